Source: an optimization exercise on an open RTL-to-GDS flow (aim: a short achievable clock period and few clock cycles). Production flows keep margins and buffers that such runs may drop. The RTL was checked by simulation tests, not by an equivalence proof against the original design. The runs stand in the order in which they began. Some may have run side by side, so a run need not build on the results above it, and the first need not be the original design. Not every run is shown, and edits may drop behaviour that the tests do not exercise. Power figures rest on the tool's default switching activity, not on a simulated workload.

==> flow/run.sh <==
#!/bin/bash
# synth_recipe.tcl (not shown) runs the flow's synth.tcl, then flattens the netlist and writes it again
# the make line also repeats each setting of config.mk as NAME=value (left out here)
make -C /OpenROAD-flow-scripts/flow DESIGN_CONFIG=/design/flow/config.mk WORK_HOME=/design/flow/orfs CLKGATE_MAP_FILE= SYNTH_SCRIPT=/design/flow/synth_recipe.tcl finish
==> flow/constraint.sdc <==
create_clock -name core_clock -period 10.0 [get_ports {clk}]
set_input_delay 2.0000 -clock core_clock [delete_from_list [all_inputs] [get_ports {clk}]]
set_output_delay 2.0000 -clock core_clock [all_outputs]
set_load 0.01 [all_outputs]
==> flow/config.mk <==
export PLATFORM = sky130hd
export DESIGN_NAME = CompleteComputer
export DESIGN_NICKNAME = CompleteComputer
export VERILOG_FILES = /design/flow/design.v
export SDC_FILE = /design/flow/constraint.sdc
export NUM_CORES = 4
export LEC_CHECK = 0
export CAP_MARGIN = 20
export CORE_MARGIN = 2
export CORE_UTILIZATION = 40
export SLEW_MARGIN = 20
==> flow/design.v <==
`timescale 1ns / 1ps
module RAM32X8S #(
    parameter [31:0] INIT_00 = 32'h0, parameter [31:0] INIT_01 = 32'h0,
    parameter [31:0] INIT_02 = 32'h0, parameter [31:0] INIT_03 = 32'h0,
    parameter [31:0] INIT_04 = 32'h0, parameter [31:0] INIT_05 = 32'h0,
    parameter [31:0] INIT_06 = 32'h0, parameter [31:0] INIT_07 = 32'h0
    )(
    input A0, input A1, input A2, input A3, input A4,
    input [7:0] D,
    input WCLK,
    input WE,
    output [7:0] O
    );
    reg [7:0] mem [0:31];
    wire [4:0] a = {A4, A3, A2, A1, A0};
    always @(posedge WCLK) begin
        if (WE) mem[a] <= D;
    end
    assign O = mem[a];
endmodule
`timescale 1ns / 1ps
module Decoder3x8(
	input [2:0] I, 		 
	input Enable,	 
	output reg [7:0] O);	 
	integer i;
	always @(*) begin
		if(Enable) begin
			for (i = 0; i<8 ; i=i+1) begin
				if (I == i) O[i] = 1'b1;
				else O[i] = 1'b0;
			end
		end
		else O = 8'b00000000;
	end
endmodule
`timescale 1ns / 1ps
module Mul2x1(
    input addr,
    input I0,
    input I1,
    output O);
	assign O = (addr) ? I1 : I0;
endmodule
`timescale 1ns / 1ps
module Mul3b2x1(
	input addr,
	input [2:0] D0,
	input [2:0] D1,
	output [2:0] F);
    genvar i;
    generate
        for (i = 0; i < 3; i = i + 1) begin: mux
            Mul2x1 M1(
                .addr(addr),
                .I0(D0[i]),
                .I1(D1[i]),
                .O(F[i])
            );
        end
    endgenerate
endmodule
`timescale 1ns / 1ps
module Mul8b2x1(
	input addr,
	input [7:0] D0,
	input [7:0] D1,
	output [7:0] F);
    genvar i;
    generate
        for (i = 0; i < 8; i = i + 1) begin: mux
            Mul2x1 M1(
                .addr(addr),
                .I0(D0[i]),
                .I1(D1[i]),
                .O(F[i])
            );
        end
    endgenerate
endmodule
`timescale 1ns / 1ps
module Mul16b2x1(
	input addr,
	input [15:0] D0,
	input [15:0] D1,
	output [15:0] F);
    genvar i;
    generate
        for (i = 0; i < 16; i = i + 1) begin: mux
            Mul2x1 M1(
                .addr(addr),
                .I0(D0[i]),
                .I1(D1[i]),
                .O(F[i])
            );
        end
    endgenerate
endmodule
`timescale 1ns / 1ps
module Mul16b4x1(
	input [1:0] addr,
	input [15:0] D0,
	input [15:0] D1,
    input [15:0] D2,
    input [15:0] D3,
	output reg [15:0] F);
    always @(*) begin
        case (addr)
            2'b00: F = D0;
            2'b01: F = D1;
            2'b10: F = D2;
            2'b11: F = D3;
            default: F = 16'b0;  
        endcase
    end
endmodule
`timescale 1ns / 1ps
module Mul16b8x1(
	input [2:0] addr,
	input [15:0] D0,
	input [15:0] D1,
	input [15:0] D2,
	input [15:0] D3,
	input [15:0] D4,
	input [15:0] D5,
	input [15:0] D6,
	input [15:0] D7,
	output reg [15:0] OutData);
    always @(*) begin
    	case (addr)
            3'b000: OutData = D0;
            3'b001: OutData = D1;
            3'b010: OutData = D2;
            3'b011: OutData = D3;
            3'b100: OutData = D4;
            3'b101: OutData = D5;
            3'b110: OutData = D6;
            3'b111: OutData = D7;
            default: OutData = 16'b0;
        endcase
    end
endmodule
`timescale 1ns / 1ps
module FA1b(
	input A,
    input B,
    input Cin,
    output Sum,
    output Cout);
    assign {Cout, Sum} = A + B + Cin;
endmodule
`timescale 1ns / 1ps
module FA16b(
	input [15:0] A,
    input [15:0] B,
    input Cin,
    output [15:0] Sum,
    output Cout);
    wire [15:0] C;
    genvar i;
    generate
        for (i=0; i<16; i=i+1) begin: FA
            if (i==0) begin
                FA1b FA1b_inst(
                    .A(A[i]),
                    .B(B[i]),
                    .Cin(Cin),
                    .Sum(Sum[i]),
                    .Cout(C[i])
                );
            end else begin
                FA1b FA1b_inst(
                    .A(A[i]),
                    .B(B[i]),
                    .Cin(C[i-1]),
                    .Sum(Sum[i]),
                    .Cout(C[i])
                );
            end
        end
    endgenerate
    assign Cout = C[15];
endmodule
`timescale 1ns / 1ps
module FA16b2c(
	input [15:0] A,
    input [15:0] B,
    input Flag,
    input PSW_C,
    input ALUop,
    output [15:0] Sum,
    output Cout,
    output Z,
    output N);
    wire [15:0] oprandB;
    wire Cin;
    Mul2x1 M1(
        .addr(Flag),
        .I0(ALUop),
        .I1(PSW_C),
        .O(Cin)
    );
    assign oprandB = {16{ALUop}} ^ B;
    FA16b FA16b_inst(
        .A(A),
        .B(oprandB),
        .Cin(Cin),
        .Sum(Sum),
        .Cout(Cout)
    );
    assign Z = ~(|Sum);
    assign N = Sum[15];
endmodule
`timescale 1ns / 1ps
module PCFA2c(
	input [15:0] A,
    input [15:0] B,
    input Cin,
    output [15:0] Sum
    );
	wire [15:0] C;	 
    genvar i;
    generate
        for (i=0; i<16; i=i+1) begin: FAchain
            if (i==0) begin
                FA1b FA1b_0(
                    .A(A[i]),
                    .B(B[i]),
                    .Cin(Cin),
                    .Sum(Sum[i]),
                    .Cout(C[i])
                );
            end else begin
                FA1b FA1b_others(
                    .A(A[i]),
                    .B(B[i]),
                    .Cin(C[i-1]),
                    .Sum(Sum[i]),
                    .Cout(C[i])
                );
            end
        end
    endgenerate
endmodule
`timescale 1ns / 1ps
module Reg16bClkEn(
	input clk, 				 
	input clk_en,			 
	input [15:0] D,			 
	output reg [15:0] Q);	 
	always @(posedge clk) begin
		if (clk_en) Q <= D;
	end
endmodule
`timescale 1ns / 1ps
module Reg16bClkEnR(
	input clk, 				 
	input clk_en,			 
	input rst,				 
	input [15:0] D,			 
	output reg [15:0] Q);	 
	always @(posedge clk, posedge rst) begin
		if(rst) Q <= 16'b0;
		else if (clk_en) Q <= D;
	end
endmodule
`timescale 1ns / 1ps
module Reg16bClkEnRp(
	input clk, 				 
	input clk_en,			 
	input rst,				 
	input [15:0] D,			 
	output reg [15:0] Q);	 
	always @(posedge clk, posedge rst) begin
		if(rst) Q <= 16'b0;
		else if (clk_en) Q <= D;
	end
endmodule
`timescale 1ns / 1ps
module Reg16bClkEnp(
	input clk, 				 
	input clk_en,			 
	input [15:0] D,			 
	output reg [15:0] Q);	 
	always @(posedge clk) begin
		if (clk_en) Q <= D;
	end
endmodule
`timescale 1ns / 1ps
module RegisterFile(
	input clk,					 
	input WE,					 
	input [2:0] Waddr,			 
	input [15:0] Wdata,			 
	input [2:0] Aaddr,			 
	input [2:0] Baddr,			 
	output [15:0] Adata,	 
	output [15:0] Bdata);	 
	wire [7:0] WEtarget;		 
	wire [15:0] regs [0:7];	 
	Decoder3x8 decoder(		 
		.I(Waddr),			 
		.Enable(WE),		 
		.O(WEtarget));		 
	genvar i;
	generate
		for (i = 0; i < 8; i = i + 1) begin: genReg
			Reg16bClkEn reg16b(
				.clk(clk),			 
				.clk_en(WEtarget[i]),	 
				.D(Wdata),				 
				.Q(regs[i]));			 
		end
	endgenerate
	Mul16b8x1 muxA(			 
		.addr(Aaddr),			 
		.D0(regs[0]),			 
		.D1(regs[1]),			 
		.D2(regs[2]),			 
		.D3(regs[3]),			 
		.D4(regs[4]),			 
		.D5(regs[5]),			 
		.D6(regs[6]),			 
		.D7(regs[7]),			 
		.OutData(Adata));		 
	Mul16b8x1 muxB(			 
		.addr(Baddr),			 
		.D0(regs[0]),			 
		.D1(regs[1]),			 
		.D2(regs[2]),			 
		.D3(regs[3]),			 
		.D4(regs[4]),			 
		.D5(regs[5]),			 
		.D6(regs[6]),			 
		.D7(regs[7]),			 
		.OutData(Bdata));		 
endmodule
`timescale 1ns / 1ps
module Memory256x16(
	input clk,					 
	input Tbornot,			 
	input [7:0] Addr_tb,	 
	input [15:0] Data_tb,	 
	input WE_tb,			 
	input [7:0] Addr_pc,	 
	input [15:0] Data_pc,	 
	input WE_pc,			 
	output [15:0] MemOut	 
	);
	wire [7:0] addr;		 
	wire [15:0] Data;		 
	wire WE;				 
	wire [7:0] WEtarget;	 
	wire [15:0] Q [0:7];	 
	Mul8b2x1 Addr_choose(	 
		.addr(Tbornot),			 
		.D0(Addr_pc),			 
		.D1(Addr_tb),			 
		.F(addr));				 
	Mul16b2x1 Data_choose(	 
		.addr(Tbornot),			 
		.D0(Data_pc),			 
		.D1(Data_tb),			 
		.F(Data));				 
	Mul2x1 WE_choose(		 
		.addr(Tbornot),			 
		.I0(WE_pc),				 
		.I1(WE_tb),				 
		.O(WE));			 
	Decoder3x8 WE_decoder(	 
		.I(addr[7:5]),		 
		.Enable(WE),			 
		.O(WEtarget));			 
	genvar i;
	generate
		for (i = 0; i < 8; i = i + 1) begin: genMem
			RAM32X8S #( .INIT_00(32'h00000000), .INIT_01(32'h00000000),
			.INIT_02(32'h00000000), .INIT_03(32'h00000000),
			.INIT_04(32'h00000000), .INIT_05(32'h00000000),
			.INIT_06(32'h00000000), .INIT_07(32'h00000000)
			)MEM_Group_low(
				.A0(addr[0]), .A1(addr[1]), .A2(addr[2]), .A3(addr[3]), .A4(addr[4]), 
				.D(Data[7:0]), .WCLK(clk), .WE(WEtarget[i]), .O(Q[i][7:0]));
			RAM32X8S #( .INIT_00(32'h00000000), .INIT_01(32'h00000000),
			.INIT_02(32'h00000000), .INIT_03(32'h00000000), 
			.INIT_04(32'h00000000), .INIT_05(32'h00000000),
			.INIT_06(32'h00000000), .INIT_07(32'h00000000)
			) MEM_Group_high(
				.A0(addr[0]), .A1(addr[1]), .A2(addr[2]), .A3(addr[3]), .A4(addr[4]), 
				.D(Data[15:8]), .WCLK(clk), .WE(WEtarget[i]), .O(Q[i][15:8]));
		end
	endgenerate
	Mul16b8x1 MemOut_choose(	 
		.addr(addr[7:5]),			 
		.D0(Q[0]),					 
		.D1(Q[1]),					 
		.D2(Q[2]),					 
		.D3(Q[3]),					 
		.D4(Q[4]),					 
		.D5(Q[5]),					 
		.D6(Q[6]),					 
		.D7(Q[7]),					 
		.OutData(MemOut));				 
endmodule
`timescale 1ns / 1ps
module PCcircuitry(
	input [15:0] PC,
    input [10:0] Ins,
    input Branch,
    input [1:0] Jump,
    input [15:0] Rm,
    input [15:0] Rd,
    output [15:0] PCplus1_mul,
    output [15:0] nextPC
    );
	wire [15:0] PCBranch;	 
    wire [15:0] PCFA;        
    PCFA2c PCFA2c_0(
        .A(16'h0001),
        .B(PC),
        .Cin(1'b0),
        .Sum(PCplus1_mul)
    );
    PCFA2c PCFA2c_1(
        .A(PC),
        .B({{8{Ins[7]}}, Ins[7:0]}),  
        .Cin(1'b0),
        .Sum(PCBranch)
    );
    Mul16b2x1 BranchOrNot(
        .addr(Branch),	         
        .D0(PCplus1_mul),		 
        .D1(PCBranch),			 
        .F(PCFA));			     
    Mul16b4x1 NextPCchoose(
        .addr(Jump),			 
        .D0(PCFA),				 
        .D1({PC[15:11], Ins}),	 
        .D2(Rm),				 
        .D3(Rd),				 
        .F(nextPC));			 
endmodule
`timescale 1ns / 1ps
module RFplusALU(
    input clk,
    input Reset,
    input WBRF,
    input WBresource,
    input RBresource,
    input OprandB,
    input LI,
    input Buff_OutR,
    input ALUop,
    input Flag,
    input PSW_C,
    input [10:0] Ins,
    input [15:0] WBData,
    input [15:0] MEMData,
    output [15:0] Rm,
    output [15:0] Rd,
    output [15:0] Sum,
    output [15:0] OutR_EXE,
    output C,
    output Z,
    output N,
    output [15:0] LI_EXE,
    output [15:0] OutR);
    wire [2:0] RB_addr;
    Mul3b2x1 M1(
        .addr(RBresource),
        .D0(Ins[4:2]),
        .D1(Ins[10:8]),
        .F(RB_addr)
    );
    wire [15:0] Data_Write;
    Mul16b2x1 M2(
        .addr(WBresource),
        .D0(WBData),
        .D1(MEMData),
        .F(Data_Write)
    );
    wire [15:0] AData;
    wire [15:0] BData;
    RegisterFile RF(
        .clk(clk),
        .WE(WBRF),
        .Waddr(Ins[10:8]),
        .Wdata(Data_Write),
        .Aaddr(Ins[7:5]),
        .Baddr(RB_addr),
        .Adata(AData),
        .Bdata(BData)
    );
	assign Rm = AData;
    assign Rd = BData;
    wire [15:0] ALUinB;
    Mul16b2x1 M3(
        .addr(OprandB),
        .D0(BData),
        .D1({10'b0, Ins[4:0]}),
        .F(ALUinB)
    );
    wire [15:0] LI_EXEbuffer;
    Mul16b2x1 M4(
        .addr(LI),
        .D0({8'b0, Ins[7:0]}),
        .D1({Ins[7:0], BData[7:0]}),
        .F(LI_EXEbuffer)
    );
    wire [15:0] oprandA_EXE;
    Reg16bClkEnR R1(
        .clk(clk),
        .clk_en(Buff_OutR),
        .rst(Reset),
        .D(AData),
        .Q(OutR)
    );
    Reg16bClkEn R1_2(
        .clk(clk),
        .clk_en(1'b1),
        .D(AData),
        .Q(oprandA_EXE)
    );
    assign OutR_EXE = oprandA_EXE;
    wire [15:0] oprandB_EXE;
    Reg16bClkEn R2(
        .clk(clk),
        .clk_en(1'b1),
        .D(ALUinB),
        .Q(oprandB_EXE)
    );
    Reg16bClkEn R3(
        .clk(clk),
        .clk_en(1'b1),
        .D(LI_EXEbuffer),
        .Q(LI_EXE)
    );
    FA16b2c FA(
        .A(oprandA_EXE),
        .B(oprandB_EXE),
        .Flag(Flag),
        .PSW_C(PSW_C),
        .ALUop(ALUop),
        .Sum(Sum),
        .Cout(C),
        .Z(Z),
        .N(N)
    );
endmodule
`timescale 1ns / 1ps
module TimingGenerator(
    input clk,
    input En,
    input Rst,
    input LastStage,
    output reg [2:0] Cnt
    );
    wire OR_LastStageRst;
    assign OR_LastStageRst = LastStage | Rst;
    always @(posedge clk) begin
        if(OR_LastStageRst) Cnt <= 3'b000;
        else if(En) begin
            Cnt <= Cnt + 1;
        end
    end
endmodule
`timescale 1ns / 1ps
module InsDecoder(
    input Rst,
    input [15:8] InsM,
    input [1:0] InsL,
    input [2:0] Cnt,
    input [1:0] PSW_NZC,
    output reg Branch,
    output reg [1:0] Jump,
    output reg Buff_PC,
    output reg MEMresource,
    output reg ALUorNot,
    output reg LIorMOV,
    output reg WE_MEM,
    output reg Buff_MEMIns,
    output reg OprandB,
    output reg RBresource,
    output reg WBresource,
    output reg LI,
    output reg Buff_OutR,
    output reg PCplus1orWB,
    output reg WE_RF,
    output reg Flag,
    output reg ALUop,
    output reg Buff_PSW,
    output reg Done
    );
    reg branch_condition;
    reg sub_condition;
    reg PCplus1orWB_condition;
    reg OprandB_condition;
    reg RBresource_condition1, RBresource_condition2;
    reg WE_RF_condition1, WE_RF_condition2;
    reg Buff_PC_condition1, Buff_PC_condition2, Buff_PC_condition3, Buff_PC_condition4;
    always @(*) begin
        if( (Rst == 0) && (InsM[15:12]==4'b1001) ) Jump[1] = 1'b1;
        else Jump[1] = 1'b0;
    end
    always @(*) begin
        if( (Rst == 0) && ((InsM[15:11]==5'b10011)||(InsM[15:11]==5'b10000)) ) Jump[0] = 1'b1;
        else Jump[0] = 1'b0;
    end
    always @(*) begin
        branch_condition = (InsM[11:8] == 4'b1110) 
            || (InsM[8] ^ ( (PSW_NZC[1] && (~InsM[9]))
            || (PSW_NZC[0] && InsM[9]) ));
        if(Rst) Branch = 1'b0;
        else if ( ( {InsM[15:12], branch_condition} == 5'b11001 )
            || (InsM[15:11] == 5'b10001) ) Branch = 1'b1;
        else Branch = 1'b0;
    end
    always @(*) begin
        sub_condition = ({InsM[15:14], InsM[11]} == 3'b010)
            || ({InsM[15:11], InsL[1:0]} == 7'b0011001)
            || ({InsM[15:11], InsL[1]} == 6'b000001);
        if ({Rst, Cnt[2:0], sub_condition}==5'b00101) ALUop = 1'b1;
        else ALUop = 1'b0;
    end
    always @(*) begin
        if({Rst, Cnt[2:0], InsM[15:11], InsL[0]} == 15'b0010_00000_1) Flag = 1'b1;
        else Flag = 1'b0;
    end
    always @(*) begin
        PCplus1orWB_condition = ~(InsM[15:11] == 5'b11100);
        if({Rst, Cnt[2:0], PCplus1orWB_condition} == 5'b01001) PCplus1orWB = 1'b1;
        else PCplus1orWB = 1'b0;
    end
    always @(*) begin
        if({Rst, Cnt[2:0], InsM[15:11]} == 9'b0001_00001) LI = 1'b1;
        else LI = 1'b0;
    end
    always @(*) begin
        OprandB_condition = (InsM[15:11] == 5'b01000)
            || ({InsM[15:14], InsM[12:11]} == 4'b0011)
            || ({InsM[15:13], InsM[11]} == 4'b0011);
        if({Rst, Cnt[2:0], OprandB_condition} == 5'b0001_1) OprandB = 1'b1;
        else OprandB = 1'b0;
    end
    always @(*) begin
        RBresource_condition1 = (InsM[15:11] == 5'b00001) || (InsM[15:11] == 5'b 10011);
        RBresource_condition2 = (InsM[15:11] == 5'b00101) || ({InsM[15:11], InsL[1:0]} == 7'b00110_00);
        case (Cnt)
            3'b001: RBresource = (Rst? 1'b0 : RBresource_condition1);
            3'b010: RBresource = (Rst? 1'b0 : RBresource_condition2);
            default: RBresource = 1'b0;
        endcase
    end
    always @(*) begin
        WE_RF_condition1 = (~(InsM[15:11] == 5'b11100)) && (Cnt[2:0] == 3'b100);
        WE_RF_condition2 = ( (InsM[15:11] == 5'b10010) || (InsM[15:11] == 5'b10001) )
                            && (Cnt[2:0] == 3'b001);
        if (Rst) WE_RF = 1'b0;
        else WE_RF = WE_RF_condition1 || WE_RF_condition2;
    end
    always @(*) begin
        if( ({Rst, Cnt[2:0]} == 4'b0100) &&
            ( (InsM[15:11] == 5'b00011) || (InsM[15:11] == 5'b00100) ) )WBresource = 1'b1;
        else WBresource = 1'b0;
    end
    always @(*) begin
        Buff_PC_condition1 = ({InsM[15:11], InsL[0]} == 6'b111000) || ({InsM[15], InsM[13]} == 2'b10);
        Buff_PC_condition2 = ({InsM[15:11], InsL[1:0]} == 7'b00110_01);
        Buff_PC_condition3 = ({InsM[15:11], InsL[1:0]} == 7'b00110_00) || (InsM[15:11] == 5'b00101);
        Buff_PC_condition4 = (InsM[15:13] == 3'b000) || (InsM[15:11] == 5'b00100) || (InsM[15:13] == 3'b010) || (InsM[13:11] == 3'b111);
        if(Rst) Buff_PC = 1'b0;
        else begin
            case (Cnt)
                3'b001: Buff_PC = Buff_PC_condition1;
                3'b010: Buff_PC = Buff_PC_condition2;
                3'b011: Buff_PC = Buff_PC_condition3;
                3'b100: Buff_PC = Buff_PC_condition4;
                default: Buff_PC = 1'b0;
            endcase
        end
    end
    always @(*) begin
        if ({Rst, Cnt[2:0]} == 4'b0010) begin
            case(InsM[15:11])
                5'b00000: Buff_PSW = 1'b1;
                5'b00111: Buff_PSW = 1'b1;
                5'b01000: Buff_PSW = 1'b1;
                5'b00110: Buff_PSW = InsL[0] & (~InsL[1]);
                default: Buff_PSW = 1'b0;
            endcase
        end else begin
            Buff_PSW = 1'b0;
        end
    end
    always @(*) begin
        Buff_MEMIns = Rst || (Cnt[2:0] == 3'b000);
    end
    always @(*) begin
        if({Rst, Cnt[2:0]} == 4'b0011) begin
            case (InsM[15:11])
                5'b00101: WE_MEM = 1'b1;
                5'b00110: WE_MEM = ~|(InsL);
                default: WE_MEM = 1'b0;
            endcase
        end
        else WE_MEM = 1'b0;
    end
    always @(*) begin
        LIorMOV = (InsM[15:11] == 5'b01011) && (Cnt[2:0] == 3'b011) && (Rst == 1'b0);
    end
    always @(*) begin
        if({Rst, Cnt[2:0]} == 4'b0011) begin
            case (InsM[15:11])
                5'b00001: ALUorNot = 1'b1;
                5'b00010: ALUorNot = 1'b1;
                5'b01011: ALUorNot = 1'b1;
                default: ALUorNot = 1'b0;
            endcase
        end else ALUorNot = 1'b0;
    end
    always @(*) begin
        if({Rst, Cnt[2:0]} == 4'b0011) begin
            case (InsM[15:11])
                5'b00011: MEMresource = 1'b1;
                5'b00100: MEMresource = 1'b1;
                5'b00101: MEMresource = 1'b1;
                5'b00110: MEMresource = ~|(InsL);
                default: MEMresource = 1'b0;
            endcase
        end else MEMresource = 1'b0;
    end
    always @(*) begin
        Buff_OutR = (Rst == 1'b0) && (InsM[15:11] == 5'b11100)
                    && (InsL[1:0] == 2'b00) && (Cnt[2:0] == 3'b001);
    end
    always @(*) begin
        Done = (Rst == 1'b0) && (Cnt[2:1] == 2'b01)
                && (InsM[15:11] == 5'b11100) && (InsL[1:0] == 2'b01);
    end
endmodule
`timescale 1ns / 1ps
module Controller(
    input clk,          input Rst,
    input [15:8] InsM,  input [1:0] InsL,   input [1:0] PSW_NZC,
    output Buff_PC,     output PCplus1orWB, output [1:0] Jump,  output Branch,
    output Buff_MEMIns, output MEMresource, output WE_MEM,
    output WBresource,  output RBresource,  output WE_RF,
    output Buff_OutR,   output Buff_PSW,    output OprandB,     output Flag, output ALUop, 
    output LIorMOV,     output ALUorNot,    output LI,
    output Done
    );
    wire [2:0] Cnt;
    TimingGenerator TG(
        .clk(clk), .En(~Done), .Rst(Rst), .LastStage(Buff_PC),
        .Cnt(Cnt)
    );
    InsDecoder ID(
        .Rst(Rst),
        .InsM(InsM), .InsL(InsL),
        .Cnt(Cnt), .PSW_NZC(PSW_NZC),
        .Buff_PC(Buff_PC), .PCplus1orWB(PCplus1orWB), .Branch(Branch), .Jump(Jump), 
        .WE_MEM(WE_MEM), .MEMresource(MEMresource), .Buff_MEMIns(Buff_MEMIns),
        .WE_RF(WE_RF), .RBresource(RBresource), .WBresource(WBresource),
        .Buff_OutR(Buff_OutR), .Buff_PSW(Buff_PSW), .Flag(Flag), .ALUop(ALUop), .OprandB(OprandB),
        .ALUorNot(ALUorNot), .LI(LI), .LIorMOV(LIorMOV),
        .Done(Done)
    );
endmodule
`timescale 1ns / 1ps
module Datapath(
	input clk,
	input Rst,
	input TBorNot,
    input [7:0] Tb_MEMAddr,
    input [15:0] Tb_MEMData,
    input Tb_MEMWE,
    input [1:0] Jump,
	input Branch,
	input Buff_PC,
	input WBresource,
	input PCplus1orWB,
	input RBresource,
	input WE_RF,
	input LI,
	input oprandB,
    input Flag,
	input ALUop,
    input Buff_PSW,
	input Buff_OutR,
	input MEMresource,
	input LIorMOV,
	input ALUorNot,
    input Buff_MEMIns,
	input WE_MEM,
    output [1:0] InsL,
    output [15:8] InsM,
    output [15:0] OutM,
    output [15:0] OutNextPC,
    output [15:0] OutPC,
    output [15:0] OutR,
    output reg [2:0] PSW_NZC
	);
	wire [15:0] PCplus1_mul;
	wire [15:0] LIorMOV_Data;
	wire [15:0] ALUorNot_Out;
	wire [7:0] Addr_pc;
	wire [15:0] Ins;
	wire [15:0] MEMData;
	wire [15:0] MemRead;
	wire [15:0] WBData1;
	wire [15:0] WBDataMux;
	wire [15:0] Rm, Rd;
	wire N, Z, C;
	wire [15:0] Sum;
	wire [15:0] LI_EXE;
	wire [15:0] OutR_EXE;
	wire [15:0] LI_MEM;
	wire [15:0] OutR_MEM;
	wire [15:0] WDR;
	wire [15:0] ALU_MEM;
	PCcircuitry PCcircuit(
		.Branch(Branch),
		.Jump(Jump),
		.PC(OutPC),
		.Ins(Ins[10:0]),
		.Rm(Rm),
		.Rd(Rd),
		.PCplus1_mul(PCplus1_mul),
		.nextPC(OutNextPC)
	);
	Reg16bClkEnRp PCbuffer(
		.clk(clk),
		.rst(Rst),
		.clk_en(Buff_PC),
		.D(OutNextPC),
		.Q(OutPC)
	);
	Mul16b2x1 Mux_LIorMOV(
		.addr(LIorMOV),
		.D0(LI_MEM),
		.D1(OutR_MEM),
		.F(LIorMOV_Data)
	);
	Mul16b2x1 Mux_ALUorNot(
		.addr(ALUorNot),
		.D0(ALU_MEM),
		.D1(LIorMOV_Data),
		.F(ALUorNot_Out)
	);
	Mul8b2x1 PCorWB(
		.addr(MEMresource),
		.D0(OutPC[7:0]),
		.D1(ALU_MEM[7:0]),
		.F(Addr_pc)
	);
	Memory256x16 MEM(
		.clk(clk),
		.Tbornot(TBorNot),
		.Addr_tb(Tb_MEMAddr),
		.Data_tb(Tb_MEMData),
		.WE_tb(Tb_MEMWE),
		.Addr_pc(Addr_pc),
		.Data_pc(WDR),
		.WE_pc(WE_MEM),
		.MemOut(MemRead)
	);
	Reg16bClkEnp OutMbuffer(
		.clk(clk),
		.clk_en(1'b1),
		.D(MemRead),
		.Q(OutM)
	);
	Reg16bClkEnp Insbuffer(
		.clk(clk),
		.clk_en(Buff_MEMIns),
		.D(MemRead),
		.Q(Ins)
	);
	assign InsL = Ins[1:0];
	assign InsM = Ins[15:8];
	Reg16bClkEnp MEMDatabuffer(
		.clk(clk),
		.clk_en(1'b1),
		.D(MemRead),
		.Q(MEMData)
	);
	Reg16bClkEnp MEMWBbuffer(
		.clk(clk),
		.clk_en(1'b1),
		.D(ALUorNot_Out),
		.Q(WBData1)
	);
	Mul16b2x1 Mux_WBData(
		.addr(PCplus1orWB),
		.D0(PCplus1_mul),
		.D1(WBData1),
		.F(WBDataMux)
	);
	RFplusALU RFplusALU_module(
		.clk(clk),
		.Reset(Rst),
		.WBRF(WE_RF),
		.WBData(WBDataMux),
		.MEMData(MEMData),
		.Ins(Ins[10:0]),
		.LI(LI),
		.Buff_OutR(Buff_OutR),
		.OprandB(oprandB),
		.WBresource(WBresource),
		.RBresource(RBresource),
		.PSW_C(PSW_NZC[0]),
		.Flag(Flag),
		.ALUop(ALUop),
		.Rm(Rm),
		.Rd(Rd),
		.Sum(Sum),
		.LI_EXE(LI_EXE),
		.N(N),
		.Z(Z),
		.C(C),
		.OutR_EXE(OutR_EXE),
		.OutR(OutR)
	);
	always @(posedge clk, posedge Rst) begin
		if(Rst) PSW_NZC <= 3'b000;
		else if(Buff_PSW) begin
			PSW_NZC[2:0] <= {N, Z, C};
		end
	end
	Reg16bClkEnp ALUbuffer(
		.clk(clk),
		.clk_en(1'b1),
		.D(Sum),
		.Q(ALU_MEM)
	);
	Reg16bClkEnp LIbuffer(
		.clk(clk),
		.clk_en(1'b1),
		.D(LI_EXE),
		.Q(LI_MEM)
	);
	Reg16bClkEnp OutRBuffer(
		.clk(clk),
		.clk_en(1'b1),
		.D(OutR_EXE),
		.Q(OutR_MEM)
	);
	Reg16bClkEnp WDRBuffer(
		.clk(clk),
		.clk_en(1'b1),
		.D(Rd),
		.Q(WDR)
	);
endmodule
`timescale 1ns / 1ps
module CompleteComputer(
    input clk,          input Rst,
    input TBorNot,      input Tb_MEMWE,         input [7:0] Tb_MEMAddr, input [15:0] Tb_MEMData,
    output [15:0] OutPC,output [15:0] OutNextPC,output [15:0] OutMEM,   output [2:0] OutPSW_NZC,
    output Done,        output [15:0] OutReg
    );
    wire ALUop;
    wire ALUorNot;
    wire Branch;
    wire Buff_MEMIns;
    wire Buff_PC;
    wire Buff_PSW;
    wire Flag;
    wire [1:0] Jump;
    wire LI;
    wire Buff_OutR;
    wire LIorMOV;
    wire MEMresource;
    wire OprandB;
    wire PCplus1orWB;
    wire RBresource;
    wire WBresource;
    wire WE_MEM;
    wire WE_RF;
    wire [15:8] InsM;
    wire [1:0] InsL;
    Controller C(
        .clk(clk), .Rst(Rst),
        .PSW_NZC(OutPSW_NZC[1:0]), .InsM(InsM[15:8]), .InsL(InsL[1:0]),
        .Buff_MEMIns(Buff_MEMIns), .WE_MEM(WE_MEM), .MEMresource(MEMresource), 
        .ALUorNot(ALUorNot), .LIorMOV(LIorMOV), .LI(LI),
        .WE_RF(WE_RF), .Buff_OutR(Buff_OutR), .WBresource(WBresource), .RBresource(RBresource),
        .Buff_PSW(Buff_PSW), .OprandB(OprandB), .Flag(Flag), .ALUop(ALUop),
        .Buff_PC(Buff_PC), .PCplus1orWB(PCplus1orWB), .Branch(Branch), .Jump(Jump),
        .Done(Done)
    );
    Datapath DP(
        .clk(clk), .Rst(Rst), .TBorNot(TBorNot),
        .Tb_MEMWE(Tb_MEMWE), .Tb_MEMAddr(Tb_MEMAddr[7:0]), .Tb_MEMData(Tb_MEMData[15:0]),
        .Buff_MEMIns(Buff_MEMIns), .WE_MEM(WE_MEM), .MEMresource(MEMresource), 
        .ALUorNot(ALUorNot), .LIorMOV(LIorMOV), .LI(LI),
        .WE_RF(WE_RF), .Buff_OutR(Buff_OutR), .WBresource(WBresource), .RBresource(RBresource),  
        .Buff_PSW(Buff_PSW), .oprandB(OprandB), .Flag(Flag), .ALUop(ALUop),
        .Buff_PC(Buff_PC), .PCplus1orWB(PCplus1orWB), .Branch(Branch), .Jump(Jump),
        .PSW_NZC(OutPSW_NZC[2:0]), .InsM(InsM[15:8]), .InsL(InsL[1:0]),
        .OutM(OutMEM[15:0]), .OutNextPC(OutNextPC[15:0]), .OutPC(OutPC[15:0]),
        .OutR(OutReg[15:0])
    );
endmodule
==> impl.org, run 1 <==
** Cells and area
- The net count of the finished layout is 12320.
- Fill cells in the final layout number 37650.
- The library cells used most frequently in the layout, excluding fill and tap cells, are sky130_fd_sc_hd__edfxtp_1 (4240), sky130_fd_sc_hd__nand2_1 (2126), sky130_fd_sc_hd__and3_1 (721).
- Of the cells placed in the final design, the portion with a size suffix greater than 1 is 0.1351.
- Leaving out fill and tap cells, the most frequent cell in the layout is sky130_fd_sc_hd__edfxtp_1.
- Compared with the post-synthesis result, the final layout area differs by 14.27%.

** Drt
- Per-cell via count in the routed design :: 6.084
- Detailed Route Iter0 Violations :: 16520
- For this run, design rule violations remaining after detail routing come to 0.
- Overall routed net length :: 573900 um
- Remaining number of nets flagged by the antenna check after routing :: 0
- First-pass iteration count of the detailed router :: 6
- After detailed routing, the average wire length per cell comes to 31.17 um.
- For this block, the via count after detailed routing is 112000.

** STA
- Unrepaired setup endpoints after global routing :: false
- On the final layout, the worst clock skew is 60.28 ps.
- In the finished design, the share of the clock period the worst path needs comes to 0.9806.
- For the pin with the worst max-slew slack, the measured transition is 1361 ps.
- In the final timing run, aggregate negative setup slack is 0 ps.
- Derived from the worst setup path, the maximum achievable clock frequency is 0.1020 GHz.
- The total count of hold-check failures in the final report came to 0.
- The tightest hold path in the finished design has a slack of 323.2 ps.
- Max_slew headroom :: 0.08439
- Final number of setup-violating endpoints :: 0
- Counting I/O delays and the setup requirement, the final critical path takes 9806 ps.
- The number of pins with negative max-slew slack in the final report came to 0.

** Yosys
- Number of synthesized flops with an enable pin :: 4240
- In the post-synthesis netlist, the biggest area contributors are sky130_fd_sc_hd__edfxtp_1 (72%), sky130_fd_sc_hd__nand2_1 (4.6%), sky130_fd_sc_hd__a211oi_1 (3.1%), sky130_fd_sc_hd__and3_1 (2.6%), sky130_fd_sc_hd__a31oi_1 (2.4%).
- Number of distinct library cells after synthesis :: 92
- For this run, asynchronously set or reset flops after synthesis account for 0.007915.
- Leading area contributor after synthesis :: sky130_fd_sc_hd__edfxtp_1
- Yosys warns :: 14
- The cell area that synthesis handed to floorplanning was 0.1758 sq mm.
- Proportion of netlist area held by the largest area contributor :: 0.7241
- Synthesis produced a netlist whose cell count is 11930.
- For this run, the leading register cell type out of synthesis is sky130_fd_sc_hd__edfxtp_1.
- The share of the Yosys chip area taken by registers is 0.7458.
- In this run the mean area of a mapped cell was 14.74 sq um.
- Synthesized Nets :: 12010
- Flip-flop and latch count after synthesis :: 4422

** Setup path
- Data on the critical path is required at its endpoint by 8000 ps.
- The critical path is of the register to output pin type.
- Worst-path maximum fanout :: 2
- Category of the worst setup path capture point :: output pin
- Critical path data arrival time :: 7810 ps
- Setup crit start kind :: register

** Run
- Max-capacitance violation count :: 0

** Global routing
- The first global-routing pass estimated 801100 um of wire.
- The via count of the first global-routing pass came to 103400.
- Global-route usage over all layers :: 0.2507
- The number of antenna violations at the first check in global routing is 42.
- Overflow left after global routing :: 0
- Maximum number of pins on one net before global-route repair :: 157

** Clock tree
- Root buffer cell :: sky130_fd_sc_hd__clkbuf_16
- TritonCTS Sinks :: 4422
- Clock tree from TritonCTS :: yes
- Clock latency reported for the late side of the worst-skew pair :: 1030 ps
- Number of buffers inserted during clock tree synthesis :: 449
- After clock tree synthesis, the clock-pin slew on the worst setup and hold paths is 60 ps.
- Counting along the longest clock path gives a buffer depth of 4.
- In this run, post-CTS hold repair placed 0 buffers.
- The H-tree was split into 5 levels.

** Hold path
- Path category of the worst min-delay check :: register to register

** Status
- The run finished with no timing, DRC or antenna violations.

** Floorplanning
- Die area :: 0.4449 sq mm
- The total area inside the core boundary comes to 0.4378 sq mm.
- Die Width :: 667 um
- The floorplan has 243 rows.
- Effective utilization at floorplan :: 0.4016
- The die is 667 um tall.
- Total I/O pin count :: 96

** Pwr
- Leakage component of the power :: 66.53 nW
- In this run the power density over the cells is 258.6 mW/mm^2.
- Max VDD drop :: 0.2240 mV

** Place
- The count of buffers added on input and output ports is 95.
- Once detailed placement completed, the half-perimeter wirelength came to 341500 um.
- Routability-driven placement finished with a final weighted congestion of 0.9238.
[path summary, 6_finish.rpt]
kind | slack (ps) | depth (start not counted) | startpoint | endpoint
min | 320 | 0 | DP.RFplusALU_module.R3.Q[1] | DP.LIbuffer.Q[1]
max | 190 | 24 | DP.Insbuffer.Q[0] | OutNextPC[15]
max reg2reg | 730 | 27 | DP.Insbuffer.Q[15] | DP.PSW_NZC[1]
min in group asynchronous | 1440 | 4 | Rst | DP.PCbuffer.Q[3]
min reg2reg | 320 | 0 | DP.RFplusALU_module.R3.Q[1] | DP.LIbuffer.Q[1]
max in group asynchronous | 8170 | 4 | Rst | DP.RFplusALU_module.R1.Q[11]
[routing by layer]
metal | share of wire | global-route usage
met1 | 0.39 | 0.3515
met4 | 0.050 | 0.1107
met3 | 0.12 | 0.06030
met5 | 0.00038 | 0
met2 | 0.44 | 0.3711
[state kept, by name, summed over array words and instances, names as in the netlist]
signal and count:
DP.PCbuffer.Q 16, DP.MEM.genMem.MEM_Group_high.mem 2048, DP.RFplusALU_module.R3.Q 16, DP.OutRBuffer.Q 16
DP.MEM.genMem.MEM_Group_low.mem 2048, DP.MEMWBbuffer.Q 16, DP.Insbuffer.Q 16, DP.LIbuffer.Q 16
DP.RFplusALU_module.R1_2.Q 16, DP.ALUbuffer.Q 16, DP.WDRBuffer.Q 16, DP.OutMbuffer.Q 16
DP.RFplusALU_module.RF.genReg.reg16b.Q 128, DP.PSW_NZC 3, DP.RFplusALU_module.R1.Q 16, C.TG.Cnt 3
DP.RFplusALU_module.R2.Q 16
[area by class of cell]
type,instances,area (sq um),share of cell area
multi-input cells,6513,40770,0.2029
repair buffers,795,7261,0.03614
inverters,60,225.2,0.001121
well taps,5757,7203,0.03585
clock buffers,565,11920,0.05933
clock inverters,270,2321,0.01155
diodes,29,72.57,0.0003612
flip-flops and latches,4422,131100,0.6527
[critical path: stages (launching register included)]
cell and delay [ps]:
sky130_fd_sc_hd__edfxtp_1 390, sky130_fd_sc_hd__ha_1 210, sky130_fd_sc_hd__inv_1 70, sky130_fd_sc_hd__fa_1 160, sky130_fd_sc_hd__inv_1 50, sky130_fd_sc_hd__fa_1 370
sky130_fd_sc_hd__fa_1 400, sky130_fd_sc_hd__fa_2 350, sky130_fd_sc_hd__fa_1 390, sky130_fd_sc_hd__fa_2 360, sky130_fd_sc_hd__fa_2 370, sky130_fd_sc_hd__fa_1 400
sky130_fd_sc_hd__fa_2 360, sky130_fd_sc_hd__fa_2 350, sky130_fd_sc_hd__fa_1 390, sky130_fd_sc_hd__fa_1 390, sky130_fd_sc_hd__fa_1 390, sky130_fd_sc_hd__fa_1 390
sky130_fd_sc_hd__xnor2_1 140, sky130_fd_sc_hd__nand2_1 70, sky130_fd_sc_hd__o21ai_0 100, sky130_fd_sc_hd__xnor2_1 140, sky130_fd_sc_hd__a21oi_1 190, sky130_fd_sc_hd__nand2_1 90
sky130_fd_sc_hd__dlygate4sd2_1 290
[metrics by stage]
step                cell area, sq um  std cells  setup slack [ps]  total power (W)    util
floorplan                     175800      11930             30.53          0.02994       -
global placement              186400      17540            -880.1          0.03547  0.4257
detailed placement            186500      17540            -794.4          0.03557  0.4259
CTS                           200700      18380             39.39          0.05177  0.4585
global route                  200800      18380             15.89          0.05339  0.4587
finish                        200900      18410             194.2          0.05195  0.4589
[synthesized netlist by cell type, drive strengths merged (4+ instances only)]
library cell  count
o211ai           27
xnor2            19
dfxtp           147
and3            721
fa               30
a311oi            5
a211o             4
a21boi            4
a211oi          723
and4             17
nand3           177
dfrtp            35
inv              59
nand2b           11
buf             539
nor4            136
o21a              8
ha               20
o221ai            6
a22o              7
nor2b            20
nor3b             7
nand2          2136
mux2i           165
nor3             23
o31ai             6
or4               7
a21oi           135
mux4            135
a22oi            60
edfxtp         4240
nand4            62
mux2             73
a32oi            81
nor2            388
o22ai           326
a31oi           684
o2111ai          83
and2              6
a222oi           16
o21ai           112
clkbuf          393
a221o             7
a221oi           38
[power breakdown]
| group | switching, W | leakage [nW] | internal, W |
|---|---|---|---|
| sequential | 0.000279 | 39.9 | 0.0222 |
| clock | 0.00714 | 6.98 | 0.00931 |
| combinational | 0.00947 | 19.7 | 0.00353 |
[kinds of logic (layout without fill, tap and decap cells)]
logic type	Yosys count	after routing	share of synthesized area
xor+xnor	22	22	0.001096
other cells	0	29	0
buf+inv	992	1690	0.02773
flops	4422	4422	0.7458
compound gates	2346	2346	0.09284
fa+ha+maj	50	50	0.004839
simple gates	3722	3722	0.09615
mux	373	373	0.03150
[timing repair]
| action | CTS | global route |
|---|---|---|
| gates resized for setup | 3 | 8 |
| setup endpoints to repair | 2 | 2 |
| buffers inserted | 1 | 0 |
| pin swaps | 0 | 1 |
Testbench counts, summed over its fixed seeds: cycles 170,461.
==> run 2, diff against run 1 <==
==> flow/design.v (replaced) <==
`timescale 1ns / 1ps
module CompleteComputer(
    input clk,          input Rst,
    input TBorNot,      input Tb_MEMWE,         input [7:0] Tb_MEMAddr, input [15:0] Tb_MEMData,
    output [15:0] OutPC,output [15:0] OutNextPC,output [15:0] OutMEM,   output [2:0] OutPSW_NZC,
    output Done,        output [15:0] OutReg
    );
    reg  [15:0] IR;          
    reg         IRv;         
    reg  [15:0] PC;          
    reg  [15:0] PCp1;        
    reg  [7:0]  FA;          
    reg  [15:0] FAh, FAl;    
    reg  [2:0]  NZC;         
    reg  [15:0] OutR;        
    reg         run;         
    reg         ldp;         
    reg  [2:0]  ldrd;        
    reg  [15:0] MARh, MARl;  
    reg         sp;          
    reg  [7:0]  sA;          
    reg  [15:0] sAh, sAl;    
    reg  [15:0] sD;          
    reg  [127:0] Rf;         
    reg  [4095:0] mem;       
    function [15:0] oh4(input [3:0] x);
        oh4 = 16'd1 << x;
    endfunction
    wire [4:0] op = IR[15:11];
    wire [2:0] fd = IR[10:8];
    wire [2:0] fm = IR[7:5];
    wire [2:0] fn = IR[4:2];
    wire i_alu3 = (op == 5'b00000);
    wire i_lhi  = (op == 5'b00001);
    wire i_lli  = (op == 5'b00010);
    wire i_ldri = (op == 5'b00011);
    wire i_ldrr = (op == 5'b00100);
    wire i_stri = (op == 5'b00101);
    wire i_strr = (op == 5'b00110) & ~IR[0];
    wire i_cmp  = (op == 5'b00110) &  IR[0];
    wire i_addi = (op == 5'b00111);
    wire i_subi = (op == 5'b01000);
    wire i_mov  = (op == 5'b01011);
    wire i_j    = (op == 5'b10000);
    wire i_jali = (op == 5'b10001);
    wire i_jalr = (op == 5'b10010);
    wire i_jr   = (op == 5'b10011);
    wire i_bcc  = (op == 5'b11000);
    wire i_bal  = (op == 5'b11001);
    wire i_outr = (op == 5'b11100) & ~IR[0];
    wire i_hlt  = (op == 5'b11100) &  IR[0];
    wire i_ld   = i_ldri | i_ldrr;
    wire i_st   = i_stri | i_strr;
    wire uses_m = i_alu3 | i_ldri | i_ldrr | i_stri | i_strr | i_cmp | i_addi | i_subi
                | i_mov | i_jalr | i_outr;
    wire uses_n = i_alu3 | i_ldrr | i_strr | i_cmp;
    wire uses_d = i_stri | i_strr | i_lhi | i_jr;
    wire hazard = ldp & ( (uses_m & (fm == ldrd)) | (uses_n & (fn == ldrd))
                        | (uses_d & (fd == ldrd)) );
    wire stale  = sp & (sA == PC[7:0]);
    wire exec   = IRv & ~i_hlt & ~hazard & ~stale;
    wire cond    = IR[8] ^ (IR[9] ? NZC[0] : NZC[1]);
    wire taken_b = (i_bcc & cond) | i_bal | i_jali;
    wire redir_r = i_jr | i_jalr;
    wire [15:0] Rm = Rf[16*fm +: 16];
    wire [15:0] Rn = Rf[16*fn +: 16];
    wire [15:0] Rd = Rf[16*fd +: 16];
    wire        useimm = i_addi | i_subi;
    wire [15:0] bsel = useimm ? {11'b0, IR[4:0]} : Rn;
    wire        inv  = i_subi | i_cmp | (i_alu3 & IR[1]);
    wire        cin  = i_alu3 ? (IR[0] ? NZC[0] : IR[1]) : (i_subi | i_cmp);
    wire [16:0] sum  = {1'b0, Rm} + {1'b0, bsel ^ {16{inv}}} + {16'b0, cin};
    wire [15:0] res  = sum[15:0];
    wire        setf = i_alu3 | i_cmp | i_addi | i_subi;
    wire        we_x = exec & (i_alu3 | i_lhi | i_lli | i_addi | i_subi | i_mov | i_jali | i_jalr);
    wire [15:0] wd_x = i_lhi ? {IR[7:0], Rd[7:0]} :
                       i_lli ? {8'h00, IR[7:0]} :
                       i_mov ? Rm :
                       (i_jali | i_jalr) ? PCp1 : res;
    wire [7:0]  addr8 = Rm[7:0] + ((i_ldri | i_stri) ? {3'b0, IR[4:0]} : Rn[7:0]);
    wire        st_en = exec & i_st;
    wire [7:0]  ba = PC[7:0] + IR[7:0];      
    wire [15:0] rdS, rdB, rdJ, rdD;
    rdoh portS(.d(mem), .hi(FAh),           .lo(FAl),           .y(rdS));
    rdoh portB(.d(mem), .hi(oh4(ba[7:4])),  .lo(oh4(ba[3:0])),  .y(rdB));
    rdoh portJ(.d(mem), .hi(oh4(IR[7:4])),  .lo(oh4(IR[3:0])),  .y(rdJ));
    rdoh portD(.d(mem), .hi(MARh),          .lo(MARl),          .y(rdD));
    wire hitS = sp & (sA == FA);
    wire hitB = sp & (sA == ba);
    wire hitJ = sp & (sA == IR[7:0]);
    wire [15:0] tgt_b = PC + {{8{IR[7]}}, IR[7:0]};
    wire [15:0] tgt_j = {PC[15:11], IR[10:0]};
    wire [15:0] tgt_r = i_jr ? Rd : Rm;
    wire [15:0] tgt   = redir_r ? tgt_r : i_j ? tgt_j : tgt_b;
    wire [15:0] tgtp1 = tgt + 16'd1;
    wire [15:0] PCp2  = PCp1 + 16'd1;
    wire tb_we = TBorNot & Tb_MEMWE;
    wire [15:0] M0fwd = (tb_we && Tb_MEMAddr == 8'd0) ? Tb_MEMData : mem[15:0];
    always @(posedge clk) begin
        if (Rst)                  IR <= M0fwd;
        else if (!IRv)            IR <= rdS;
        else if (!exec)           IR <= IR;
        else if (taken_b)         IR <= rdB;
        else if (i_j)             IR <= rdJ;
        else                      IR <= rdS;
    end
    reg [7:0] FA_n;
    always @(*) begin
        FA_n = FA;
        if (!IRv) begin
            if (!hitS) FA_n = PCp1[7:0];
        end else if (stale) begin
            FA_n = PC[7:0];
        end else if (exec) begin
            if (redir_r)                      FA_n = tgt[7:0];
            else if (taken_b | i_j)           FA_n = (taken_b ? hitB : hitJ) ? tgt[7:0] : tgtp1[7:0];
            else                              FA_n = hitS ? PCp1[7:0] : PCp2[7:0];
        end
    end
    always @(posedge clk or posedge Rst) begin
        if (Rst) begin
            IRv  <= 1'b1;
            PC   <= 16'd0;
            PCp1 <= 16'd1;
            FA   <= 8'd1;
            FAh  <= 16'h0001;
            FAl  <= 16'h0002;
            NZC  <= 3'b000;
            OutR <= 16'd0;
            run  <= 1'b0;
            ldp  <= 1'b0;
            sp   <= 1'b0;
        end else begin
            run <= 1'b1;
            ldp <= exec & i_ld;
            sp  <= st_en;
            FA  <= FA_n;
            FAh <= oh4(FA_n[7:4]);
            FAl <= oh4(FA_n[3:0]);
            if (!IRv) begin
                if (!hitS) IRv <= 1'b1;
            end else if (stale) begin
                IRv <= 1'b0;
            end else if (exec) begin
                if (redir_r) begin
                    IRv  <= 1'b0;
                    PC   <= tgt;
                    PCp1 <= tgtp1;
                end else if (taken_b | i_j) begin
                    PC   <= tgt;
                    PCp1 <= tgtp1;
                    if (taken_b ? hitB : hitJ) IRv <= 1'b0;
                end else begin
                    PC   <= PCp1;
                    PCp1 <= PCp2;
                    if (hitS) IRv <= 1'b0;
                end
                if (setf) NZC <= {res[15], (res == 16'd0), sum[16]};
                if (i_outr) OutR <= Rm;
            end
        end
    end
    always @(posedge clk) begin
        if (exec & i_ld) begin
            MARh <= oh4(addr8[7:4]);
            MARl <= oh4(addr8[3:0]);
            ldrd <= fd;
        end
        if (st_en) begin
            sA  <= addr8;
            sAh <= oh4(addr8[7:4]);
            sAl <= oh4(addr8[3:0]);
            sD  <= Rd;
        end
    end
    genvar gi;
    generate
        for (gi = 0; gi < 8; gi = gi + 1) begin : genR
            always @(posedge clk) begin
                if (we_x && fd == gi)          Rf[16*gi +: 16] <= wd_x;
                else if (ldp && ldrd == gi)    Rf[16*gi +: 16] <= rdD;
            end
        end
    endgenerate
    wire [15:0] wdata = run ? sD : Tb_MEMData;
    wire        swe   = sp;
    wire [15:0] Th    = oh4(Tb_MEMAddr[7:4]);
    wire [15:0] Tl    = oh4(Tb_MEMAddr[3:0]);
    generate
        for (gi = 0; gi < 256; gi = gi + 1) begin : genM
            always @(posedge clk) begin
                if ((tb_we && Th[gi/16] && Tl[gi%16]) || (swe && sAh[gi/16] && sAl[gi%16]))
                    mem[16*gi +: 16] <= wdata;
            end
        end
    endgenerate
    reg  [255:0] Tw;
    reg  [15:0]  TlQ;
    generate
        for (gi = 0; gi < 16; gi = gi + 1) begin : genT
            wire [255:0] part;
            genvar gk;
            for (gk = 0; gk < 16; gk = gk + 1) begin : genP
                assign part[16*gk +: 16] = mem[16*(16*gk+gi) +: 16];
            end
            wire [15:0] y;
            ohmux16 portT(.d(part), .s(Th), .y(y));
            always @(posedge clk) Tw[16*gi +: 16] <= y;
        end
    endgenerate
    always @(posedge clk) TlQ <= Tl;
    wire [15:0] outm;
    ohmux16 portO(.d(Tw), .s(TlQ), .y(outm));
    assign OutMEM     = outm;
    assign OutPC      = PC;
    assign OutNextPC  = PCp1;
    assign OutPSW_NZC = NZC;
    assign OutReg     = OutR;
    assign Done       = run & IRv & i_hlt & ~sp;
endmodule
module rdoh(input [4095:0] d, input [15:0] hi, input [15:0] lo, output [15:0] y);
    wire [255:0] g;      
    genvar h, l;
    generate
        for (h = 0; h < 16; h = h + 1) begin : grp
            wire [255:0] part;
            for (l = 0; l < 16; l = l + 1) begin : w
                assign part[16*l +: 16] = d[16*(16*h+l) +: 16];
            end
            ohmux16 m(.d(part), .s(lo), .y(g[16*h +: 16]));
        end
    endgenerate
    ohmux16 top(.d(g), .s(hi), .y(y));
endmodule
module ohmux16(input [255:0] d, input [15:0] s, output [15:0] y);
    genvar b, k;
    generate
        for (b = 0; b < 16; b = b + 1) begin : bit_
            wire [15:0] col;
            for (k = 0; k < 16; k = k + 1) begin : w
                assign col[k] = d[16*k + b] & s[k];
            end
            assign y[b] = |col;
        end
    endgenerate
endmodule
==> flow/flow/run.sh (new file) <==
#!/bin/bash
# The standard layout, with the timing repair aimed below the 10 ns clock
# (a setup margin), on the worst endpoints only, so the achieved period shrinks.
# The constraints are the standard flow's; only the repair target changes.
set -uo pipefail
bash standard.sh synth > synth.log 2>&1
bash standard.sh SETUP_SLACK_MARGIN=6.5 TNS_END_PERCENT=5 finish > layout.log 2>&1
==> flow/standard.sh (new file) <==
#!/bin/bash
# synth_recipe.tcl (not shown) runs the flow's synth.tcl, then flattens the netlist and writes it again
# the make line also repeats each setting of config.mk as NAME=value (left out here)
make -C /OpenROAD-flow-scripts/flow DESIGN_CONFIG=/design/flow/config.mk WORK_HOME=/design/flow/orfs CLKGATE_MAP_FILE= SYNTH_SCRIPT=/design/flow/synth_recipe.tcl "${@:-finish}"
--- a/flow/config.mk
+++ b/flow/config.mk
@@ -5,6 +5,7 @@
 export SDC_FILE = /design/flow/constraint.sdc
 export NUM_CORES = 4
 export LEC_CHECK = 0
+export ABC_CLOCK_PERIOD_IN_PS = 3000
 export CAP_MARGIN = 20
 export CORE_MARGIN = 2
 export CORE_UTILIZATION = 40
removed: flow/run.sh
==> run 2 against run 1 <==
Against the previous run:
- the run now fails in global routing
- synthesized cell count grew 110%
- area after synthesis grew 58%
==> impl.org, run 2 <==
** Place
- The pre-CTS setup slack came to 2344 ps (+3138 ps).
- The post-placement cell count was 33310 (+90%).
- The last weighted congestion value of the routability-driven placer is 1.374 (+49%).
- HPWL reported at the end of detailed placement :: 2345000 um (+590%)
- The count of input and output buffers was 95 (unchanged).

** Yosys
- The most common cell in the synthesized netlist is sky130_fd_sc_hd__edfxtp_1.
- The share of the synthesized area in the top cell type came to 0.4678 (-0.2563).
- The Yosys warning count was 1 (-13).
- The post-synthesis instance area came to 0.2780 sq mm (+58%).
- Post-synthesis sequential area ratio :: 0.4960 (-0.2499)
- Share of synthesized registers carrying an async set or reset :: 0.02022 (+0.01231)
- Synthesized Nets :: 25070 (+110%)
- The average footprint of a synthesized cell was 11.12 sq um (-25%).
- Number of distinct library cells after synthesis :: 98 (+6.5%)
- Gate count after technology mapping :: 25000 (+110%)
- Most area-consuming cells after synthesis :: sky130_fd_sc_hd__edfxtp_1 (47%), sky130_fd_sc_hd__a22o_1 (9.3%), sky130_fd_sc_hd__a221oi_1 (8.9%), sky130_fd_sc_hd__a22oi_1 (8.4%), sky130_fd_sc_hd__clkbuf_1 (2.7%)
- Most instantiated flip-flop cell in the synthesis netlist :: sky130_fd_sc_hd__edfxtp_1
- Most used standard cells in the synthesized netlist :: sky130_fd_sc_hd__edfxtp_1 (4331), sky130_fd_sc_hd__a22oi_1 (3096), sky130_fd_sc_hd__a22o_1 (2953), sky130_fd_sc_hd__a221oi_1 (2827), sky130_fd_sc_hd__clkbuf_1 (1965)
- The biggest area contributor in the post-synthesis netlist is sky130_fd_sc_hd__edfxtp_1.
- The number of synthesized flops with an enable pin came to 4331 (+2.1%).
- Flip-flop and latch count after synthesis :: 4698 (+6.2%)

** Global routing
- Via count of the first global-routing pass :: 402000
- Summed over all layers, the global routing overflow is 35470.
- Maximum number of pins on one net before global-route repair :: 213
- The first global-routing pass estimated 4905000 um of wire.
- Global-route usage over all layers :: 1.036

** Clock tree
- The CTS buffer count is 568 (+27%).
- TritonCTS Sinks :: 4698 (+6.2%)
- Root buffer cell :: sky130_fd_sc_hd__clkbuf_16
- The maximum clock path buffer count came to 4 (unchanged).
- The H-tree level count was 6 (+1).
- Hold buffer count at CTS :: 0 (unchanged)

** Floorplanning
- # rows :: 306 (+26%)
- The number of top-level pins was 96 (unchanged).
- The initial cell density of the core is 0.4010 (-0.0006364).
- The height of the chip came to 837.7 um (+26%).
- The horizontal die dimension came to 837.7 um (+26%).

** Status
- Run status :: stopped before the end
- Tool error :: [ERROR GRT-0116] Global routing finished with congestion. Check the congestion regions in the DRC Viewer.
- Last stage the flow got to :: global routing
[run 2: cell count changes after synthesis, sizes merged, moves of 611 or more]
| cell | delta |
|---|---|
| o21ai | +934 |
| a22o | +2946 |
| a22oi | +3036 |
| a221oi | +2789 |
| nand4 | +895 |
| a211oi | -650 |
| nand2 | -809 |
| clkbuf | +1572 |
| and3 | -611 |
[run 2: metrics by stage]
step	power, W	area, sq um
CTS	0.1545	333500
detailed placement	0.1177	301200
global placement	0.1178	300200
floorplan	0.06301	279600
[run 2: worst max path at each step]
stage	startpoint	endpoint	slack, ps	depth (start not counted)
2_1_floorplan	IR[2]	Rf[110]	5280	25
3_5_place_dp	IR[3]	IR[1]	2340	13
3_3_place_gp	IR[3]	IR[1]	1770	13
4_1_cts	TlQ[2]	OutMEM[12]	3980	6
[run 2: logic make-up after synthesis]
group / Yosys count / synth area share
and+or+nand+nor: 4160 / 0.07395
DFF: 4698 / 0.4960
adders and majority gates: 43 / 0.002043
muxes: 934 / 0.04081
AOI/OAI and AO/OA: 12210 / 0.3447
other: 1 / 0.00001349
buffers and inverters: 2853 / 0.03947
xor gates and xnor gates: 97 / 0.003105
[run 2: timing repair]
item                                    in CTS
buffers inserted                           515
gates cloned                                90
resized for setup                         1273
endpoints found under the setup margin    6617
pin swaps                                  222
[run 2: power groups by stage]
| stage | Clock (W) | Combinational (W) | Sequential [W] |
|---|---|---|---|
| floorplan | 0 | 0.0390 | 0.0240 |
| global placement | 0 | 0.0925 | 0.0253 |
| detailed placement | 0 | 0.0924 | 0.0252 |
| CTS | 0.0221 | 0.108 | 0.0247 |
[run 2: routing by layer]
layer	track usage	overflow
met1	1.015	7033
met2	1.081	14670
met3	1.018	6511
met4	1.040	6615
met5	0.9717	636
Testbench counts for the RTL of run 2, summed over its fixed seeds: cycles 45,326.
==> run 3, diff against run 2 <==
--- a/flow/design.v
+++ b/flow/design.v
@@ -14,6 +14,7 @@
     reg  [2:0]  NZC;         
     reg  [15:0] OutR;        
     reg         run;         
+    reg         DoneQ;       
     reg         ldp;         
     reg  [2:0]  ldrd;        
     reg  [15:0] MARh, MARl;  
@@ -21,6 +22,9 @@
     reg  [7:0]  sA;          
     reg  [15:0] sAh, sAl;    
     reg  [15:0] sD;          
+    reg  [15:0] lnk;         
+    reg  [15:0] ctg;         
+    reg  [15:0] lnkh, lnkl, ctgh, ctgl;   
     reg  [127:0] Rf;         
     reg  [4095:0] mem;       
     function [15:0] oh4(input [3:0] x);
@@ -72,6 +76,10 @@
     wire [16:0] sum  = {1'b0, Rm} + {1'b0, bsel ^ {16{inv}}} + {16'b0, cin};
     wire [15:0] res  = sum[15:0];
     wire        setf = i_alu3 | i_cmp | i_addi | i_subi;
+    wire [15:0] bop  = bsel ^ {16{inv}};
+    wire [15:0] zp   = Rm ^ bop;
+    wire [15:0] zc   = {Rm[14:0] | bop[14:0], cin};
+    wire        zero = &(zp ~^ zc);
     wire        we_x = exec & (i_alu3 | i_lhi | i_lli | i_addi | i_subi | i_mov | i_jali | i_jalr);
     wire [15:0] wd_x = i_lhi ? {IR[7:0], Rd[7:0]} :
                        i_lli ? {8'h00, IR[7:0]} :
@@ -83,43 +91,66 @@
     wire [15:0] rdS, rdB, rdJ, rdD;
     rdoh portS(.d(mem), .hi(FAh),           .lo(FAl),           .y(rdS));
     rdoh portB(.d(mem), .hi(oh4(ba[7:4])),  .lo(oh4(ba[3:0])),  .y(rdB));
-    rdoh portJ(.d(mem), .hi(oh4(IR[7:4])),  .lo(oh4(IR[3:0])),  .y(rdJ));
+    wire [15:0] pred  = IR[11] ? lnk : ctg;
+    wire [15:0] predh = IR[11] ? lnkh : ctgh;
+    wire [15:0] predl = IR[11] ? lnkl : ctgl;
+    wire [7:0]  ja    = IR[12] ? pred[7:0] : IR[7:0];
+    rdoh portJ(.d(mem), .hi(IR[12] ? predh : oh4(IR[7:4])),
+                        .lo(IR[12] ? predl : oh4(IR[3:0])), .y(rdJ));
     rdoh portD(.d(mem), .hi(MARh),          .lo(MARl),          .y(rdD));
     wire hitS = sp & (sA == FA);
     wire hitB = sp & (sA == ba);
-    wire hitJ = sp & (sA == IR[7:0]);
+    wire hitJ = sp & (sA == ja);
     wire [15:0] tgt_b = PC + {{8{IR[7]}}, IR[7:0]};
     wire [15:0] tgt_j = {PC[15:11], IR[10:0]};
     wire [15:0] tgt_r = i_jr ? Rd : Rm;
+    wire        pred_ok = (tgt_r == pred);
     wire [15:0] tgt   = redir_r ? tgt_r : i_j ? tgt_j : tgt_b;
     wire [15:0] tgtp1 = tgt + 16'd1;
     wire [15:0] PCp2  = PCp1 + 16'd1;
     wire tb_we = TBorNot & Tb_MEMWE;
     wire [15:0] M0fwd = (tb_we && Tb_MEMAddr == 8'd0) ? Tb_MEMData : mem[15:0];
-    always @(posedge clk) begin
-        if (Rst)                  IR <= M0fwd;
-        else if (!IRv)            IR <= rdS;
-        else if (!exec)           IR <= IR;
-        else if (taken_b)         IR <= rdB;
-        else if (i_j)             IR <= rdJ;
-        else                      IR <= rdS;
-    end
+    reg [15:0] IR_n;
+    always @(*) begin
+        if (Rst)                  IR_n = M0fwd;
+        else if (!IRv)            IR_n = rdS;
+        else if (!exec)           IR_n = IR;
+        else if (taken_b)         IR_n = rdB;
+        else if (i_j | redir_r)   IR_n = rdJ;
+        else                      IR_n = rdS;
+    end
+    always @(posedge clk) IR <= IR_n;
     reg [7:0] FA_n;
+    reg       IRv_n;
     always @(*) begin
-        FA_n = FA;
+        FA_n  = FA;
+        IRv_n = IRv;
         if (!IRv) begin
-            if (!hitS) FA_n = PCp1[7:0];
+            if (!hitS) begin
+                FA_n  = PCp1[7:0];
+                IRv_n = 1'b1;
+            end
         end else if (stale) begin
-            FA_n = PC[7:0];
+            FA_n  = PC[7:0];
+            IRv_n = 1'b0;
         end else if (exec) begin
-            if (redir_r)                      FA_n = tgt[7:0];
-            else if (taken_b | i_j)           FA_n = (taken_b ? hitB : hitJ) ? tgt[7:0] : tgtp1[7:0];
-            else                              FA_n = hitS ? PCp1[7:0] : PCp2[7:0];
-        end
-    end
+            if (redir_r & ~pred_ok) begin
+                FA_n  = tgt[7:0];
+                IRv_n = 1'b0;
+            end else if (taken_b | i_j | redir_r) begin
+                FA_n  = (taken_b ? hitB : hitJ) ? tgt[7:0] : tgtp1[7:0];
+                IRv_n = ~(taken_b ? hitB : hitJ);
+            end else begin
+                FA_n  = hitS ? PCp1[7:0] : PCp2[7:0];
+                IRv_n = ~hitS;
+            end
+        end
+    end
+    wire Done_n = IRv_n & (IR_n[15:11] == 5'b11100) & IR_n[0] & ~st_en;
     always @(posedge clk or posedge Rst) begin
         if (Rst) begin
             IRv  <= 1'b1;
+            DoneQ <= 1'b0;
             PC   <= 16'd0;
             PCp1 <= 16'd1;
             FA   <= 8'd1;
@@ -130,32 +161,40 @@
             run  <= 1'b0;
             ldp  <= 1'b0;
             sp   <= 1'b0;
+            lnk  <= 16'd0;
+            lnkh <= 16'h0001;
+            lnkl <= 16'h0001;
+            ctg  <= 16'd0;
+            ctgh <= 16'h0001;
+            ctgl <= 16'h0001;
         end else begin
             run <= 1'b1;
             ldp <= exec & i_ld;
             sp  <= st_en;
             FA  <= FA_n;
+            IRv <= IRv_n;
+            DoneQ <= Done_n;
             FAh <= oh4(FA_n[7:4]);
             FAl <= oh4(FA_n[3:0]);
-            if (!IRv) begin
-                if (!hitS) IRv <= 1'b1;
-            end else if (stale) begin
-                IRv <= 1'b0;
-            end else if (exec) begin
-                if (redir_r) begin
-                    IRv  <= 1'b0;
+            if (exec) begin
+                if (taken_b | i_j | redir_r) begin
                     PC   <= tgt;
                     PCp1 <= tgtp1;
-                end else if (taken_b | i_j) begin
-                    PC   <= tgt;
-                    PCp1 <= tgtp1;
-                    if (taken_b ? hitB : hitJ) IRv <= 1'b0;
                 end else begin
                     PC   <= PCp1;
                     PCp1 <= PCp2;
-                    if (hitS) IRv <= 1'b0;
                 end
-                if (setf) NZC <= {res[15], (res == 16'd0), sum[16]};
+                if (setf) NZC <= {res[15], zero, sum[16]};
+                if (i_jali | i_jalr) begin
+                    lnk  <= PCp1;
+                    lnkh <= oh4(PCp1[7:4]);
+                    lnkl <= oh4(PCp1[3:0]);
+                end
+                if (i_jalr) begin
+                    ctg  <= Rm;
+                    ctgh <= oh4(Rm[7:4]);
+                    ctgl <= oh4(Rm[3:0]);
+                end
                 if (i_outr) OutR <= Rm;
             end
         end
@@ -194,29 +233,16 @@
             end
         end
     endgenerate
-    reg  [255:0] Tw;
-    reg  [15:0]  TlQ;
-    generate
-        for (gi = 0; gi < 16; gi = gi + 1) begin : genT
-            wire [255:0] part;
-            genvar gk;
-            for (gk = 0; gk < 16; gk = gk + 1) begin : genP
-                assign part[16*gk +: 16] = mem[16*(16*gk+gi) +: 16];
-            end
-            wire [15:0] y;
-            ohmux16 portT(.d(part), .s(Th), .y(y));
-            always @(posedge clk) Tw[16*gi +: 16] <= y;
-        end
-    endgenerate
-    always @(posedge clk) TlQ <= Tl;
-    wire [15:0] outm;
-    ohmux16 portO(.d(Tw), .s(TlQ), .y(outm));
-    assign OutMEM     = outm;
+    reg  [15:0] OutM;
+    wire [15:0] rdT;
+    rdoh portT(.d(mem), .hi(Th), .lo(Tl), .y(rdT));
+    always @(posedge clk) OutM <= rdT;
+    assign OutMEM     = OutM;
     assign OutPC      = PC;
     assign OutNextPC  = PCp1;
     assign OutPSW_NZC = NZC;
     assign OutReg     = OutR;
-    assign Done       = run & IRv & i_hlt & ~sp;
+    assign Done       = DoneQ;
 endmodule
 module rdoh(input [4095:0] d, input [15:0] hi, input [15:0] lo, output [15:0] y);
     wire [255:0] g;      
--- a/flow/config.mk
+++ b/flow/config.mk
@@ -8,5 +8,5 @@
 export ABC_CLOCK_PERIOD_IN_PS = 3000
 export CAP_MARGIN = 20
 export CORE_MARGIN = 2
-export CORE_UTILIZATION = 40
+export CORE_UTILIZATION = 50
 export SLEW_MARGIN = 20
==> run 3 against run 2 <==
Against the previous run:
- the run again fails in global routing
- area after synthesis fell by 1.2%
- synthesized cell count fell by 1.1%
==> impl.org, run 3 <==
** Status
- Run status :: stopped before the end
- Last stage the flow got to :: global routing
- The first error in the log reads "[ERROR GRT-0116] Global routing finished with congestion. Check the congestion regions in the DRC Viewer".

** Floorplanning
- The site row count was 272 (-11%).
- Total I/O pin count :: 96 (unchanged)
- The initial cell density of the core is 0.5014 (+0.1005).
- Vertical die dimension :: 745.3 um (-11%)
- Die Width :: 745.3 um (-11%)

** Place
- The post-DP HPWL was 1749000 um (-25%).
- The count of input and output buffers came to 95 (unchanged).
- The post-placement cell count came to 31470 (-5.5%).
- Last weighted congestion value of the routability-driven placer :: 1.365 (-0.66%)

** Clock tree
- The root buffer cell chosen for the clock tree is sky130_fd_sc_hd__clkbuf_16.
- TritonCTS Sinks :: 4539 (-3.4%)
- The CTS buffer count is 523 (-7.9%).
- Hold buffer count at CTS :: 0 (unchanged)
- Longest Clk Path Bufs :: 4 (unchanged)
- CTS H-Tree Depth :: 6 (unchanged)

** Yosys
- The share of the synthesized area in the top cell type is 0.4727 (+0.004904).
- The post-synthesis instance area is 0.2747 sq mm (-1.2%).
- Most used standard cells in the synthesized netlist :: sky130_fd_sc_hd__edfxtp_1 (4325), sky130_fd_sc_hd__a22oi_1 (4149), sky130_fd_sc_hd__a22o_1 (2788), sky130_fd_sc_hd__a221oi_1 (2545), sky130_fd_sc_hd__clkbuf_1 (1548)
- Most instantiated flip-flop cell in the synthesis netlist :: sky130_fd_sc_hd__edfxtp_1
- Most area-consuming cells after synthesis :: sky130_fd_sc_hd__edfxtp_1 (47%), sky130_fd_sc_hd__a22oi_1 (11%), sky130_fd_sc_hd__a22o_1 (8.9%), sky130_fd_sc_hd__a221oi_1 (8.1%), sky130_fd_sc_hd__nand4_1 (2.2%)
- Average instance area after synthesis :: 11.11 sq um (about the same)
- The register area share after synthesis came to 0.4918 (-0.004124).
- By instance count, the leading cell after synthesis is sky130_fd_sc_hd__edfxtp_1.
- Share of synthesized registers carrying an async set or reset :: 0.04230 (+0.02208)
- The synthesized instance count came to 24720 (-1.1%).
- The synthesized design spends more area on one cell type than any other, namely sky130_fd_sc_hd__edfxtp_1.
- The synthesized netlist net count was 24810 (-1.0%).
- The Yosys warning count was 1 (unchanged).
- The number of synthesized flops with an enable pin came to 4325 (-0.14%).
- Flip-flop and latch count after synthesis :: 4539 (-3.4%)
- Number of distinct library cells after synthesis :: 106 (+8.2%)

** Global routing
- Global routing finished with a remaining overflow of 19770.
- Via count of the first global-routing pass :: 378500
- First-pass GRT wire length :: 3932000 um
- Entering global routing, the biggest net connects 109 pins.
- Across every metal layer, demand over resource in global routing totals 1.014.
==> run 3: cell count changes after synthesis, sizes merged, moves of 108 or more <==
cell / delta
dfxtp: -250
a31oi: +138
a221oi: -280
clkbuf: -417
a22o: -165
mux2i: -108
a21oi: -243
nand2: -286
and3: +187
o21ai: -305
a22oi: +1053
buf: +371
==> run 3: logic make-up after synthesis <==
| group | after synthesis | share of synthesized area |
|---|---|---|
| simple gates | 4219 | 0.07862 |
| buf+inv | 2842 | 0.04156 |
| flops | 4539 | 0.4918 |
| compound gates | 12250 | 0.3514 |
| other cells | 1 | 0.00001365 |
| xor+xnor | 121 | 0.004012 |
| fa+ha+maj | 63 | 0.002978 |
| mux | 688 | 0.02962 |
==> run 3: stage by stage <==
stage / setup slack (ps) / util / total power (W) / hold slack [ps] / cell area [sq um]
after CTS: 4546 / 0.6095 / 0.1626 / 473.9 / 334000
after detailed placement: 2280 / 0.5407 / 0.1263 / 460.5 / 296300
after global placement: 1887 / 0.5393 / 0.1257 / 449.9 / 295500
after floorplan: 4031 / - / 0.06445 / 437.6 / 275200
==> run 3: worst max path at each step <==
stage / start / end / slack (ps) / cells past startpoint
after floorplan: Rst / DoneQ / 4030 / 8
after global placement: IR[2] / DoneQ / 1890 / 16
after detailed placement: IR[1] / IR[2] / 2280 / 19
after CTS: IR[1] / IR[2] / 4550 / 19
==> run 3: power groups by stage <==
stage	clock network, W	logic (W)	registers, W
after floorplan	0	0.0387	0.0257
after global placement	0	0.0983	0.0274
after detailed placement	0	0.0990	0.0273
after CTS	0.0200	0.116	0.0268
==> run 3: repair_timing <==
item	CTS
gates cloned	128
endpoints found under the setup margin	6590
resized for setup	2039
setup buffers	672
pin swaps	454
==> run 3: metal layers <==
layer,GRT usage,GRT overflow
met1,0.9984,3157
met2,1.055,8828
met3,0.9921,3070
met4,1.016,4319
met5,0.9519,391
Testbench counts for the RTL of run 3, summed over its fixed seeds: cycles 43,088.
==> run 4, diff against run 3 <==
--- a/flow/flow/run.sh
+++ b/flow/flow/run.sh
@@ -4,4 +4,4 @@
 # The constraints are the standard flow's; only the repair target changes.
 set -uo pipefail
 bash standard.sh synth > synth.log 2>&1
-bash standard.sh SETUP_SLACK_MARGIN=6.5 TNS_END_PERCENT=5 finish > layout.log 2>&1
+bash standard.sh SETUP_SLACK_MARGIN=6 TNS_END_PERCENT=100 finish > layout.log 2>&1
--- a/flow/config.mk
+++ b/flow/config.mk
@@ -5,8 +5,8 @@
 export SDC_FILE = /design/flow/constraint.sdc
 export NUM_CORES = 4
 export LEC_CHECK = 0
-export ABC_CLOCK_PERIOD_IN_PS = 3000
+export ABC_CLOCK_PERIOD_IN_PS = 1000
 export CAP_MARGIN = 20
 export CORE_MARGIN = 2
-export CORE_UTILIZATION = 50
+export CORE_UTILIZATION = 38
 export SLEW_MARGIN = 20
==> run 4 against run 3 <==
Against the previous run:
- the flow again stops in global routing
- area after synthesis unchanged
- synthesized cell count unchanged
==> impl.org, run 4 <==
** Yosys
- The average footprint of a synthesized cell was 11.11 sq um (unchanged).
- Share of synthesized registers carrying an async set or reset :: 0.04230 (unchanged)
- By area the synthesized netlist is led by sky130_fd_sc_hd__edfxtp_1 (47%), sky130_fd_sc_hd__a22oi_1 (11%), sky130_fd_sc_hd__a22o_1 (8.9%), sky130_fd_sc_hd__a221oi_1 (8.1%), sky130_fd_sc_hd__nand4_1 (2.2%).
- Yosys warns :: 1 (unchanged)
- Number of distinct library cells after synthesis :: 106 (unchanged)
- Leading area contributor after synthesis :: sky130_fd_sc_hd__edfxtp_1
- sky130_fd_sc_hd__edfxtp_1 is the most common cell in the netlist.
- Post-synthesis sequential area ratio :: 0.4918 (unchanged)
- Flip-flop and latch count after synthesis :: 4539 (unchanged)
- Most instantiated flip-flop cell in the synthesis netlist :: sky130_fd_sc_hd__edfxtp_1
- Proportion of netlist area held by the largest area contributor :: 0.4727 (unchanged)
- Number of synthesized flops with an enable pin :: 4325 (unchanged)
- Gate count after technology mapping :: 24720 (unchanged)
- Total standard cell area after synthesis :: 0.2747 sq mm (unchanged)
- By count the netlist is led by sky130_fd_sc_hd__edfxtp_1 (4325), sky130_fd_sc_hd__a22oi_1 (4149), sky130_fd_sc_hd__a22o_1 (2788), sky130_fd_sc_hd__a221oi_1 (2545), sky130_fd_sc_hd__clkbuf_1 (1548).
- The synthesized netlist net count was 24810 (unchanged).

** Clock tree
- The maximum clock path buffer count came to 4 (unchanged).
- Clock tree synthesis selected as its root buffer the cell sky130_fd_sc_hd__clkbuf_16.
- CTS H-Tree Depth :: 6 (unchanged)
- The total clock sinks is 4539 (unchanged).
- Number of buffers inserted during clock tree synthesis :: 542 (+3.6%)
- Hold buffer count at CTS :: 0 (unchanged)

** Global routing
- Entering global routing, the biggest net connects 126 pins.
- Global-route usage over all layers :: 0.8512
- First-pass GRT wire length :: 4062000 um
- The via count of the first global-routing pass came to 347300.
- Overflow left after global routing :: 15

** Floorplanning
- Die Width :: 854.3 um (+15%)
- # rows :: 312 (+15%)
- Vertical die dimension :: 854.3 um (+15%)
- Total I/O pin count :: 96 (unchanged)
- The initial cell density of the core was 0.3811 (-0.1204).

** Place
- Port Buffers :: 95 (unchanged)
- HPWL reported at the end of detailed placement :: 2048000 um (+17%)
- The last weighted congestion value of the routability-driven placer came to 1.274 (-6.7%).

** Status
- Tool error :: [ERROR GRT-0116] Global routing finished with congestion. Check the congestion regions in the DRC Viewer.
- Run status :: stopped before the end
- It got as far as global routing and failed there.
[run 4: power groups by stage]
stage | sequential, W | combinational [W] | clock [W]
after detailed placement | 0.0274 | 0.110 | 0
after global placement | 0.0275 | 0.110 | 0
after floorplan | 0.0257 | 0.0390 | 0
after CTS | 0.0267 | 0.128 | 0.0211
[run 4: kinds of logic after synthesis]
logic type / after synthesis / synth area share
AO/OA/AOI/OAI: 12250 / 0.3514
flip-flops: 4539 / 0.4918
AND/OR/NAND/NOR: 4219 / 0.07862
buffers and inverters: 2842 / 0.04156
multiplexers: 688 / 0.02962
XOR/XNOR: 121 / 0.004012
adder cells (fa/ha/maj): 63 / 0.002978
other: 1 / 0.00001365
[run 4: through the flow]
| stage | setup WS (ps) | total power, W | cell area [sq um] | instances |
|---|---|---|---|---|
| 4_1_cts | 4114 | 0.1759 | 342200 | 35780 |
| 3_5_place_dp | 1741 | 0.1378 | 303900 | 33900 |
| 3_3_place_gp | 966.1 | 0.1380 | 302200 | 33830 |
| 2_1_floorplan | 4031 | 0.06463 | 277600 | 24720 |
[run 4: worst max path at each step]
stage | to | slack, ps | depth (start not counted) | start
after floorplan | DoneQ | 4030 | 8 | Rst
after global placement | IR[2] | 970 | 15 | PC[2]
after detailed placement | DoneQ | 1740 | 13 | Tb_MEMAddr[3]
after CTS | IR[10] | 4110 | 21 | IR[0]
[run 4: metal layers]
metal  GRT overflow  global-route usage
met1              0              0.8623
met2              3              0.9202
met3              4              0.7964
met4              8              0.8042
met5              0              0.6723
[run 4: what timing repair did]
item / 4_1_cts
gates resized for setup: 2020
hold endpoints to repair: 0
pin swaps: 357
gates cloned: 119
endpoints found under the setup margin: 4905
setup buffers: 779
==> run 5, diff against run 4 <==
--- a/flow/design.v
+++ b/flow/design.v
@@ -9,14 +9,16 @@
     reg         IRv;         
     reg  [15:0] PC;          
     reg  [15:0] PCp1;        
+    reg  [15:0] PCh, PCl;    
     reg  [7:0]  FA;          
-    reg  [15:0] FAh, FAl;    
+    reg  [255:0] FAw;        
     reg  [2:0]  NZC;         
     reg  [15:0] OutR;        
     reg         run;         
     reg         DoneQ;       
     reg         ldp;         
     reg  [2:0]  ldrd;        
+    reg         staleQ;      
     reg  [15:0] MARh, MARl;  
     reg         sp;          
     reg  [7:0]  sA;          
@@ -27,8 +29,13 @@
     reg  [15:0] lnkh, lnkl, ctgh, ctgl;   
     reg  [127:0] Rf;         
     reg  [4095:0] mem;       
+    reg  [255:0]  mhlt;      
     function [15:0] oh4(input [3:0] x);
         oh4 = 16'd1 << x;
+    endfunction
+    function [255:0] ohw(input [15:0] h, input [15:0] l);
+        integer i;
+        for (i = 0; i < 256; i = i + 1) ohw[i] = h[i / 16] & l[i % 16];
     endfunction
     wire [4:0] op = IR[15:11];
     wire [2:0] fd = IR[10:8];
@@ -59,13 +66,14 @@
                 | i_mov | i_jalr | i_outr;
     wire uses_n = i_alu3 | i_ldrr | i_strr | i_cmp;
     wire uses_d = i_stri | i_strr | i_lhi | i_jr;
-    wire hazard = ldp & ( (uses_m & (fm == ldrd)) | (uses_n & (fn == ldrd))
-                        | (uses_d & (fd == ldrd)) );
-    wire stale  = sp & (sA == PC[7:0]);
-    wire exec   = IRv & ~i_hlt & ~hazard & ~stale;
     wire cond    = IR[8] ^ (IR[9] ? NZC[0] : NZC[1]);
     wire taken_b = (i_bcc & cond) | i_bal | i_jali;
     wire redir_r = i_jr | i_jalr;
+    wire use_x   = taken_b | i_j | redir_r;    
+    wire hazard = ldp & ( (uses_m & (fm == ldrd)) | (uses_n & (fn == ldrd))
+                        | (uses_d & (fd == ldrd)) );
+    wire stale  = staleQ;
+    wire exec   = IRv & ~i_hlt & ~hazard & ~stale;
     wire [15:0] Rm = Rf[16*fm +: 16];
     wire [15:0] Rn = Rf[16*fn +: 16];
     wire [15:0] Rd = Rf[16*fd +: 16];
@@ -87,26 +95,43 @@
                        (i_jali | i_jalr) ? PCp1 : res;
     wire [7:0]  addr8 = Rm[7:0] + ((i_ldri | i_stri) ? {3'b0, IR[4:0]} : Rn[7:0]);
     wire        st_en = exec & i_st;
-    wire [7:0]  ba = PC[7:0] + IR[7:0];      
-    wire [15:0] rdS, rdB, rdJ, rdD;
-    rdoh portS(.d(mem), .hi(FAh),           .lo(FAl),           .y(rdS));
-    rdoh portB(.d(mem), .hi(oh4(ba[7:4])),  .lo(oh4(ba[3:0])),  .y(rdB));
+    wire [15:0] rdS, rdX;
+    rdw  portS(.d(mem), .w(FAw), .y(rdS));
     wire [15:0] pred  = IR[11] ? lnk : ctg;
     wire [15:0] predh = IR[11] ? lnkh : ctgh;
     wire [15:0] predl = IR[11] ? lnkl : ctgl;
-    wire [7:0]  ja    = IR[12] ? pred[7:0] : IR[7:0];
-    rdoh portJ(.d(mem), .hi(IR[12] ? predh : oh4(IR[7:4])),
-                        .lo(IR[12] ? predl : oh4(IR[3:0])), .y(rdJ));
-    rdoh portD(.d(mem), .hi(MARh),          .lo(MARl),          .y(rdD));
-    wire hitS = sp & (sA == FA);
-    wire hitB = sp & (sA == ba);
-    wire hitJ = sp & (sA == ja);
+    wire        x_br  = i_bcc | i_bal | i_jali;
+    wire        x_j   = i_j;
+    wire        x_r   = redir_r & ~(ldp & (i_jr ? (fd == ldrd) : (fm == ldrd)));
+    wire        x_ld  = ldp & ~(x_br | x_j | x_r);     
+    wire [15:0] ab_l  = x_br ? PCl : {15'b0, x_j};
+    wire [15:0] ab_h  = x_br ? PCh : {15'b0, x_j};
+    wire [15:0] ao_l  = x_ld ? MARl : x_r ? predl : 16'b0;
+    wire [15:0] ao_h  = x_ld ? MARh : x_r ? predh : 16'b0;
+    wire [15:0] il    = oh4(IR[3:0]);
+    wire [15:0] ih    = oh4(IR[7:4]);
+    wire        c4    = x_br & ({1'b0, PC[3:0]} + {1'b0, IR[3:0]} > 5'd15);
+    wire [15:0] xl, xh0;
+    ohadd  addl(.a(ab_l), .b(il), .o(ao_l), .y(xl));
+    ohadd  addh(.a(ab_h), .b(ih), .o(ao_h), .y(xh0));
+    wire [15:0] xh    = c4 ? {xh0[14:0], xh0[15]} : xh0;
+    wire [255:0] xw = ohw(xh, xl);
+    rdw  portX(.d(mem), .w(xw), .y(rdX));
+    wire hltS = |(mhlt & FAw);
+    wire hltX = |(mhlt & xw);
+    wire [7:0]  ba    = PC[7:0] + IR[7:0];
+    wire [7:0]  xa    = i_j ? IR[7:0] : redir_r ? pred[7:0] : ba;    
+    wire hitS = (st_en & (addr8 == FA)) | (sp & (sA == FA));
+    wire hitX = sp & (sA == xa);
     wire [15:0] tgt_b = PC + {{8{IR[7]}}, IR[7:0]};
     wire [15:0] tgt_j = {PC[15:11], IR[10:0]};
     wire [15:0] tgt_r = i_jr ? Rd : Rm;
     wire        pred_ok = (tgt_r == pred);
     wire [15:0] tgt   = redir_r ? tgt_r : i_j ? tgt_j : tgt_b;
-    wire [15:0] tgtp1 = tgt + 16'd1;
+    wire [15:0] tgt_b1 = PC + {{8{IR[7]}}, IR[7:0]} + 16'd1;
+    wire [15:0] tgt_j1 = {PC[15:11], IR[10:0]} + 16'd1;
+    wire [15:0] tgt_r1 = (i_jr ? Rd : Rm) + 16'd1;
+    wire [15:0] tgtp1 = redir_r ? tgt_r1 : i_j ? tgt_j1 : tgt_b1;
     wire [15:0] PCp2  = PCp1 + 16'd1;
     wire tb_we = TBorNot & Tb_MEMWE;
     wire [15:0] M0fwd = (tb_we && Tb_MEMAddr == 8'd0) ? Tb_MEMData : mem[15:0];
@@ -115,8 +140,7 @@
         if (Rst)                  IR_n = M0fwd;
         else if (!IRv)            IR_n = rdS;
         else if (!exec)           IR_n = IR;
-        else if (taken_b)         IR_n = rdB;
-        else if (i_j | redir_r)   IR_n = rdJ;
+        else if (use_x)           IR_n = rdX;
         else                      IR_n = rdS;
     end
     always @(posedge clk) IR <= IR_n;
@@ -126,10 +150,8 @@
         FA_n  = FA;
         IRv_n = IRv;
         if (!IRv) begin
-            if (!hitS) begin
-                FA_n  = PCp1[7:0];
-                IRv_n = 1'b1;
-            end
+            FA_n  = PCp1[7:0];
+            IRv_n = 1'b1;
         end else if (stale) begin
             FA_n  = PC[7:0];
             IRv_n = 1'b0;
@@ -137,29 +159,31 @@
             if (redir_r & ~pred_ok) begin
                 FA_n  = tgt[7:0];
                 IRv_n = 1'b0;
-            end else if (taken_b | i_j | redir_r) begin
-                FA_n  = (taken_b ? hitB : hitJ) ? tgt[7:0] : tgtp1[7:0];
-                IRv_n = ~(taken_b ? hitB : hitJ);
+            end else if (use_x) begin
+                FA_n  = tgtp1[7:0];
             end else begin
-                FA_n  = hitS ? PCp1[7:0] : PCp2[7:0];
-                IRv_n = ~hitS;
+                FA_n  = PCp2[7:0];
             end
         end
     end
-    wire Done_n = IRv_n & (IR_n[15:11] == 5'b11100) & IR_n[0] & ~st_en;
+    wire hit_n  = !IRv ? hitS : (exec & use_x) ? hitX : (exec & hitS);
+    wire hlt_n  = !IRv ? hltS : !exec ? i_hlt : use_x ? hltX : hltS;
+    wire Done_n = IRv_n & hlt_n & ~st_en & ~hit_n;
     always @(posedge clk or posedge Rst) begin
         if (Rst) begin
             IRv  <= 1'b1;
             DoneQ <= 1'b0;
             PC   <= 16'd0;
+            PCh  <= 16'h0001;
+            PCl  <= 16'h0001;
             PCp1 <= 16'd1;
             FA   <= 8'd1;
-            FAh  <= 16'h0001;
-            FAl  <= 16'h0002;
+            FAw  <= 256'd2;
             NZC  <= 3'b000;
             OutR <= 16'd0;
             run  <= 1'b0;
             ldp  <= 1'b0;
+            staleQ <= 1'b0;
             sp   <= 1'b0;
             lnk  <= 16'd0;
             lnkh <= 16'h0001;
@@ -169,19 +193,23 @@
             ctgl <= 16'h0001;
         end else begin
             run <= 1'b1;
-            ldp <= exec & i_ld;
+            ldp <= (exec & i_ld) | (ldp & ~x_ld & ~(we_x & (fd == ldrd)));
+            staleQ <= hit_n;
             sp  <= st_en;
             FA  <= FA_n;
             IRv <= IRv_n;
             DoneQ <= Done_n;
-            FAh <= oh4(FA_n[7:4]);
-            FAl <= oh4(FA_n[3:0]);
+            FAw <= 256'd1 << FA_n;
             if (exec) begin
-                if (taken_b | i_j | redir_r) begin
+                if (use_x) begin
                     PC   <= tgt;
+                    PCh  <= oh4(tgt[7:4]);
+                    PCl  <= oh4(tgt[3:0]);
                     PCp1 <= tgtp1;
                 end else begin
                     PC   <= PCp1;
+                    PCh  <= oh4(PCp1[7:4]);
+                    PCl  <= oh4(PCp1[3:0]);
                     PCp1 <= PCp2;
                 end
                 if (setf) NZC <= {res[15], zero, sum[16]};
@@ -217,7 +245,7 @@
         for (gi = 0; gi < 8; gi = gi + 1) begin : genR
             always @(posedge clk) begin
                 if (we_x && fd == gi)          Rf[16*gi +: 16] <= wd_x;
-                else if (ldp && ldrd == gi)    Rf[16*gi +: 16] <= rdD;
+                else if (x_ld && ldrd == gi)   Rf[16*gi +: 16] <= rdX;
             end
         end
     endgenerate
@@ -229,13 +257,16 @@
         for (gi = 0; gi < 256; gi = gi + 1) begin : genM
             always @(posedge clk) begin
                 if ((tb_we && Th[gi/16] && Tl[gi%16]) || (swe && sAh[gi/16] && sAl[gi%16]))
+                begin
                     mem[16*gi +: 16] <= wdata;
+                    mhlt[gi] <= (wdata[15:11] == 5'b11100) & wdata[0];
+                end
             end
         end
     endgenerate
     reg  [15:0] OutM;
     wire [15:0] rdT;
-    rdoh portT(.d(mem), .hi(Th), .lo(Tl), .y(rdT));
+    rdw  portT(.d(mem), .w(ohw(Th, Tl)), .y(rdT));
     always @(posedge clk) OutM <= rdT;
     assign OutMEM     = OutM;
     assign OutPC      = PC;
@@ -244,29 +275,27 @@
     assign OutReg     = OutR;
     assign Done       = DoneQ;
 endmodule
-module rdoh(input [4095:0] d, input [15:0] hi, input [15:0] lo, output [15:0] y);
-    wire [255:0] g;      
-    genvar h, l;
-    generate
-        for (h = 0; h < 16; h = h + 1) begin : grp
-            wire [255:0] part;
-            for (l = 0; l < 16; l = l + 1) begin : w
-                assign part[16*l +: 16] = d[16*(16*h+l) +: 16];
-            end
-            ohmux16 m(.d(part), .s(lo), .y(g[16*h +: 16]));
-        end
-    endgenerate
-    ohmux16 top(.d(g), .s(hi), .y(y));
-endmodule
-module ohmux16(input [255:0] d, input [15:0] s, output [15:0] y);
+module rdw(input [4095:0] d, input [255:0] w, output [15:0] y);
     genvar b, k;
     generate
         for (b = 0; b < 16; b = b + 1) begin : bit_
-            wire [15:0] col;
-            for (k = 0; k < 16; k = k + 1) begin : w
-                assign col[k] = d[16*k + b] & s[k];
+            wire [255:0] col;
+            for (k = 0; k < 256; k = k + 1) begin : w_
+                assign col[k] = d[16*k + b] & w[k];
             end
             assign y[b] = |col;
         end
     endgenerate
 endmodule
+module ohadd(input [15:0] a, input [15:0] b, input [15:0] o, output [15:0] y);
+    genvar k, j;
+    generate
+        for (k = 0; k < 16; k = k + 1) begin : out_
+            wire [15:0] t;
+            for (j = 0; j < 16; j = j + 1) begin : term
+                assign t[j] = a[j] & b[(k - j + 16) % 16];
+            end
+            assign y[k] = (|t) | o[k];
+        end
+    endgenerate
+endmodule
--- a/flow/config.mk
+++ b/flow/config.mk
@@ -7,6 +7,8 @@
 export LEC_CHECK = 0
 export ABC_CLOCK_PERIOD_IN_PS = 1000
 export CAP_MARGIN = 20
+export CELL_PAD_IN_SITES_DETAIL_PLACEMENT = 1
+export CELL_PAD_IN_SITES_GLOBAL_PLACEMENT = 2
 export CORE_MARGIN = 2
-export CORE_UTILIZATION = 38
+export CORE_UTILIZATION = 40
 export SLEW_MARGIN = 20
==> run 5 against run 4 <==
Against the previous run:
- the flow again stops in global routing
- area after synthesis down 10%
- synthesized cell count fell by 22%
==> impl.org, run 5 <==
** Yosys
- Sorting the synthesized cells by area gives the leading types as sky130_fd_sc_hd__edfxtp_1 (56%), sky130_fd_sc_hd__a22o_1 (7.3%), sky130_fd_sc_hd__a221oi_1 (7.3%), sky130_fd_sc_hd__a22oi_1 (5.6%), sky130_fd_sc_hd__dfrtp_1 (4.4%).
- Share of synthesized registers carrying an async set or reset :: 0.08888 (+0.04658)
- The register bit count reported by yosys came to 5052 (+11%).
- The share of the synthesized area in the top cell type was 0.5573 (+0.08464).
- The synthesized instance count is 19360 (-22%).
- For this run, the leading register cell type out of synthesis is sky130_fd_sc_hd__edfxtp_1.
- Dominant cell by count in the synthesized netlist :: sky130_fd_sc_hd__edfxtp_1
- The average footprint of a synthesized cell was 12.77 sq um (+15%).
- The synthesized netlist net count was 19460 (-22%).
- The Yosys warning count was 1 (unchanged).
- Leading area contributor after synthesis :: sky130_fd_sc_hd__edfxtp_1
- In the synthesized netlist, the cells that appear most often are sky130_fd_sc_hd__edfxtp_1 (4587), sky130_fd_sc_hd__a22o_1 (2056), sky130_fd_sc_hd__a221oi_1 (2048), sky130_fd_sc_hd__a22oi_1 (1845), sky130_fd_sc_hd__clkbuf_1 (1417).
- The post-synthesis instance area was 0.2471 sq mm (-10%).
- Number of synthesized flops with an enable pin :: 4587 (+6.1%)
- Number of distinct library cells after synthesis :: 105 (-0.94%)
- Post-synthesis sequential area ratio :: 0.6041 (+0.1123)

** Clock tree
- The maximum clock path buffer count was 4 (unchanged).
- TritonCTS Sinks :: 5052 (+11%)
- Hold buffer count at CTS :: 0 (unchanged)
- Root buffer cell :: sky130_fd_sc_hd__clkbuf_16
- The H-tree level count was 6 (unchanged).
- The CTS buffer count is 566 (+4.4%).

** Global routing
- First-pass GRT wire length :: 5164000 um
- Across every metal layer, demand over resource in global routing totals 1.328.
- Via count of the first global-routing pass :: 338500
- Summed over all layers, the global routing overflow is 169900.
- Entering global routing, the biggest net connects 186 pins.

** Status
- The first error in the log reads "[ERROR GRT-0116] Global routing finished with congestion. Check the congestion regions in the DRC Viewer".
- The flow did not finish.
- Last stage the flow got to :: global routing

** Place
- The pre-CTS setup slack came to 1131 ps (-609.8 ps).
- The count of input and output buffers came to 95 (unchanged).
- The post-placement cell count came to 28090 (-17%).
- Last weighted congestion value of the routability-driven placer :: 2.036 (+60%)
- HPWL reported at the end of detailed placement :: 2754000 um (+34%)

** Floorplanning
- The height of the chip was 790.0 um (-7.5%).
- The site row count was 288 (-7.7%).
- Total I/O pin count :: 96 (unchanged)
- Effective utilization at floorplan :: 0.4016 (+0.02050)
- Die Width :: 790.0 um (-7.5%)
-- run 5: cell count changes after synthesis, sizes merged, moves of 213 or more --
cell    previous run  this run
buf             1206       297
edfxtp          4325      4587
nand3            816       322
a22oi           4149      1845
mux2i            404       143
a221oi          2547      2048
o21ai            741       484
a31oi            350        72
nor2             553      1056
dfrtp            183       439
a22o            2788      2056
and3             297        84
-- run 5: cells by family after synthesis --
kind of cell	Yosys count	synth area share
flops	5052	0.6041
mux	414	0.02256
simple gates	3973	0.08005
compound gates	7920	0.2564
fa+ha+maj	68	0.003564
buf+inv	1805	0.02870
other cells	1	0.00001517
xor+xnor	128	0.004536
-- run 5: stage by stage --
step           utilization  TNS [ps]  hold slack [ps]  area, sq um
2_1_floorplan            -    -21800            420.6       248000
3_3_place_gp        0.4522    -134.7            457.1       278300
3_5_place_dp        0.4555         0            465.1       280300
4_1_cts             0.5366         0            477.3       330300
-- run 5: worst max path at each step --
stage,cells past startpoint,startpoint,end
CTS,20,IR[4],Rf[65]
detailed placement,15,IR[1],Rf[20]
global placement,17,IR[1],Rf[83]
floorplan,2,Rst,IR[0]
-- run 5: layer usage --
layer  overflow  global-route usage
met5       1851               1.012
met4      12990               1.117
met3      18950               1.119
met2      84310               1.629
met1      51820               1.318
-- run 5: timing repair --
| action | 4_1_cts |
|---|---|
| setup buffers | 1549 |
| pin swaps | 615 |
| endpoints found under the setup margin | 5988 |
| resized for setup | 3121 |
| cloned | 121 |
-- run 5: power groups by stage --
stage	clock (W)	sequential, W	combinational, W
3_3_place_gp	0	0.0302	0.0524
2_1_floorplan	0	0.0273	0.0210
4_1_cts	0.0214	0.0301	0.0701
3_5_place_dp	0	0.0302	0.0526
Testbench counts for the RTL of run 5, summed over its fixed seeds: cycles 43,220.
==> run 6, diff against run 5 <==
--- a/flow/design.v
+++ b/flow/design.v
@@ -11,7 +11,7 @@
     reg  [15:0] PCp1;        
     reg  [15:0] PCh, PCl;    
     reg  [7:0]  FA;          
-    reg  [255:0] FAw;        
+    reg  [15:0] FAh, FAl;    
     reg  [2:0]  NZC;         
     reg  [15:0] OutR;        
     reg         run;         
@@ -29,14 +29,9 @@
     reg  [15:0] lnkh, lnkl, ctgh, ctgl;   
     reg  [127:0] Rf;         
     reg  [4095:0] mem;       
-    reg  [255:0]  mhlt;      
     function [15:0] oh4(input [3:0] x);
         oh4 = 16'd1 << x;
     endfunction
-    function [255:0] ohw(input [15:0] h, input [15:0] l);
-        integer i;
-        for (i = 0; i < 256; i = i + 1) ohw[i] = h[i / 16] & l[i % 16];
-    endfunction
     wire [4:0] op = IR[15:11];
     wire [2:0] fd = IR[10:8];
     wire [2:0] fm = IR[7:5];
@@ -96,7 +91,7 @@
     wire [7:0]  addr8 = Rm[7:0] + ((i_ldri | i_stri) ? {3'b0, IR[4:0]} : Rn[7:0]);
     wire        st_en = exec & i_st;
     wire [15:0] rdS, rdX;
-    rdw  portS(.d(mem), .w(FAw), .y(rdS));
+    rdoh portS(.d(mem), .hi(FAh), .lo(FAl), .y(rdS));
     wire [15:0] pred  = IR[11] ? lnk : ctg;
     wire [15:0] predh = IR[11] ? lnkh : ctgh;
     wire [15:0] predl = IR[11] ? lnkl : ctgl;
@@ -115,13 +110,10 @@
     ohadd  addl(.a(ab_l), .b(il), .o(ao_l), .y(xl));
     ohadd  addh(.a(ab_h), .b(ih), .o(ao_h), .y(xh0));
     wire [15:0] xh    = c4 ? {xh0[14:0], xh0[15]} : xh0;
-    wire [255:0] xw = ohw(xh, xl);
-    rdw  portX(.d(mem), .w(xw), .y(rdX));
-    wire hltS = |(mhlt & FAw);
-    wire hltX = |(mhlt & xw);
+    rdoh portX(.d(mem), .hi(xh), .lo(xl), .y(rdX));
     wire [7:0]  ba    = PC[7:0] + IR[7:0];
     wire [7:0]  xa    = i_j ? IR[7:0] : redir_r ? pred[7:0] : ba;    
-    wire hitS = (st_en & (addr8 == FA)) | (sp & (sA == FA));
+    wire hitS = sp & (sA == FA);
     wire hitX = sp & (sA == xa);
     wire [15:0] tgt_b = PC + {{8{IR[7]}}, IR[7:0]};
     wire [15:0] tgt_j = {PC[15:11], IR[10:0]};
@@ -150,8 +142,10 @@
         FA_n  = FA;
         IRv_n = IRv;
         if (!IRv) begin
-            FA_n  = PCp1[7:0];
-            IRv_n = 1'b1;
+            if (!hitS) begin
+                FA_n  = PCp1[7:0];
+                IRv_n = 1'b1;
+            end
         end else if (stale) begin
             FA_n  = PC[7:0];
             IRv_n = 1'b0;
@@ -160,15 +154,15 @@
                 FA_n  = tgt[7:0];
                 IRv_n = 1'b0;
             end else if (use_x) begin
-                FA_n  = tgtp1[7:0];
+                FA_n  = hitX ? tgt[7:0] : tgtp1[7:0];
+                IRv_n = ~hitX;
             end else begin
-                FA_n  = PCp2[7:0];
+                FA_n  = hitS ? PCp1[7:0] : PCp2[7:0];
+                IRv_n = ~hitS;
             end
         end
     end
-    wire hit_n  = !IRv ? hitS : (exec & use_x) ? hitX : (exec & hitS);
-    wire hlt_n  = !IRv ? hltS : !exec ? i_hlt : use_x ? hltX : hltS;
-    wire Done_n = IRv_n & hlt_n & ~st_en & ~hit_n;
+    wire Done_n = IRv_n & (IR_n[15:11] == 5'b11100) & IR_n[0] & ~st_en;
     always @(posedge clk or posedge Rst) begin
         if (Rst) begin
             IRv  <= 1'b1;
@@ -178,7 +172,8 @@
             PCl  <= 16'h0001;
             PCp1 <= 16'd1;
             FA   <= 8'd1;
-            FAw  <= 256'd2;
+            FAh  <= 16'h0001;
+            FAl  <= 16'h0002;
             NZC  <= 3'b000;
             OutR <= 16'd0;
             run  <= 1'b0;
@@ -194,12 +189,13 @@
         end else begin
             run <= 1'b1;
             ldp <= (exec & i_ld) | (ldp & ~x_ld & ~(we_x & (fd == ldrd)));
-            staleQ <= hit_n;
+            staleQ <= st_en & (addr8 == PCp1[7:0]);
             sp  <= st_en;
             FA  <= FA_n;
             IRv <= IRv_n;
             DoneQ <= Done_n;
-            FAw <= 256'd1 << FA_n;
+            FAh <= oh4(FA_n[7:4]);
+            FAl <= oh4(FA_n[3:0]);
             if (exec) begin
                 if (use_x) begin
                     PC   <= tgt;
@@ -257,16 +253,13 @@
         for (gi = 0; gi < 256; gi = gi + 1) begin : genM
             always @(posedge clk) begin
                 if ((tb_we && Th[gi/16] && Tl[gi%16]) || (swe && sAh[gi/16] && sAl[gi%16]))
-                begin
                     mem[16*gi +: 16] <= wdata;
-                    mhlt[gi] <= (wdata[15:11] == 5'b11100) & wdata[0];
-                end
             end
         end
     endgenerate
     reg  [15:0] OutM;
     wire [15:0] rdT;
-    rdw  portT(.d(mem), .w(ohw(Th, Tl)), .y(rdT));
+    rdoh portT(.d(mem), .hi(Th), .lo(Tl), .y(rdT));
     always @(posedge clk) OutM <= rdT;
     assign OutMEM     = OutM;
     assign OutPC      = PC;
@@ -275,17 +268,19 @@
     assign OutReg     = OutR;
     assign Done       = DoneQ;
 endmodule
-module rdw(input [4095:0] d, input [255:0] w, output [15:0] y);
-    genvar b, k;
+module rdoh(input [4095:0] d, input [15:0] hi, input [15:0] lo, output [15:0] y);
+    wire [255:0] g;      
+    genvar h, l;
     generate
-        for (b = 0; b < 16; b = b + 1) begin : bit_
-            wire [255:0] col;
-            for (k = 0; k < 256; k = k + 1) begin : w_
-                assign col[k] = d[16*k + b] & w[k];
+        for (h = 0; h < 16; h = h + 1) begin : grp
+            wire [255:0] part;
+            for (l = 0; l < 16; l = l + 1) begin : w
+                assign part[16*l +: 16] = d[16*(16*h+l) +: 16];
             end
-            assign y[b] = |col;
+            ohmux16 m(.d(part), .s(lo), .y(g[16*h +: 16]));
         end
     endgenerate
+    ohmux16 top(.d(g), .s(hi), .y(y));
 endmodule
 module ohadd(input [15:0] a, input [15:0] b, input [15:0] o, output [15:0] y);
     genvar k, j;
@@ -299,3 +294,15 @@
         end
     endgenerate
 endmodule
+module ohmux16(input [255:0] d, input [15:0] s, output [15:0] y);
+    genvar b, k;
+    generate
+        for (b = 0; b < 16; b = b + 1) begin : bit_
+            wire [15:0] col;
+            for (k = 0; k < 16; k = k + 1) begin : w
+                assign col[k] = d[16*k + b] & s[k];
+            end
+            assign y[b] = |col;
+        end
+    endgenerate
+endmodule
--- a/flow/config.mk
+++ b/flow/config.mk
@@ -10,5 +10,5 @@
 export CELL_PAD_IN_SITES_DETAIL_PLACEMENT = 1
 export CELL_PAD_IN_SITES_GLOBAL_PLACEMENT = 2
 export CORE_MARGIN = 2
-export CORE_UTILIZATION = 40
+export CORE_UTILIZATION = 32
 export SLEW_MARGIN = 20
==> run 6 against run 5 <==
Against the previous run:
- now fails the layout checks on max-capacitance violations, max-slew violations
- synthesized cell count fell by 7.2%
- area after synthesis fell by 7.4%
==> impl.org, run 6 <==
** Global routing
- Maximum number of pins on one net before global-route repair :: 161
- The first global-routing pass estimated 2273000 um of wire.
- The number of antenna violations at the first check in global routing was 287.
- In the global route stage, overall resource usage came out at 0.4727.
- Overflow left after global routing :: 0
- The via count of the first global-routing pass was 209500.

** Yosys
- The most common cell in the synthesized netlist is sky130_fd_sc_hd__edfxtp_1.
- The synthesized netlist net count came to 18070 (-7.1%).
- Total standard cell area after synthesis :: 0.2290 sq mm (-7.4%)
- Number of distinct library cells after synthesis :: 114 (+8.6%)
- Share of synthesized registers carrying an async set or reset :: 0.04921 (-0.03966)
- Leading area contributor after synthesis :: sky130_fd_sc_hd__edfxtp_1
- Proportion of netlist area held by the largest area contributor :: 0.5673 (+0.009916)
- Gate count after technology mapping :: 17980 (-7.2%)
- Average instance area after synthesis :: 12.74 sq um (-0.22%)
- Flip-flop and latch count after synthesis :: 4572 (-9.5%)
- Sorting the synthesized cells by area gives the leading types as sky130_fd_sc_hd__edfxtp_1 (57%), sky130_fd_sc_hd__a22oi_1 (9.6%), sky130_fd_sc_hd__a22o_1 (6.3%), sky130_fd_sc_hd__a221oi_1 (4.6%), sky130_fd_sc_hd__dfrtp_1 (2.3%).
- Post-synthesis sequential area ratio :: 0.5938 (-0.01032)
- Yosys warns :: 1 (unchanged)
- Most instantiated flip-flop cell in the synthesis netlist :: sky130_fd_sc_hd__edfxtp_1
- Ranked by instance count, the synthesized netlist is headed by sky130_fd_sc_hd__edfxtp_1 (4325), sky130_fd_sc_hd__a22oi_1 (2943), sky130_fd_sc_hd__a22o_1 (1655), sky130_fd_sc_hd__a221oi_1 (1197), sky130_fd_sc_hd__clkbuf_1 (958).
- The number of synthesized flops with an enable pin came to 4325 (-5.7%).

** Setup path
- Crit Reg-Reg Endpoint :: IR[9]
- Along the worst path, the maximum fanout reaches 6.
- Critical path data arrival time :: 7370 ps
- Worst reg-to-reg path cell count :: 18
- The worst setup path is of the register to register kind.
- CP cell instances :: buf_8, buf_16, mux2_4, a211o_1, a221oi_2, o2bb2ai_2, buf_12, buf_4, a21boi_0, a2111oi_0, nand3_1, o31ai_1, o2111ai_1, nor4_4, buf_6, o21ai_4, a221oi_2, a31oi_1
- For this run, the slowest stage of the critical path takes 1000 ps.
- At the worst endpoint, the required time is 10920 ps.
- Source of the worst register-to-register timing path :: IR[1]
- Cell type of the slowest stage on the worst timing path :: sky130_fd_sc_hd__o31ai_1
- The critical path ends at IR[9].
- Setup slack on the worst flop-to-flop path :: 3560 ps
- The critical path contains buffers and inverters numbering 5 combined.
- Category of the worst setup path capture point :: register
- Worst setup path startpoint :: IR[1]
- In this run the number of cells on the critical path is 18.
- Setup crit start kind :: register
- Worst path most repeated cell :: sky130_fd_sc_hd__a221oi_2
- Largest delay contributor family on the critical path :: compound AO/OA/AOI/OAI gates

** STA
- The total count of hold-check failures in the final report was 0.
- Setup repair after global routing could not meet its margin everywhere.
- For the final routed database, the setup TNS stands at 0 ps.
- Worst clock skew :: 59.90 ps
- Minimum clock period after layout :: 6444 ps
- Max Slew Vio Count :: 16
- The worst pin sits at a relative slew slack of -0.07756.
- Final number of setup-violating endpoints :: 0
- FMAX :: 0.1552 GHz
- For the pin with the worst max-slew slack, the measured transition is 1616 ps.
- Final cycle utilization of the critical path :: 0.6444

** Status
- Run status :: finished with violations
- A clean result was blocked by max-capacitance violations, max-slew violations.

** Drt
- After detailed routing, the total wire length is 1819000 um.
- Per-cell via count in the routed design :: 8.069
- Remaining number of nets flagged by the antenna check after routing :: 0
- The routed layout has 235200 vias.
- In the routed design, unresolved DRC markers number 0.
- Before antenna repair, the detailed router went through 16 iterations.
- Detailed Route Iter0 Violations :: 53860
- Average detailed-routed wire length per instance :: 62.39 um

** Pwr
- Power density cells :: 343.5 mW/mm^2
- Int Power :: 0.05208 W
- Leakage component of the power :: 94.13 nW
- The share of total power dissipated in combinational logic is 0.531.
- Net Switching :: 0.04698 W
- Max VDD drop :: 0.3531 mV
- Of the total power, the share spent switching nets is 0.4742.
- Relative contribution of sequential cells to total power :: 0.252
- The share of total power dissipated in the clock network is 0.218.

** Hold path
- The min-delay analysis places its worst path in the category register to register.
- Worst Hold Launch :: ctgh[0]

** Cells and area
- Most frequent standard cell in the layout excluding fill and tap cells :: sky130_fd_sc_hd__edfxtp_1
- Leaving out fill and tap cells, the most frequent cells in the layout are sky130_fd_sc_hd__edfxtp_1 (4325), sky130_fd_sc_hd__a22oi_1 (2909), sky130_fd_sc_hd__a22o_1 (1405).
- mem holds more flip-flops than any other register.
- Largest registers ranked by flip-flop count :: mem x4096, Rf x128
- The register with the most flip-flops in the layout has 4096 of them.
- Compared with the post-synthesis result, the final layout area differs by 25.94%.
- Excluding fillers, the count of instances in the completed layout stands at 29150.
- Nets :: 18940
- Share of layout cells above drive strength 1 :: 0.2324

** Clock tree
- Number of buffers inserted during clock tree synthesis :: 562 (-0.71%)
- Clock-pin slew reported for the worst setup and hold paths after clock tree synthesis :: 60 ps
- The H-tree level count came to 6 (unchanged).
- Hold buffer count at CTS :: 0 (unchanged)
- TritonCTS Sinks :: 4572 (-9.5%)
- Clock tree from TritonCTS :: yes
- Clock latency reported for the late side of the worst-skew pair :: 1230 ps
- The maximum clock path buffer count is 4 (unchanged).
- Root buffer cell :: sky130_fd_sc_hd__clkbuf_16

** Place
- HPWL reported at the end of detailed placement :: 1084000 um (-61%)
- The count of input and output buffers was 95 (unchanged).
- Placed cell count :: 26940 (-4.1%)
- Last weighted congestion value of the routability-driven placer :: 1.049 (-48%)

** Floorplanning
- The horizontal die dimension was 849.9 um (+7.6%).
- The number of top-level pins came to 96 (unchanged).
- The die covers 0.7223 sq mm.
- The initial cell density of the core is 0.3212 (-0.08040).
- The height of the chip is 849.9 um (+7.6%).
- # rows :: 310 (+7.6%)
- After floorplanning, the core was sized to cover 0.7129 sq mm.

** Run
- Max-capacitance violation count :: 1
==> run 6: cell type report <==
type                    instances  area (sq um)
repair inverters                1         8.758
clock buffers                 682         14870
flip-flops and latches       4572        136100
repair buffers               2117         25240
diodes                        348         870.8
multi-input cells           11450         95060
inverters                     143         649.4
fillers                     72690        424600
well taps                    9516         11910
clock inverters               320          3602
==> run 6: repair_timing <==
action,4_1_cts,5_1_grt
pin swaps,213,233
cloned,100,36
gates resized for setup,1393,646
endpoints found under the setup margin,4900,1556
buffers inserted,468,245
==> run 6: layer usage <==
layer / wire (um) / GRT usage
met3: 299800 / 0.2317
met2: 703800 / 0.6332
met4: 194200 / 0.3954
met1: 618700 / 0.5632
met5: 2257 / 0.01154
==> run 6: cell families after synthesis <==
group | synth area share
AO/OA/AOI/OAI | 0.2681
adder cells (fa/ha/maj) | 0.003847
flip-flops | 0.5938
XOR/XNOR | 0.005050
other | 0.00001638
multiplexers | 0.02456
AND/OR/NAND/NOR | 0.06947
buffers and inverters | 0.03516
==> run 6: worst min path at each step <==
stage	end	slack (ps)	cells past startpoint
CTS	ctgl[14]	480	2
global placement	ctgh[14]	460	2
floorplan	ldrd[0]	420	0
global route	ctgh[0]	490	2
finish	ctgh[0]	470	2
detailed placement	ctgh[10]	470	2
==> run 6: metrics by stage <==
stage / total power [W] / hold WS (ps) / worst slack, ps / area [sq um] / utilization
6_report: 0.09906 / 473.9 / 3556 / 288300 / 0.4045
4_1_cts: 0.09166 / 479.2 / 4085 / 281200 / 0.3944
3_3_place_gp: 0.06327 / 455.9 / 335.0 / 249000 / 0.3492
3_5_place_dp: 0.06355 / 466.3 / 1769 / 249600 / 0.3501
5_1_grt: 0.09846 / 487.9 / 3810 / 287800 / 0.4037
2_1_floorplan: 0.04255 / 420.6 / 3236 / 231300 / -
==> run 6: power groups by stage <==
stage / logic [W] / clock network, W / registers [W]
2_1_floorplan: 0.0182 / 0 / 0.0244
3_3_place_gp: 0.0380 / 0 / 0.0253
3_5_place_dp: 0.0383 / 0 / 0.0253
4_1_cts: 0.0455 / 0.0214 / 0.0248
5_1_grt: 0.0515 / 0.0220 / 0.0249
6_report: 0.0526 / 0.0216 / 0.0249
==> run 6: tightest hold or removal path, stage by stage, from the launching register on <==
cell,delay [ps]
sky130_fd_sc_hd__dfstp_2,370
sky130_fd_sc_hd__nand2_1,50
sky130_fd_sc_hd__o31ai_1,50
Testbench counts for the RTL of run 6, summed over its fixed seeds: cycles 43,220.

## re-timing with driven ports
Ports are ideal in the flow. The routed layouts listed here were re-timed in OpenROAD. Step 1: set_driving_cell puts a clkbuf_16 on clk and a buf_2 on each other input, an assumption about the parent block. Step 2 also shifts input and output timing later by t, the mid clock arrival at the registers, as if the neighbouring blocks saw the same clock. Three values: no drivers, after step 1, after step 2; two values: the first two.
| run | t (ns) | slack for setup (ns) | worst data-port slew with drivers (ns) | pins driven straight from the clock port |
|---|---|---|---|---|
| run 1 | 1.108 | 0.194 / 0.083 / -0.628 | 0.18 | 1 |
| run 6 | 1.369 | 3.556 / 3.556 / 3.556 | 0.24 | 1 |
Met with ideal ports but missed after step 2: setup timing in run 1. For run 1, which loses most, drivers alone change the setup slack by -0.111 ns; drivers and shift together by -0.822 ns.
